This is an optimization exercise on Yosys and OpenROAD, whose aim is small area, not a production implementation. In this exercise RTL edits were held to simulation tests only and were not proved equivalent to the original. Runs are listed by start time; runs that overlapped did not see each other's results, and the first one shown may already differ from the original design. The series may have gaps, and a smaller design here may also do less where the tests do not look. The clock cells of run 7 come from the design's own scripts or RTL, not from TritonCTS. No driver is modelled on the clock port, so clock power and skew are understated where the tree is cut down; a real chip needs a root buffer or a tree. Power and IR drop assume default switching activity.

===== config.mk =====
export PLATFORM = sky130hd
export DESIGN_NAME = mcasp_slaver
export DESIGN_NICKNAME = mcasp_slaver
export VERILOG_FILES = /design/flow/design.v
export SDC_FILE = /design/flow/constraint.sdc
export NUM_CORES = 4
export LEC_CHECK = 0
export CAP_MARGIN = 20
export CORE_MARGIN = 2
export CORE_UTILIZATION = 40
export PLACE_DENSITY = 0.6
export SLEW_MARGIN = 20

===== constraint.sdc =====
create_clock -name core_clock -period 5.0 [get_ports {clk}]
set_input_delay 1.0000 -clock core_clock [delete_from_list [all_inputs] [get_ports {clk}]]
set_output_delay 1.0000 -clock core_clock [all_outputs]
set_load 0.01 [all_outputs]

===== run.sh =====
#!/bin/bash
# synth_recipe.tcl (not shown) runs the flow's synth.tcl, then flattens the netlist and writes it again
# the make line also repeats each setting of config.mk as NAME=value (left out here)
make -C /OpenROAD-flow-scripts/flow DESIGN_CONFIG=/design/flow/config.mk WORK_HOME=/design/flow/orfs CLKGATE_MAP_FILE= SYNTH_SCRIPT=/design/flow/synth_recipe.tcl finish

===== design.v =====
module mcasp_slaver(
					input clk,                 
					input rst,
					input dr,                  
					input fsx,
					input clkx,
					input transform_en,		   
					output reg rx_ready,
					output reg [31:0] rx_data_out, 
					output reg [11:0] data_cnt,
					output reg read_fh_num_en,     
					output fsx_risingedge
);
reg[2:0] fsx_r; 
always@(posedge clk or posedge rst)
	begin
		if(rst)
			begin
				fsx_r <= 3'b000;			
			end
		else
			begin
				fsx_r <={fsx_r[1:0],fsx};  
			end
	end
assign  fsx_risingedge  =  (fsx_r==3'b110); 
reg[5:0] clkx_r; 
always@(posedge clk or posedge rst)
	begin
		if(rst)
			begin
				clkx_r <= 6'd0;			
			end
		else
			begin
				clkx_r <={clkx_r[4:0],clkx};  
			end
	end
(*keep*) wire clkx_risingedge  =  (clkx_r[5:4]==2'b01);  	   
wire clkx_fallingedge =  (clkx_r[5:4]==2'b10);      
parameter rx_idle = 3'b001;
parameter rx_data = 3'b010;
parameter rx_end  = 3'b100;
reg[2:0] rx_state;
reg[7:0] rx_cnt;       
always@(posedge clk or posedge rst)
	begin
		if(rst)
			begin
				rx_state <= rx_idle;
				rx_cnt <= 8'd31;
				rx_ready <= 1'b0;
				data_cnt <= 12'd0;
				read_fh_num_en <= 1'b0;
			end
		else
			begin
				case(rx_state)
		rx_idle:
				begin
					if(transform_en)
						begin
							read_fh_num_en <= 1'b0;
							if(fsx_risingedge)
								rx_state <= rx_data;
							else
								rx_state <= rx_idle;
						end
					else
						begin
							rx_state <= rx_idle;
							read_fh_num_en <= 1'b1;
						end
				end
		rx_data:
				begin
				if(transform_en)
					if(clkx_risingedge)   
						begin
							if(rx_cnt == 8'd0)
								begin
									if(data_cnt == 12'd720)
										begin
											read_fh_num_en <= 1'b1;  
											rx_state <= rx_end;		 
											data_cnt <= 12'd0;
										end
									else
										begin
											rx_state <= rx_data;									
											data_cnt <= data_cnt + 12'd1;
										end
									rx_ready <= 1'b1;
									rx_cnt <= 8'd31;
								end
							else
								begin
									rx_cnt <= rx_cnt - 8'd1;
									rx_state <= rx_data;
									rx_ready <= 1'b0;
								end
						end
				if(!transform_en)
					begin
						rx_state <= rx_idle;
					end
			end	
		rx_end:
				begin
					read_fh_num_en <= 1'b1;
					rx_state <= rx_idle;
					rx_ready <= 1'b0;
				end
		default:
				begin
				    read_fh_num_en <= 1'b0;
					rx_state <= rx_idle;
					rx_ready <= 1'b0;
				end
				endcase			
			end	
	end
reg[31:0] rx_data_reg; 
always @(posedge clk or posedge rst)
begin
    if(rst)
        begin 
        rx_data_reg <= 32'd0; 
        rx_data_out <= 32'd0;
        end
    else
        begin
        case(rx_state)
        rx_data:
            begin
			if(clkx_risingedge)
				begin
				rx_data_reg[rx_cnt] <= dr;
					if(rx_cnt == 8'd31)
						rx_data_out	<= rx_data_reg;
					else
						rx_data_out <= rx_data_out;
					end
				end
        default:
            begin
            rx_data_reg <= 32'd0;
			rx_data_out <= rx_data_out;
            end
        endcase
        end
end
endmodule 

==> parameters.txt, run 1 <==
Parameter                              Value

Outcome
  Outcome  no timing/DRC/antenna violations

Critical path
  Ordered list of cells on the worst path    inv_1 -> ha_1 -> nor4b_2 -> nand4_1 -> or2_1 -> nor3_1 -> xor2_1
  CP endpoint kind    flop
  Crit path max fanout    12
  Master of the slowest instance on the critical path    nor4b_2
  Minimum setup slack among reg-to-reg paths    2.14 ns
  CP peak stage delay    0.68 ns
  Data arrival time of the worst path    3.15 ns
  Nature of the critical path startpoint    flop
  Destination of the worst register-to-register timing path    data_cnt[10]
  Critical path data required time    5.29 ns
  Worst Reg2Reg Path Length in Cells    7
  Launch point of the worst reg-to-reg path    rx_cnt[0]
  Critical setup path kind    flop to flop

Drt
  Count of TritonRoute iterations in the first routing pass    4
  Total Routed Length    9560 um
  Per-cell via count in the routed design    around 5.4
  Remaining number of nets flagged by the antenna check after routing    0
  Routed length per placed instance    16.8 um
  Number of violations reported at the end of detailed-routing iteration 0    about 150
  Routed vias    3088
  Number of remaining DRC errors    0

Pwr
  Pwr per Cell Area    around 270 mW/mm^2
  Switching part of the total    23.0%
  Fraction of power consumed by sequential logic    55.4%
  P_sw    0.335 mW
  Cell Int Power    1.12 mW
  Leakage power total    2.30 nW
  Power after layout    1.45 mW
  Fraction of power consumed by the clock network    about two fifths
  Comb power frac    4.5%
  IR drop worst, VDD    about 150 uV

Clock network
  Buffers inserted by post-CTS timing repair    0
  Clock-pin slew of the registers on the worst-case setup and hold paths    ~0.09 ns
  H-tree levels    3
  Later-pin clock latency in the skew report    0.37 ns
  TritonCTS clock tree    done
  Hold-fix buffers, CTS    0
  Number of CTS-inserted buffers    9
  Root buffer selected by CTS    clkbuf_8
  Post-cts sizing count    0
  Maximum number of buffers from clock root to sink    2
  Sinks on the clock net    98

Logic synthesis
  Seq cells post-synth    98
  Cell taking the most area after synthesis    dfrtp_1
  Seq/Total Area, Yosys    a little under three fifths
  Instance count of the mapped netlist    around 380
  Average size of a mapped cell    11.8 sq um
  Dominant register cell in the synthesized netlist    dfrtp_1
  Share of synthesized flip-flops with an asynchronous set or reset    between 90% and 100%
  Largest cells by area after synthesis    dfrtp_1 (52%), mux2_2 (7.1%), a32o_1 (5.4%)
  Cell area after synthesis    0.00447 sq mm
  Unique cell type count in the Yosys netlist    between 50 and 60
  Number of enable-type register cells in the synthesized netlist    0
  Fraction of post-synthesis cell area in the top cell type by area    around half
  YS warnings    1

Timing
  Tightest slew margin relative to the limit    38.5%
  Hold Slack    0.354 ns
  Ratio of final minimum period to clock period    57.1%
  Max-slew violation count    0
  Achievable frequency    around 350 MHz
  PnR worst setup slack    2.14 ns
  Setup TNS after final layout    0 ns
  Final clock skew    0.0138 ns
  Final worst path period need    about 2.9 ns
  Measured slew at the worst slew-check pin    0.915 ns
  Number of failing hold endpoints at the final stage    0
  Setup repair after global routing missed its margin    no
  Final Setup Violations    0

GRT
  Number of global-route vias before repair    roughly 3000
  Antenna violations before repair    0
  GR Overflow Total    0
  Total GRT Usage    17.1%
  Pin count of the biggest net entering global routing    50
  Global-route wire length before repair    15600 um

Run
  Max-cap violations    0

Worst hold path
  Worst Min Path Start    clkx_r[3]
  Hold/Removal Path Class    flop to flop
  Worst Hold Path EP    clkx_r[4]
  Number of cells on the worst hold path    0

Floorplanning
  Floorplan core area    0.0109 sq mm
  Overall die height    110 um
  DIE AREA    0.0120 sq mm
  Num rows    38
  Die Wd    110 um
  Top-level port count    53
  Initial cell density of the core    41.0%

Placement
  Standard cell area after detailed placement    roughly 0.005 sq mm
  Routability Congestion    0.807
  Post-Place Worst Slack    1.95 ns
  Placed cell count    554
  I/O Buffers    52
  Placed wire-length estimate after detailed placement    ~6400 um

Cells and area
  Final Core Density    49.0%
  Final-layout fill cell count    roughly 1000
  ANT cells    0
  Combined area of the multi-input logic cells    around 0.0019 sq mm
  Fraction of final layout cells sized beyond drive strength 1    15.6%
  Nets    approximately 440
  Sequential cell area    0.00246 sq mm
  Area Overhead vs Synth    19.5%
  Final Non-Filler Cells    570
  Final Instance Area    0.00534 sq mm
## placed cells by master, fill, tap and decap left out, types with 3 or more instances in the layout
cell,count
a21oi_1,7
a32o_1,24
and3_1,7
buf_4,4
clkbuf_8,10
clkdlybuf4s50_1,52
dfrtp_1,92
dfstp_2,6
ha_1,4
inv_1,7
mux2_1,6
mux2_2,28
mux2i_1,8
nand2_1,46
nand2b_1,5
nand3_1,10
nand4_1,5
nor2_1,20
nor2b_1,3
nor3_1,12
nor4b_1,3
o21ai_0,10
or3_1,3
xnor2_1,5
xor2_1,8
## worst max-delay path by stage
| stage | start | end | slack, ns | cells after the start |
|---|---|---|---|---|
| after global routing | rx_cnt[0] | data_cnt[8] | 1.80 | 7 |
| final | rx_cnt[0] | data_cnt[10] | 2.14 | 7 |
| after floorplan | rst | clkx_r[0] | 1.45 | 1 |
| after detailed placement | transform_en | data_cnt[8] | 1.95 | 6 |
| after global placement | transform_en | data_cnt[10] | 2.04 | 6 |
| after CTS | rx_cnt[0] | data_cnt[8] | 2.14 | 7 |
## kinds of logic (layout without fill, tap and decap cells)
kind of cell,after synthesis,count (layout),synth area share (%)
XOR/XNOR,13,13,2.55
flip-flops,98,98,55.1
AO/OA/AOI/OAI,55,55,10.8
adder cells (fa/ha/maj),4,4,1.12
multiplexers,42,42,10.4
buffers and inverters,29,80,2.86
AND/OR/NAND/NOR,138,138,17.2
## synthesized netlist by cell type, drive strengths merged, types with 2 or more instances
cell	instances
nand2b	5
inv	8
dfstp	6
nor4	2
nand3b	2
or3	3
o31ai	2
nor2	20
nor4b	6
a2111oi	2
clkbuf	13
nand2	46
nor2b	3
nor3b	3
o21ai	11
and3	7
a21bo	2
a32o	24
xnor2	5
o21a	2
and4	2
nand4	5
buf	8
dfrtp	92
ha	4
or4	2
nor3	14
mux2i	8
xor2	8
or2	3
mux2	34
nand3	10
a31oi	2
and2	2
a21oi	7
## power groups by stage
stage | clock [mW] | combinational [mW] | sequential (mW)
floorplan | 0 | 0.0485 | 0.818
global placement | 0 | 0.0666 | 0.820
detailed placement | 0 | 0.0669 | 0.821
CTS | 0.593 | 0.0673 | 0.805
global route | 0.627 | 0.0740 | 0.806
finish | 0.583 | 0.0657 | 0.805
## layout make-up
cell class | instances | area share, %
flip-flops and latches | 98 | 46.1
repair buffers | 56 | 10.3
inverters | 8 | 0.586
clock inverters | 5 | 1.59
well taps | 140 | 3.28
multi-input cells | 252 | 35.5
clock buffers | 11 | 2.65
## critical path: cells and delay by family, from the launching register on
family | cells | cell delay (ns)
and+or+nand+nor | 4 | 1.88
buffers and inverters | 1 | 0.07
adders and majority gates | 1 | 0.26
DFF | 1 | 0.43
xor gates and xnor gates | 1 | 0.16
## per-layer routing
metal,vias to the layer above,GRT usage [%],wire [um]
met2,63,24.6,4310
met3,6,4.09,326
met1,1558,25.7,4850
li1,1461,-,-
met5,-,0,0
met4,0,4.70,77
==> inputs of run 2 (changes only) <==
==> design.v (replaced) <==
module mcasp_slaver(
					input clk,
					input rst,
					input dr,
					input fsx,
					input clkx,
					input transform_en,
					output reg rx_ready,
					output reg [31:0] rx_data_out,
					output [11:0] data_cnt,
					output reg read_fh_num_en,
					output fsx_risingedge
);
reg fsx_r0, fsx_r2;
reg fsx_r1;
always @(posedge clk or posedge rst)
	if (rst) begin
		fsx_r0 <= 1'b0;
		fsx_r2 <= 1'b0;
	end else begin
		fsx_r0 <= fsx;
		fsx_r2 <= fsx_r1;
	end
always @(posedge clk)
	fsx_r1 <= fsx_r0;
assign fsx_risingedge = fsx_r2 & fsx_r1 & ~fsx_r0;
reg [1:0] clkx_lo;
reg [5:2] clkx_hi;
always @(posedge clk or posedge rst)
	if (rst)
		clkx_lo <= 2'b00;
	else
		clkx_lo <= {clkx_lo[0], clkx};
always @(posedge clk)
	clkx_hi <= {clkx_hi[4:2], clkx_lo[1]};
wire clkx_risingedge = ~clkx_hi[5] & clkx_hi[4];
reg st_data, st_end;
reg [4:0] up_cnt;           
reg [9:0] cnt;              
assign data_cnt = {2'b00, cnt};
wire edge_d   = st_data & clkx_risingedge;
wire step     = edge_d & transform_en;
wire last_bit = &up_cnt;              
wire first_bit = ~|up_cnt;            
wire cnt_top  = cnt[9] & cnt[7] & cnt[6] & cnt[4];    
wire word_end = step & last_bit;
wire wrap     = word_end & cnt_top;
always @(posedge clk or posedge rst)
	if (rst) begin
		st_data <= 1'b0;
		st_end <= 1'b0;
		up_cnt <= 5'd0;
		cnt <= 10'd0;
		rx_ready <= 1'b0;
		read_fh_num_en <= 1'b0;
	end else begin
		st_end <= wrap;
		if (st_data)
			st_data <= transform_en & ~wrap;
		else
			st_data <= ~st_end & transform_en & fsx_risingedge;
		if (step)
			up_cnt <= up_cnt + 5'd1;
		if (word_end)
			cnt <= cnt_top ? 10'd0 : cnt + 10'd1;
		if (step)
			rx_ready <= last_bit;
		else if (st_end)
			rx_ready <= 1'b0;
		if (st_data)
			read_fh_num_en <= wrap;
		else if (!st_end)
			read_fh_num_en <= ~transform_en;
	end
reg [31:0] sreg;
always @(posedge clk)
	if (!st_data)
		sreg <= 32'd0;
	else if (clkx_risingedge)
		sreg <= {sreg[30:0], dr};
always @(posedge clk or posedge rst)
	if (rst)
		rx_data_out <= 32'd0;
	else if (edge_d & first_bit)
		rx_data_out <= sreg;
endmodule
==> run 2 against run 1 <==
Fmax increased by 7.5%. Synthesized cell count shrank 15%. Register-to-register slack improved by 0.20 ns. Non-clock buffer count down 3. Cell area fell by 19%. Critical endpoint is now rx_data_out[26]. Critical path type unchanged. Clock power decreased by 17%. Largest power group unchanged. Power shrank 9.8%. Worst hold slack lost 0.020 ns. Combinational power shrank 12%. Critical path depth shrank 5.
==> parameters.txt, run 2 <==
Parameter                              Value

Clock network
  Clock-pin slew of the registers on the worst-case setup and hold paths    0.08 ns (was 0.09 ns)
  Later-pin clock latency in the skew report    0.35 ns (was 0.37 ns)
  Maximum number of buffers from clock root to sink    2 (unchanged)
  Post-cts sizing count    0 (unchanged)
  Hold-fix buffers, CTS    0 (unchanged)
  H-tree levels    3 (unchanged)
  Buffers inserted by post-CTS timing repair    0 (unchanged)
  Number of CTS-inserted buffers    9 (unchanged)
  Root buffer selected by CTS    clkbuf_8 (unchanged)
  Sinks on the clock net    92 (was 98)
  TritonCTS clock tree    done (unchanged)

GRT
  Number of global-route vias before repair    2279 (was 3010)
  Global-route wire length before repair    11000 um (was 15600 um)
  Antenna violations before repair    0 (unchanged)
  Total GRT Usage    14.2% (was 17.1%)
  Pin count of the biggest net entering global routing    56 (was 50)
  GR Overflow Total    0 (unchanged)

Pwr
  Power after layout    1.31 mW (was 1.45 mW)
  Comb power frac    4.4% (was 4.5%)
  IR drop worst, VDD    182 uV (was 147 uV)
  P_sw    0.295 mW (was 0.335 mW)
  Cell Int Power    1.02 mW (was 1.12 mW)
  Fraction of power consumed by sequential logic    58.8% (was 55.4%)
  Pwr per Cell Area    304 mW/mm^2 (was 273 mW/mm^2)
  Switching part of the total    22.5% (was 23.0%)
  Fraction of power consumed by the clock network    36.8% (was 40.1%)
  Leakage power total    1.77 nW (was 2.30 nW)

Drt
  Per-cell via count in the routed design    4.95 (was 5.42)
  Total Routed Length    6310 um (was 9560 um)
  Top sig layer    met4 (unchanged)
  Routed vias    2380 (was 3088)
  Count of TritonRoute iterations in the first routing pass    4 (unchanged)
  Met1 Wirelength    3150 um (was 4850 um)
  Number of violations reported at the end of detailed-routing iteration 0    116 (was 146)
  Met3 wire length    249 um (was 326 um)
  Number of remaining DRC errors    0 (unchanged)
  Remaining number of nets flagged by the antenna check after routing    0 (unchanged)
  Routed length per placed instance    13.1 um (was 16.8 um)
  Length of routed met2 wiring    2790 um (was 4310 um)

Timing
  Setup TNS after final layout    0 ns (unchanged)
  Number of failing hold endpoints at the final stage    0 (unchanged)
  Max-slew violation count    0 (unchanged)
  Hold Slack    0.333 ns (was 0.354 ns)
  Measured slew at the worst slew-check pin    0.989 ns (was 0.915 ns)
  Ratio of final minimum period to clock period    53.1% (was 57.1%)
  Achievable frequency    376 MHz (was 350 MHz)
  Final worst path period need    2.66 ns (was 2.86 ns)
  Final Setup Violations    0 (unchanged)
  Setup repair after global routing missed its margin    no (unchanged)
  Final clock skew    0.0104 ns (was 0.0138 ns)
  Tightest slew margin relative to the limit    34.1% (was 38.5%)

Cells and area
  Final Core Density    49.9% (was 49.0%)
  Area Overhead vs Synth    21.7% (was 19.5%)
  Most frequent cells in the layout    nand2_1 (80), dfrtp_1 (55), clkdlybuf4s50_1 (50), dfxtp_1 (37) (was dfrtp_1 (92), clkdlybuf4s50_1 (52), nand2_1 (46), mux2_2 (28), a32o_1 (24))
  Nets    378 (was 435)
  ANT cells    0 (unchanged)
  Combined area of the multi-input logic cells    0.00133 sq mm (was 0.00189 sq mm)
  Final-layout fill cell count    799 (was 1002)
  Sequential cell area    0.00212 sq mm (was 0.00246 sq mm)
  Fraction of final layout cells sized beyond drive strength 1    14.7% (was 15.6%)
  Most frequent standard cell in the layout excluding fill and tap cells    nand2_1 (was dfrtp_1)

Logic synthesis
  Cell area after synthesis    0.00354 sq mm (was 0.00447 sq mm)
  Multiplexer share of the synthesized area    10.5% (was 10.4%)
  YS warnings    1 (unchanged)
  Average size of a mapped cell    11.0 sq um (was 11.8 sq um)
  Fraction of post-synthesis cell area in the top cell type by area    38.9% (was 51.6%)
  Ranking of synthesized cells by instance count    nand2_1 (80), dfrtp_1 (55), dfxtp_1 (37) (was dfrtp_1 (92), nand2_1 (46), mux2_2 (28))
  Number of enable-type register cells in the synthesized netlist    0 (unchanged)
  Leading cell type by number of instances after synthesis    nand2_1 (was dfrtp_1)
  Xor/xnor cell area share of the yosys netlist    0.742% (was 2.55%)
  Cell taking the most area after synthesis    dfrtp_1 (unchanged)
  Main combinational cell family by area after synthesis    simple AND/OR/NAND/NOR gates (unchanged)
  Dominant register cell in the synthesized netlist    dfrtp_1 (unchanged)
  Unique cell type count in the Yosys netlist    38 (was 52)
  Largest cells by area after synthesis    dfrtp_1 (39%), dfxtp_1 (21%), mux2_2 (10%) (was dfrtp_1 (52%), mux2_2 (7.1%), a32o_1 (5.4%))
  Seq cells post-synth    92 (was 98)
  Area fraction in and, or, nand and nor cells after synthesis    14.3% (was 17.2%)
  Seq/Total Area, Yosys    59.8% (was 55.1%)
  Post-synthesis compound-gate area fraction    10.1% (was 10.8%)
  Instance count of the mapped netlist    323 (was 379)
  Share of synthesized flip-flops with an asynchronous set or reset    59.8% (was 100%)
  Synthesized-area fraction occupied by adder cells    1.41% (was 1.12%)

Critical path
  Critical setup path kind    flop to flop (unchanged)
  Minimum setup slack among reg-to-reg paths    2.34 ns (was 2.14 ns)
  Data arrival time of the worst path    2.89 ns (was 3.15 ns)
  Critical path data required time    5.23 ns (was 5.29 ns)
  Launch point of the worst reg-to-reg path    st_data (was rx_cnt[0])
  Launching instance or port of the critical path    st_data (was rx_cnt[0])
  Crit path max fanout    37 (was 12)
  Nature of the critical path startpoint    flop (unchanged)
  CP endpoint kind    flop (unchanged)

Outcome
  Outcome  no timing/DRC/antenna violations (unchanged)

Floorplanning
  Floorplan core area    0.00864 sq mm (was 0.0109 sq mm)
  Die Wd    98.1 um (was 110 um)
  Top-level port count    53 (unchanged)
  Overall die height    98.1 um (was 110 um)
  DIE AREA    0.00962 sq mm (was 0.0120 sq mm)
  Initial cell density of the core    41.0% (about the same)
  Num rows    34 (was 38)

Worst hold path
  Worst Min Path Start    clkx_hi[2] (was clkx_r[3])
  Hold/Removal Path Class    flop to flop (unchanged)

Placement
  Placed wire-length estimate after detailed placement    3930 um (was 6400 um)
  Routability Congestion    0.826 (was 0.807)
  I/O Buffers    50 (was 52)

Run
  Max-cap violations    0 (unchanged)
[run 2: cell families (layout without fill, tap and decap cells)]
group	count (synthesis)	count (layout)
buffers and inverters	23	72
adders and majority gates	4	4
and+or+nand+nor	116	116
muxes	33	33
DFF	92	92
xor gates and xnor gates	3	3
other	1	2
AOI/OAI and AO/OA	51	51
[run 2: layer usage]
layer	GRT usage, %	vias up
li1	-	1170
met1	19.8	1151
met2	20.7	49
met3	3.87	10
met4	6.62	0
met5	0	-
[run 2: final cells by class]
type	count	share of cell area [%]
multi-input combinational	209	30.8
tap	108	3.13
timing repair buffer	53	12.1
clock buffer	13	4.18
clock inverter	3	0.406
sequential	92	49.1
inverter	3	0.261
[run 2: worst paths after layout]
kind                                   endpoint  cells past startpoint
min in group asynchronous       rx_data_out[31]                      3
worst max register to register  rx_data_out[26]                      2
max in group asynchronous              rx_ready                      3
worst min register to register       clkx_hi[3]                      0
worst min-delay path                 clkx_hi[3]                      0
worst max-delay path            rx_data_out[26]                      2
[run 2: power groups by stage]
stage               clock network (mW)  registers (mW)  logic, mW
floorplan                            0           0.781     0.0465
global placement                     0           0.788     0.0594
detailed placement                   0           0.787     0.0599
CTS                              0.501           0.772     0.0600
global route                     0.534           0.775     0.0681
finish                           0.482           0.772     0.0578
[run 2: worst max-delay path, cell delays in order (launching register included)]
cell     delay (ns)
dfrtp_1        1.00
nand3_2        0.95
mux2_2         0.57
[run 2: stage by stage]
step                      setup WS [ns]  instance area (sq um)  cells
after floorplan                    2.66                   3550    324
after global placement             2.15                   4110    465
after detailed placement           2.11                   4110    465
after CTS                          2.26                   4310    481
after global routing               2.04                   4310    481
final                              2.34                   4310    481
==> inputs of run 3 (changes only) <==
--- a/design.v
+++ b/design.v
@@ -1 +1,8 @@
+module mcbsp_ao22(input a, input x, input b, input y, output o);
+	assign o = (a & x) | (b & y);
+endmodule
+module mcbsp_ha(input a, input b, output s, output c);
+	assign s = a ^ b;
+	assign c = a & b;
+endmodule
 module mcasp_slaver(
@@ -40,9 +47,27 @@
 assign data_cnt = {2'b00, cnt};
-wire edge_d   = st_data & clkx_risingedge;
-wire step     = edge_d & transform_en;
-wire last_bit = &up_cnt;              
+wire edge_d = st_data & clkx_risingedge;    
+wire hold_d = st_data & ~clkx_risingedge;   
+wire step   = edge_d & transform_en;        
+wire [5:0] uc;
+wire [4:0] up_nxt;
+assign uc[0] = step;
+genvar gi;
+generate
+	for (gi = 0; gi < 5; gi = gi + 1) begin : g_up
+		mcbsp_ha u_ha (.a(up_cnt[gi]), .b(uc[gi]), .s(up_nxt[gi]), .c(uc[gi+1]));
+	end
+endgenerate
+wire word_end = uc[5];
 wire first_bit = ~|up_cnt;            
-wire cnt_top  = cnt[9] & cnt[7] & cnt[6] & cnt[4];    
-wire word_end = step & last_bit;
-wire wrap     = word_end & cnt_top;
+wire [10:0] cc;
+wire [9:0] cnt_inc;
+assign cc[0] = word_end;
+generate
+	for (gi = 0; gi < 10; gi = gi + 1) begin : g_cnt
+		mcbsp_ha u_ha (.a(cnt[gi]), .b(cc[gi]), .s(cnt_inc[gi]), .c(cc[gi+1]));
+	end
+endgenerate
+wire cnt_top = cnt[9] & cnt[7] & cnt[6] & cnt[4];    
+wire wrap    = word_end & cnt_top;
+wire [9:0] cnt_nxt = cnt_inc & ~({10{wrap}} & 10'b1011010001);
 always @(posedge clk or posedge rst)
@@ -57,25 +82,26 @@
 		st_end <= wrap;
-		if (st_data)
-			st_data <= transform_en & ~wrap;
-		else
-			st_data <= ~st_end & transform_en & fsx_risingedge;
-		if (step)
-			up_cnt <= up_cnt + 5'd1;
-		if (word_end)
-			cnt <= cnt_top ? 10'd0 : cnt + 10'd1;
-		if (step)
-			rx_ready <= last_bit;
-		else if (st_end)
-			rx_ready <= 1'b0;
-		if (st_data)
-			read_fh_num_en <= wrap;
-		else if (!st_end)
-			read_fh_num_en <= ~transform_en;
+		st_data <= transform_en & ~wrap & (st_data | (~st_end & fsx_risingedge));
+		up_cnt <= up_nxt;
+		cnt <= cnt_nxt;
+		rx_ready <= word_end | (rx_ready & ~(step | st_end));
+		read_fh_num_en <= wrap | ~(st_data | (transform_en & ~st_end));
 	end
 reg [31:0] sreg;
+wire [31:0] sreg_nxt;
+wire [31:0] sreg_in = {sreg[30:0], dr};
+generate
+	for (gi = 0; gi < 32; gi = gi + 1) begin : g_sreg
+		mcbsp_ao22 u_ao (.a(edge_d), .x(sreg_in[gi]), .b(hold_d), .y(sreg[gi]), .o(sreg_nxt[gi]));
+	end
+endgenerate
 always @(posedge clk)
-	if (!st_data)
-		sreg <= 32'd0;
-	else if (clkx_risingedge)
-		sreg <= {sreg[30:0], dr};
+	sreg <= sreg_nxt;
+wire ld  = edge_d & first_bit;
+wire nld = ~ld;
+wire [31:0] out_nxt;
+generate
+	for (gi = 0; gi < 32; gi = gi + 1) begin : g_out
+		mcbsp_ao22 u_ao (.a(ld), .x(sreg[gi]), .b(nld), .y(rx_data_out[gi]), .o(out_nxt[gi]));
+	end
+endgenerate
 always @(posedge clk or posedge rst)
@@ -83,4 +109,4 @@
 		rx_data_out <= 32'd0;
-	else if (edge_d & first_bit)
-		rx_data_out <= sreg;
+	else
+		rx_data_out <= out_nxt;
 endmodule
==> flow/run.sh (new file) <==
#!/bin/bash
export BUFFER_PORTS_ARGS="-buffer_cell sky130_fd_sc_hd__buf_1"
bash standard.sh > standard.log 2>&1
==> standard.sh (new file) <==
#!/bin/bash
# synth_recipe.tcl (not shown) runs the flow's synth.tcl, then flattens the netlist and writes it again
# the make line also repeats each setting of config.mk as NAME=value (left out here)
make -C /OpenROAD-flow-scripts/flow DESIGN_CONFIG=/design/flow/config.mk WORK_HOME=/design/flow/orfs CLKGATE_MAP_FILE= SYNTH_SCRIPT=/design/flow/synth_recipe.tcl "${@:-finish}"
--- a/config.mk
+++ b/config.mk
@@ -12 +12,2 @@
 export SLEW_MARGIN = 20
+export SYNTH_HIERARCHICAL = 1
removed: run.sh
==> run 3 against run 2 <==
Die area fell by 13%. Synthesized area down 14%. Critical path depth grew 16. Register-to-register slack got worse by 1.1 ns. Cell area is 17% lower.
==> parameters.txt, run 3 <==
Parameter                              Value

Critical path
  Destination of the worst register-to-register timing path    cnt[9] (was rx_data_out[26])
  Worst Reg2Reg Path Length in Cells    17 (was 2)
  Critical setup path kind    input pin to flop (was flop to flop)
  Data arrival time of the worst path    4.28 ns (was 2.89 ns)
  Nature of the critical path startpoint    input pin (was flop)
  Crit path max fanout    3 (was 37)
  Launch point of the worst reg-to-reg path    st_data (unchanged)
  Critical path data required time    5.23 ns (about the same)
  Minimum setup slack among reg-to-reg paths    1.28 ns (was 2.34 ns)
  CP endpoint kind    flop (unchanged)

Drt
  Total Routed Length    5570 um (was 6310 um)
  Per-cell via count in the routed design    5.11 (was 4.95)
  Routed vias    1875 (was 2380)
  Number of violations reported at the end of detailed-routing iteration 0    92 (was 116)
  Routed length per placed instance    15.2 um (was 13.1 um)
  Number of remaining DRC errors    0 (unchanged)
  Remaining number of nets flagged by the antenna check after routing    0 (unchanged)
  Count of TritonRoute iterations in the first routing pass    4 (unchanged)

Floorplanning
  Floorplan core area    0.00733 sq mm (was 0.00864 sq mm)
  Num rows    31 (was 34)
  Initial cell density of the core    41.7% (was 41.0%)
  Overall die height    91.5 um (was 98.1 um)
  DIE AREA    0.00837 sq mm (was 0.00962 sq mm)
  Top-level port count    53 (unchanged)
  Die Wd    91.5 um (was 98.1 um)

Outcome
  Outcome  no timing/DRC/antenna violations (unchanged)

Clock network
  Buffers inserted by post-CTS timing repair    0 (unchanged)
  Later-pin clock latency in the skew report    0.36 ns (was 0.35 ns)
  Post-cts sizing count    0 (unchanged)
  Sinks on the clock net    92 (unchanged)
  TritonCTS clock tree    done (unchanged)
  H-tree levels    3 (unchanged)
  Maximum number of buffers from clock root to sink    2 (unchanged)
  Number of CTS-inserted buffers    9 (unchanged)
  Hold-fix buffers, CTS    0 (unchanged)
  Clock-pin slew of the registers on the worst-case setup and hold paths    0.09 ns (was 0.08 ns)
  Root buffer selected by CTS    clkbuf_8 (unchanged)

Worst hold path
  Worst Min Path Start    clkx_hi[2] (unchanged)
  Number of cells on the worst hold path    0 (unchanged)
  Worst Hold Path EP    clkx_hi[3] (unchanged)
  Hold/Removal Path Class    flop to flop (unchanged)

Logic synthesis
  Largest cells by area after synthesis    dfrtp_1 (45%), dfxtp_1 (24%), a22o_1 (19%) (was dfrtp_1 (39%), dfxtp_1 (21%), mux2_2 (10%))
  Cell taking the most area after synthesis    dfrtp_1 (unchanged)
  YS warnings    7 (was 1)
  Xor/xnor cell area share of the yosys netlist    0% (was 0.742%)
  Leading cell type by number of instances after synthesis    a22o_1 (was nand2_1)
  Ranking of synthesized cells by instance count    a22o_1 (65), dfrtp_1 (55), dfxtp_1 (37) (was nand2_1 (80), dfrtp_1 (55), dfxtp_1 (37))
  Area fraction in and, or, nand and nor cells after synthesis    2.82% (was 14.3%)
  Fraction of post-synthesis cell area in the top cell type by area    45.0% (was 38.9%)
  Seq cells post-synth    92 (unchanged)
  Multiplexer share of the synthesized area    0% (was 10.5%)
  Post-synthesis compound-gate area fraction    20.5% (was 10.1%)
  Unique cell type count in the Yosys netlist    23 (was 38)
  Synthesized-area fraction occupied by adder cells    6.13% (was 1.41%)
  Cell area after synthesis    0.00306 sq mm (was 0.00354 sq mm)
  Seq/Total Area, Yosys    69.2% (was 59.8%)
  Average size of a mapped cell    15.2 sq um (was 11.0 sq um)
  Main combinational cell family by area after synthesis    compound AO/OA/AOI/OAI gates (was simple AND/OR/NAND/NOR gates)
  Number of enable-type register cells in the synthesized netlist    0 (unchanged)
  Share of synthesized flip-flops with an asynchronous set or reset    59.8% (unchanged)
  Instance count of the mapped netlist    201 (was 323)
  Dominant register cell in the synthesized netlist    dfrtp_1 (unchanged)

GRT
  GR Overflow Total    0 (unchanged)
  Antenna violations before repair    0 (unchanged)
  Global-route wire length before repair    9390 um (was 11000 um)
  Number of global-route vias before repair    1841 (was 2279)
  Total GRT Usage    14.3% (was 14.2%)
  Pin count of the biggest net entering global routing    56 (unchanged)

Placement
  Post-Place Worst Slack    0.553 ns (was 2.11 ns)
  Placed cell count    351 (was 465)
  Placed wire-length estimate after detailed placement    3330 um (was 3930 um)
  Routability Congestion    0.677 (was 0.826)
  I/O Buffers    50 (unchanged)

Pwr
  IR drop worst, VDD    158 uV (was 182 uV)
  Pwr per Cell Area    367 mW/mm^2 (was 304 mW/mm^2)
  Leakage power total    1.69 nW (was 1.77 nW)

Cells and area
  Final-layout fill cell count    645 (was 799)
  Final Core Density    49.1% (was 49.9%)
  Area Overhead vs Synth    17.6% (was 21.7%)
  Most frequent cells in the layout    a22o_1 (65), dfrtp_1 (55), buf_1 (50), dfxtp_1 (37), ha_1 (15) (was nand2_1 (80), dfrtp_1 (55), clkdlybuf4s50_1 (50), dfxtp_1 (37))
  Most frequent standard cell in the layout excluding fill and tap cells    a22o_1 (was nand2_1)
  ANT cells    0 (unchanged)
  Fraction of final layout cells sized beyond drive strength 1    8.96% (was 14.7%)
  Final Non-Filler Cells    367 (was 481)
  Nets    284 (was 378)

Timing
  Setup repair after global routing missed its margin    no (unchanged)
  Setup TNS after final layout    0 ns (unchanged)
  Measured slew at the worst slew-check pin    0.971 ns (was 0.989 ns)
  Achievable frequency    247 MHz (was 376 MHz)
  Max-slew violation count    0 (unchanged)
  Tightest slew margin relative to the limit    35.2% (was 34.1%)
  PnR worst setup slack    0.948 ns (was 2.34 ns)
  Final worst path period need    4.05 ns (was 2.66 ns)
  Number of failing hold endpoints at the final stage    0 (unchanged)
  Hold Slack    0.332 ns (was 0.333 ns)
  Ratio of final minimum period to clock period    81.0% (was 53.1%)
  Final Setup Violations    0 (unchanged)
  Final clock skew    0.0166 ns (was 0.0104 ns)

Run
  Max-cap violations    0 (unchanged)
[run 3: changes by cell type after synthesis, sizes merged, moves of 3 or more]
cell	before	now
a21boi	32	5
nand4	3	0
ha	4	15
xnor2	3	0
a22o	0	65
mux2	32	0
a31oi	3	0
nand3	8	0
nor2	8	1
nand2	80	1
buf	11	2
o21ai	9	0
clkbuf	9	1
[run 3: report_power, final]
part | switching [mW] | internal [mW] | total [mW]
Combinational | 0.0284 | 0.0142 | 0.0426
Clock | 0.276 | 0.243 | 0.518
Sequential | 0.00770 | 0.752 | 0.760
Total | 0.312 | 1.01 | 1.32
[run 3: worst max path at each step]
stage | slack, ns | startpoint | end
5_1_grt | 0.74 | transform_en | cnt[9]
3_5_place_dp | 0.55 | transform_en | cnt[9]
6_report | 0.95 | transform_en | cnt[9]
3_3_place_gp | 0.68 | transform_en | cnt[9]
2_1_floorplan | 0.89 | transform_en | cnt[9]
4_1_cts | 0.92 | transform_en | cnt[9]
[run 3: logic make-up after synthesis]
family / count (synthesis)
buffers and inverters: 8
and+or+nand+nor: 12
other: 1
DFF: 92
adders and majority gates: 15
AOI/OAI and AO/OA: 73
[run 3: layout make-up]
class	instances	area [sq um]	area share, %
Clock buffer	9	124	3.44
Clock inverter	7	85.1	2.36
Inverter	5	18.8	0.522
Multi-Input combinational cell	102	920	25.6
Sequential cell	92	2120	58.8
Tap cell	99	124	3.44
Timing Repair Buffer	53	210	5.84
[run 3: layer usage]
| metal | track usage (%) | part of all wire, % | up-vias |
|---|---|---|---|
| met3 | 4.23 | 3.5 | 7 |
| met2 | 21.5 | 44 | 34 |
| met1 | 19.6 | 51 | 929 |
| met4 | 5.30 | 1.4 | 0 |
| met5 | 0 | 0 | - |
| li1 | - | - | 905 |
[run 3: metrics by stage]
stage	total power [mW]	instance area [sq um]
2_1_floorplan	0.803	3060
3_3_place_gp	0.819	3390
3_5_place_dp	0.820	3390
4_1_cts	1.34	3600
5_1_grt	1.38	3600
6_report	1.32	3600
[run 3: modules after synthesis, one instance, submodules excluded]
module / flip-flops and latches / copies in the design / area, sq um / cells
mcasp_slaver: 92 / 1 / 2310 / 122
mcbsp_ha: 0 / 15 / 12.5 / 1
mcbsp_ao22: 0 / 64 / 8.76 / 1
[run 3: worst max-delay path, stage by stage]
cell      delay [ns]
buf_1           0.10
and4b_1         0.21
ha_1            0.18
ha_1            0.18
ha_1            0.18
ha_1            0.18
ha_1            0.22
ha_1            0.20
ha_1            0.18
ha_1            0.17
ha_1            0.18
ha_1            0.18
ha_1            0.18
ha_1            0.19
ha_1            0.19
ha_1            0.18
ha_1            0.26
a21boi_0        0.12
==> inputs of run 4 (changes only) <==
==> flow/run.sh (replaced) <==
#!/bin/bash
export BUFFER_PORTS_ARGS="-buffer_cell sky130_fd_sc_hd__buf_1"
export CTS_ARGS="-sink_clustering_enable -repair_clock_nets -dont_use_dummy_load"
bash standard.sh > standard.log 2>&1
==> run 4 against run 3 <==
Critical endpoint unchanged. Wire length down 1.2%. Cell count down 1.9%. Global-route usage down 0.35 points. Still clean. Largest cell class unchanged.
==> parameters.txt, run 4 <==
Parameter                              Value

GRT
  GR Overflow Total    0 (unchanged)
  Antenna violations before repair    0 (unchanged)
  Pin count of the biggest net entering global routing    56 (unchanged)
  Number of global-route vias before repair    1801 (was 1841)
  Total GRT Usage    14.0% (was 14.3%)
  Global-route wire length before repair    9200 um (was 9390 um)

Timing
  Final Setup Violations    0 (unchanged)
  Number of failing hold endpoints at the final stage    0 (unchanged)
  Ratio of final minimum period to clock period    81.6% (was 81.0%)
  Tightest slew margin relative to the limit    35.1% (was 35.2%)
  Max-slew violation count    0 (unchanged)
  Measured slew at the worst slew-check pin    0.972 ns (was 0.971 ns)
  Final clock skew    0.0370 ns (was 0.0166 ns)
  Setup repair after global routing missed its margin    no (unchanged)
  Setup TNS after final layout    0 ns (unchanged)
  Achievable frequency    245 MHz (was 247 MHz)
  Final worst path period need    4.08 ns (was 4.05 ns)

Clock network
  Hold-fix buffers, CTS    0 (unchanged)
  Root buffer selected by CTS    clkbuf_8 (unchanged)
  Later-pin clock latency in the skew report    0.35 ns (was 0.36 ns)
  Maximum number of buffers from clock root to sink    2 (unchanged)
  H-tree levels    3 (unchanged)
  Clock-pin slew of the registers on the worst-case setup and hold paths    0.07 ns (was 0.09 ns)
  TritonCTS clock tree    done (unchanged)
  Sinks on the clock net    92 (unchanged)
  Number of CTS-inserted buffers    9 (unchanged)
  Post-cts sizing count    0 (unchanged)
  Buffers inserted by post-CTS timing repair    0 (unchanged)

Drt
  Number of remaining DRC errors    0 (unchanged)
  Routed vias    1845 (was 1875)
  Number of violations reported at the end of detailed-routing iteration 0    73 (was 92)
  Remaining number of nets flagged by the antenna check after routing    0 (unchanged)
  Per-cell via count in the routed design    5.13 (was 5.11)
  Total Routed Length    5500 um (was 5570 um)
  Routed length per placed instance    15.3 um (was 15.2 um)
  Count of TritonRoute iterations in the first routing pass    4 (unchanged)

Logic synthesis
  Average size of a mapped cell    15.2 sq um (unchanged)
  Largest cells by area after synthesis    dfrtp_1 (45%), dfxtp_1 (24%), a22o_1 (19%) (unchanged)
  Seq/Total Area, Yosys    69.2% (unchanged)
  Share of synthesized flip-flops with an asynchronous set or reset    59.8% (unchanged)
  Ranking of synthesized cells by instance count    a22o_1 (65), dfrtp_1 (55), dfxtp_1 (37) (unchanged)
  Unique cell type count in the Yosys netlist    23 (unchanged)
  Fraction of post-synthesis cell area in the top cell type by area    45.0% (unchanged)
  Instance count of the mapped netlist    201 (unchanged)
  Seq cells post-synth    92 (unchanged)
  Dominant register cell in the synthesized netlist    dfrtp_1 (unchanged)
  YS warnings    7 (unchanged)
  Leading cell type by number of instances after synthesis    a22o_1 (unchanged)
  Cell taking the most area after synthesis    dfrtp_1 (unchanged)
  Cell area after synthesis    0.00306 sq mm (unchanged)
  Number of enable-type register cells in the synthesized netlist    0 (unchanged)

Cells and area
  Most frequent cells in the layout    a22o_1 (65), dfrtp_1 (55), buf_1 (50), dfxtp_1 (37), ha_1 (15) (unchanged)
  Area Overhead vs Synth    14.8% (was 17.6%)
  Combined area of the multi-input logic cells    920 sq um (unchanged)
  ANT cells    0 (unchanged)
  Final Instance Area    0.00351 sq mm (was 0.00360 sq mm)
  Final-layout fill cell count    656 (was 645)
  Most frequent standard cell in the layout excluding fill and tap cells    a22o_1 (unchanged)
  Fraction of final layout cells sized beyond drive strength 1    6.51% (was 8.96%)
  Nets    284 (unchanged)
  Sequential cell area    0.00212 sq mm (unchanged)

Placement
  Routability Congestion    0.677 (unchanged)
  Standard cell area after detailed placement    0.00339 sq mm (unchanged)
  Placed wire-length estimate after detailed placement    3330 um (unchanged)
  I/O Buffers    50 (unchanged)

Pwr
  Pwr per Cell Area    335 mW/mm^2 (was 367 mW/mm^2)
  IR drop worst, VDD    109 uV (was 158 uV)
  Leakage power total    1.65 nW (was 1.69 nW)

Critical path
  Nature of the critical path startpoint    input pin (unchanged)
  CP endpoint kind    flop (unchanged)
  Critical path data required time    5.20 ns (was 5.23 ns)
  Minimum setup slack among reg-to-reg paths    1.29 ns (was 1.28 ns)
  Critical setup path kind    input pin to flop (unchanged)
  Crit path max fanout    3 (unchanged)
  Data arrival time of the worst path    4.27 ns (was 4.28 ns)
  Worst Reg2Reg Path Length in Cells    17 (unchanged)

Worst hold path
  Hold/Removal Path Class    flop to flop (unchanged)
  Number of cells on the worst hold path    0 (unchanged)

Outcome
  Outcome  no timing/DRC/antenna violations (unchanged)

Floorplanning
  DIE AREA    0.00837 sq mm (unchanged)
  Die Wd    91.5 um (unchanged)
  Overall die height    91.5 um (unchanged)
  Floorplan core area    0.00733 sq mm (unchanged)
  Top-level port count    53 (unchanged)
  Num rows    31 (unchanged)
  Initial cell density of the core    41.7% (unchanged)

Run
  Max-cap violations    0 (unchanged)
==> run 4: Yosys stat by module (local to each module, per instance) <==
module	area, sq um	times used
mcasp_slaver	2310	1
mcbsp_ha	12.5	15
mcbsp_ao22	8.76	64
==> run 4: area by class of cell <==
cell class                 count  area share, %
timing repair buffer          53           5.98
sequential                    92           60.3
clock buffer                   9           3.53
inverter                       5          0.534
tap                           99           3.53
multi-input combinational    102           26.2
==> run 4: cell families after synthesis <==
family                     after synthesis  synth area share [%]
DFF                                     92                  69.2
and+or+nand+nor                         12                  2.82
other                                    1                 0.123
buffers and inverters                    8                  1.23
AOI/OAI and AO/OA                       73                  20.5
adders and majority gates               15                  6.13
==> run 4: metrics by stage <==
step                util [%]  worst slack, ns  hold WS [ns]  power, mW  instances
finish                  47.9            0.922         0.327       1.18        360
global route            47.9            0.709         0.347       1.23        360
CTS                     47.9            0.902         0.329       1.20        360
detailed placement      46.2            0.553         0.315      0.820        351
global placement        46.2            0.678         0.313      0.819        351
floorplan                  -            0.890         0.310      0.803        202
==> run 4: critical path, cell delays in order <==
cell      delay (ns)
buf_1           0.10
and4b_1         0.21
ha_1            0.18
ha_1            0.18
ha_1            0.18
ha_1            0.18
ha_1            0.22
ha_1            0.19
ha_1            0.18
ha_1            0.17
ha_1            0.18
ha_1            0.18
ha_1            0.18
ha_1            0.19
ha_1            0.19
ha_1            0.18
ha_1            0.26
a21boi_0        0.12
==> run 4: worst paths after layout <==
kind	startpoint	endpoint
worst max-delay path	transform_en	cnt[9]
worst min register to register	clkx_hi[2]	clkx_hi[3]
worst min-delay path	clkx_hi[2]	clkx_hi[3]
max in group asynchronous	rst	rx_data_out[8]
min in group asynchronous	rst	rx_data_out[24]
worst max register to register	st_data	cnt[9]
==> run 4: routing by layer <==
| metal | track usage, % | share of wire [%] | vias up |
|---|---|---|---|
| met4 | 4.92 | 1.3 | 0 |
| met5 | 0 | 0 | - |
| met1 | 19.1 | 50 | 904 |
| met3 | 3.73 | 3.4 | 6 |
| met2 | 21.4 | 45 | 36 |
| li1 | - | - | 899 |
==> run 4: power breakdown <==
part | leakage (nW) | internal (mW) | switching, mW | total, mW
combinational | 0.531 | 0.0142 | 0.0283 | 0.0425
sequential | 1.05 | 0.753 | 0.00762 | 0.760
clock | 0.0647 | 0.162 | 0.212 | 0.374
==> inputs of run 5 (changes only) <==
==> flow/run.sh (replaced) <==
#!/bin/bash
export BUFFER_PORTS_ARGS="-buffer_cell sky130_fd_sc_hd__buf_1"
export CTS_ARGS="-sink_clustering_enable -repair_clock_nets -dont_use_dummy_load -buf_list sky130_fd_sc_hd__clkbuf_8 -sink_clustering_size 24"
bash standard.sh > standard.log 2>&1
==> run 5 against run 4 <==
Cell count is the same. Via count is the same. Combinational power is essentially flat.
==> parameters.txt, run 5 <==
Parameter                              Value

Outcome
  Outcome  no timing/DRC/antenna violations (unchanged)

Logic synthesis
  Unique cell type count in the Yosys netlist    23 (unchanged)
  Multiplexer share of the synthesized area    0% (unchanged)
  YS warnings    7 (unchanged)
  Average size of a mapped cell    15.2 sq um (unchanged)
  Fraction of post-synthesis cell area in the top cell type by area    45.0% (unchanged)
  Dominant register cell in the synthesized netlist    dfrtp_1 (unchanged)
  Xor/xnor cell area share of the yosys netlist    0% (unchanged)
  Cell area after synthesis    0.00306 sq mm (unchanged)
  Area fraction in and, or, nand and nor cells after synthesis    2.82% (unchanged)
  Cell taking the most area after synthesis    dfrtp_1 (unchanged)
  Number of enable-type register cells in the synthesized netlist    0 (unchanged)
  Share of synthesized flip-flops with an asynchronous set or reset    59.8% (unchanged)
  Leading cell type by number of instances after synthesis    a22o_1 (unchanged)
  Post-synthesis compound-gate area fraction    20.5% (unchanged)
  Main combinational cell family by area after synthesis    compound AO/OA/AOI/OAI gates (unchanged)
  Ranking of synthesized cells by instance count    a22o_1 (65), dfrtp_1 (55), dfxtp_1 (37) (unchanged)
  Seq/Total Area, Yosys    69.2% (unchanged)
  Instance count of the mapped netlist    201 (unchanged)
  Seq cells post-synth    92 (unchanged)
  Synthesized-area fraction occupied by adder cells    6.13% (unchanged)
  Largest cells by area after synthesis    dfrtp_1 (45%), dfxtp_1 (24%), a22o_1 (19%) (unchanged)

Timing
  Max-slew violation count    0 (unchanged)
  Final worst path period need    4.08 ns (unchanged)
  PnR worst setup slack    0.922 ns (unchanged)
  Final clock skew    0.0370 ns (unchanged)
  Number of failing hold endpoints at the final stage    0 (unchanged)
  Setup TNS after final layout    0 ns (unchanged)
  Hold Slack    0.327 ns (unchanged)
  Tightest slew margin relative to the limit    35.1% (unchanged)
  Ratio of final minimum period to clock period    81.6% (unchanged)
  Final Setup Violations    0 (unchanged)
  Setup repair after global routing missed its margin    no (unchanged)
  Measured slew at the worst slew-check pin    0.972 ns (unchanged)
  Achievable frequency    245 MHz (unchanged)

Critical path
  Ordered list of cells on the worst path    buf_1 -> and4b_1 -> ha_1 -> ha_1 -> ha_1 -> ha_1 -> ha_1 -> ha_1 -> ha_1 -> ha_1 -> ha_1 -> ha_1 -> ha_1 -> ha_1 -> ha_1 -> ha_1 -> ha_1 -> a21boi_0 (unchanged)
  Master of the slowest instance on the critical path    ha_1 (unchanged)
  CP delay by family, top    adder cells (unchanged)
  Critical setup path kind    input pin to flop (unchanged)
  Crit path max fanout    3 (unchanged)
  Nature of the critical path startpoint    input pin (unchanged)
  Data arrival time of the worst path    4.27 ns (about the same)
  CP peak stage delay    0.26 ns (about the same)
  Critical path data required time    5.20 ns (about the same)
  Buffers and inverters on the worst path    1 (unchanged)
  Most frequent cell on the critical path    ha_1 (unchanged)
  CP endpoint kind    flop (unchanged)

Pwr
  IR drop worst, VDD    109 uV (unchanged)
  Pwr per Cell Area    335 mW/mm^2 (unchanged)
  Power after layout    1.18 mW (unchanged)
  Leakage power total    1.65 nW (unchanged)

GRT
  Total GRT Usage    14.0% (unchanged)
  Pin count of the biggest net entering global routing    56 (unchanged)
  GR Overflow Total    0 (unchanged)
  Global-route wire length before repair    9200 um (unchanged)
  Number of global-route vias before repair    1801 (unchanged)
  Antenna violations before repair    0 (unchanged)

Drt
  Per-cell via count in the routed design    5.13 (unchanged)
  Routed vias    1845 (unchanged)
  Routed length per placed instance    15.3 um (unchanged)
  Total Routed Length    5500 um (unchanged)
  Number of violations reported at the end of detailed-routing iteration 0    73 (unchanged)
  Remaining number of nets flagged by the antenna check after routing    0 (unchanged)
  Number of remaining DRC errors    0 (unchanged)
  Count of TritonRoute iterations in the first routing pass    4 (unchanged)

Placement
  Routability Congestion    0.677 (unchanged)
  I/O Buffers    50 (unchanged)
  Post-Place Worst Slack    0.553 ns (unchanged)
  Placed wire-length estimate after detailed placement    3330 um (unchanged)

Floorplanning
  Initial cell density of the core    41.7% (unchanged)
  Top-level port count    53 (unchanged)
  Overall die height    91.5 um (unchanged)
  Num rows    31 (unchanged)
  Floorplan core area    0.00733 sq mm (unchanged)
  DIE AREA    0.00837 sq mm (unchanged)
  Die Wd    91.5 um (unchanged)

Cells and area
  ANT cells    0 (unchanged)
  Nets    284 (unchanged)
  Most frequent standard cell in the layout excluding fill and tap cells    a22o_1 (unchanged)
  Most frequent cells in the layout    a22o_1 (65), dfrtp_1 (55), buf_1 (50), dfxtp_1 (37), ha_1 (15) (unchanged)
  Fraction of final layout cells sized beyond drive strength 1    6.51% (unchanged)
  Area Overhead vs Synth    14.8% (unchanged)

Clock network
  Hold-fix buffers, CTS    0 (unchanged)
  Buffers inserted by post-CTS timing repair    0 (unchanged)
  Root buffer selected by CTS    clkbuf_8 (unchanged)
  Post-cts sizing count    0 (unchanged)
  Number of CTS-inserted buffers    9 (unchanged)
  H-tree levels    3 (unchanged)
  Later-pin clock latency in the skew report    0.35 ns (about the same)
  Sinks on the clock net    92 (unchanged)
  TritonCTS clock tree    done (unchanged)
  Maximum number of buffers from clock root to sink    2 (unchanged)
  Clock-pin slew of the registers on the worst-case setup and hold paths    0.07 ns (about the same)

Worst hold path
  Hold/Removal Path Class    flop to flop (unchanged)

Run
  Max-cap violations    0 (unchanged)
## run 5: cell counts in the layout (fill, tap and decap cells not counted)
Identical to the previous run, type by type.
## run 5: worst paths after layout
check / startpoint / endpoint / slack (ns) / depth (start not counted)
setup / recovery: transform_en / cnt[9] / 0.92 / 18
hold / removal: clkx_hi[2] / clkx_hi[3] / 0.33 / 0
setup reg to reg: st_data / cnt[9] / 1.29 / 17
hold reg to reg: clkx_hi[2] / clkx_hi[3] / 0.33 / 0
max in group asynchronous: rst / rx_data_out[8] / 3.68 / 3
min in group asynchronous: rst / rx_data_out[24] / 0.80 / 3
## run 5: cell families (layout without fill, tap and decap cells)
family,after synthesis,in the layout
AOI/OAI and AO/OA,73,73
adders and majority gates,15,15
buffers and inverters,8,67
DFF,92,92
other,1,2
and+or+nand+nor,12,12
## run 5: stage by stage
stage / instance area [sq um] / util (%) / std cells
2_1_floorplan: 3060 / - / 202
3_3_place_gp: 3390 / 46.2 / 351
3_5_place_dp: 3390 / 46.2 / 351
4_1_cts: 3510 / 47.9 / 360
5_1_grt: 3510 / 47.9 / 360
6_report: 3510 / 47.9 / 360
## run 5: routing by layer
| layer | track usage [%] | up-vias | part of all wire (%) |
|---|---|---|---|
| met5 | 0 | - | 0 |
| met4 | 4.92 | 0 | 1.3 |
| met3 | 3.73 | 6 | 3.4 |
| met2 | 21.4 | 36 | 45 |
| met1 | 19.1 | 904 | 50 |
| li1 | - | 899 | - |
## run 5: per-module statistics from Yosys (local to each module, per instance)
module	times used	cell area, sq um	flops+latches
mcasp_slaver	1	2310	92
mcbsp_ao22	64	8.76	0
mcbsp_ha	15	12.5	0
## run 5: area by class of cell
| class | count | area (sq um) |
|---|---|---|
| multi-input cells | 102 | 920 |
| flip-flops and latches | 92 | 2120 |
| clock buffers | 9 | 124 |
| inverters | 5 | 18.8 |
| repair buffers | 53 | 210 |
| fillers | 656 | 3820 |
| well taps | 99 | 124 |
## run 5: worst reg2reg max path, stage by stage (launching register included)
cell and delay, ns:
dfrtp_1 0.39, and4b_1 0.23, ha_1 0.18, ha_1 0.18
ha_1 0.18, ha_1 0.18, ha_1 0.22, ha_1 0.19
ha_1 0.18, ha_1 0.17, ha_1 0.18, ha_1 0.18
ha_1 0.18, ha_1 0.19, ha_1 0.19, ha_1 0.18
ha_1 0.26, a21boi_0 0.12
## run 5: power by group
| group | internal (mW) | leakage, nW | switching (mW) |
|---|---|---|---|
| logic | 0.0142 | 0.531 | 0.0283 |
| clock network | 0.162 | 0.0647 | 0.212 |
| registers | 0.753 | 1.05 | 0.00762 |
==> inputs of run 6 (changes only) <==
==> flow/run.sh (replaced) <==
#!/bin/bash
export BUFFER_PORTS_ARGS="-buffer_cell sky130_fd_sc_hd__buf_1"
export CTS_ARGS="-sink_clustering_enable -repair_clock_nets -dont_use_dummy_load -buf_list sky130_fd_sc_hd__clkbuf_16"
bash standard.sh > standard.log 2>&1
==> run 6 against run 5 <==
First-iteration DRC count grew 9.6%. Setup slack lost 0.018 ns. Register-to-register slack is essentially flat. Global-route usage grew 0.11 points. Synthesized area is the same. Still clean on timing, DRC and antenna. Clock-buffer cell count is the same. Sequential power is essentially flat. Critical endpoint unchanged. Wire length is essentially flat. Combinational power is essentially flat. Core utilization grew 1.4 points. Via count grew 2.0%. Critical path depth is the same. Highest routed layer unchanged.
==> parameters.txt, run 6 <==
Parameter                              Value

Clock network
  Root buffer selected by CTS    clkbuf_16 (was clkbuf_8)
  Post-cts sizing count    0 (unchanged)
  Sinks on the clock net    92 (unchanged)
  Number of CTS-inserted buffers    9 (unchanged)
  TritonCTS clock tree    done (unchanged)
  Hold-fix buffers, CTS    0 (unchanged)
  Maximum number of buffers from clock root to sink    2 (unchanged)
  Later-pin clock latency in the skew report    0.34 ns (was 0.35 ns)
  Clock-pin slew of the registers on the worst-case setup and hold paths    0.05 ns (was 0.07 ns)
  H-tree levels    3 (unchanged)
  Buffers inserted by post-CTS timing repair    0 (unchanged)

Logic synthesis
  Leading cell type by number of instances after synthesis    a22o_1 (unchanged)
  Dominant register cell in the synthesized netlist    dfrtp_1 (unchanged)
  Synthesized-area fraction occupied by adder cells    6.13% (unchanged)
  Instance count of the mapped netlist    201 (unchanged)
  Cell area after synthesis    0.00306 sq mm (unchanged)
  Ranking of synthesized cells by instance count    a22o_1 (65), dfrtp_1 (55), dfxtp_1 (37) (unchanged)
  Xor/xnor cell area share of the yosys netlist    0% (unchanged)
  Seq cells post-synth    92 (unchanged)
  Unique cell type count in the Yosys netlist    23 (unchanged)
  Share of synthesized flip-flops with an asynchronous set or reset    59.8% (unchanged)
  Largest cells by area after synthesis    dfrtp_1 (45%), dfxtp_1 (24%), a22o_1 (19%) (unchanged)
  Post-synthesis compound-gate area fraction    20.5% (unchanged)
  Multiplexer share of the synthesized area    0% (unchanged)
  Seq/Total Area, Yosys    69.2% (unchanged)
  Number of enable-type register cells in the synthesized netlist    0 (unchanged)
  Area fraction in and, or, nand and nor cells after synthesis    2.82% (unchanged)
  Fraction of post-synthesis cell area in the top cell type by area    45.0% (unchanged)
  YS warnings    7 (unchanged)
  Cell taking the most area after synthesis    dfrtp_1 (unchanged)
  Average size of a mapped cell    15.2 sq um (unchanged)
  Main combinational cell family by area after synthesis    compound AO/OA/AOI/OAI gates (unchanged)

Critical path
  Crit path max fanout    3 (unchanged)
  Nature of the critical path startpoint    input pin (unchanged)
  Data arrival time of the worst path    4.28 ns (was 4.27 ns)
  Minimum setup slack among reg-to-reg paths    1.28 ns (was 1.29 ns)
  Critical path data required time    5.18 ns (was 5.20 ns)
  Critical setup path kind    input pin to flop (unchanged)
  CP endpoint kind    flop (unchanged)

Floorplanning
  Num rows    31 (unchanged)
  Top-level port count    53 (unchanged)
  Overall die height    91.5 um (unchanged)
  Initial cell density of the core    41.7% (unchanged)
  Die Wd    91.5 um (unchanged)
  Floorplan core area    0.00733 sq mm (unchanged)
  DIE AREA    0.00837 sq mm (unchanged)

Cells and area
  Most frequent cells in the layout    a22o_1 (65), dfrtp_1 (55), buf_1 (50), dfxtp_1 (37), ha_1 (15) (unchanged)
  Nets    284 (unchanged)
  Area Overhead vs Synth    18.1% (was 14.8%)
  ANT cells    0 (unchanged)
  Fraction of final layout cells sized beyond drive strength 1    6.51% (unchanged)
  Most frequent standard cell in the layout excluding fill and tap cells    a22o_1 (unchanged)

Timing
  Tightest slew margin relative to the limit    35.4% (was 35.1%)
  PnR worst setup slack    0.904 ns (was 0.922 ns)
  Measured slew at the worst slew-check pin    0.967 ns (was 0.972 ns)
  Final clock skew    0.0266 ns (was 0.0370 ns)
  Final Setup Violations    0 (unchanged)
  Achievable frequency    244 MHz (was 245 MHz)
  Ratio of final minimum period to clock period    81.9% (was 81.6%)
  Setup repair after global routing missed its margin    no (unchanged)
  Max-slew violation count    0 (unchanged)
  Setup TNS after final layout    0 ns (unchanged)
  Number of failing hold endpoints at the final stage    0 (unchanged)
  Final worst path period need    4.10 ns (was 4.08 ns)

Drt
  Number of remaining DRC errors    0 (unchanged)
  Count of TritonRoute iterations in the first routing pass    4 (unchanged)
  Routed length per placed instance    15.3 um (about the same)
  Total Routed Length    5500 um (about the same)
  Per-cell via count in the routed design    5.23 (was 5.13)
  Number of violations reported at the end of detailed-routing iteration 0    80 (was 73)
  Routed vias    1881 (was 1845)
  Remaining number of nets flagged by the antenna check after routing    0 (unchanged)

Placement
  Placed wire-length estimate after detailed placement    3330 um (unchanged)
  Post-Place Worst Slack    0.553 ns (unchanged)
  Routability Congestion    0.677 (unchanged)
  I/O Buffers    50 (unchanged)

GRT
  Total GRT Usage    14.1% (was 14.0%)
  GR Overflow Total    0 (unchanged)
  Pin count of the biggest net entering global routing    56 (unchanged)
  Antenna violations before repair    0 (unchanged)
  Number of global-route vias before repair    1856 (was 1801)
  Global-route wire length before repair    9290 um (was 9200 um)

Pwr
  IR drop worst, VDD    147 uV (was 109 uV)
  Leakage power total    1.69 nW (was 1.65 nW)
  Pwr per Cell Area    374 mW/mm^2 (was 335 mW/mm^2)

Worst hold path
  Hold/Removal Path Class    flop to flop (unchanged)

Run
  Max-cap violations    0 (unchanged)

Outcome
  Outcome  no timing/DRC/antenna violations (unchanged)
## run 6: cell types whose count changed in the layout (fill, tap and decap cells not counted)
cell       previous run  this run
clkbuf_16             0         9
clkbuf_8              9         0
## run 6: metal layers
layer | part of all wire, % | up-vias | GRT usage, % | wire length, um
li1 | - | 896 | - | -
met1 | 50 | 943 | 19.1 | 2730
met2 | 46 | 35 | 21.6 | 2500
met3 | 3.5 | 7 | 3.24 | 192
met4 | 1.3 | 0 | 6.06 | 73
met5 | 0 | - | 0 | 0
## run 6: worst paths after layout
path,from,end,cells after the start
worst max-delay path,transform_en,cnt[9],18
worst min-delay path,clkx_hi[2],clkx_hi[3],0
worst max register to register,st_data,cnt[9],17
worst min register to register,clkx_hi[2],clkx_hi[3],0
max in group asynchronous,rst,rx_data_out[8],3
min in group asynchronous,rst,rx_data_out[25],3
## run 6: cell families after synthesis
kind of cell / after synthesis
AO/OA/AOI/OAI: 73
adder cells (fa/ha/maj): 15
buffers and inverters: 8
flip-flops: 92
other: 1
AND/OR/NAND/NOR: 12
## run 6: worst max-delay path, stage by stage
cell and delay, ns:
buf_1 0.10, and4b_1 0.21, ha_1 0.18, ha_1 0.18, ha_1 0.18, ha_1 0.18
ha_1 0.22, ha_1 0.20, ha_1 0.18, ha_1 0.17, ha_1 0.18, ha_1 0.18
ha_1 0.18, ha_1 0.19, ha_1 0.19, ha_1 0.18, ha_1 0.26, a21boi_0 0.12
## run 6: metrics by stage
stage | utilization [%] | hold WS [ns] | total power, mW | cells | cell area (sq um)
finish | 49.3 | 0.324 | 1.35 | 360 | 3610
global route | 49.3 | 0.343 | 1.41 | 360 | 3610
CTS | 49.3 | 0.326 | 1.37 | 360 | 3610
detailed placement | 46.2 | 0.315 | 0.820 | 351 | 3390
global placement | 46.2 | 0.313 | 0.819 | 351 | 3390
floorplan | - | 0.310 | 0.803 | 202 | 3060
## run 6: area by class of cell
cell class	count	area, sq um
sequential	92	2120
multi-input combinational	102	920
fill	647	3720
inverter	5	18.8
timing repair buffer	53	210
clock buffer	9	225
tap	99	124
## run 6: modules after synthesis (local to each module, per instance)
module        copies in the design  cells  flip-flops and latches
mcbsp_ao22                      64      1                       0
mcbsp_ha                        15      1                       0
mcasp_slaver                     1    122                      92
## run 6: where the power goes
| group | internal (mW) | total [mW] | switching, mW |
|---|---|---|---|
| clock | 0.316 | 0.549 | 0.232 |
| combinational | 0.0142 | 0.0425 | 0.0283 |
| sequential | 0.754 | 0.761 | 0.00775 |
| total | 1.08 | 1.35 | 0.268 |
==> inputs of run 7 (changes only) <==
==> flow/run.sh (replaced) <==
#!/bin/bash
here=$(pwd)
export BUFFER_PORTS_ARGS="-buffer_cell sky130_fd_sc_hd__buf_1"
export PRE_CTS_TCL=$here/flow/clock_tree.tcl
export CLK_BUF=${CLK_BUF:-sky130_fd_sc_hd__clkbuf_8}
export CLK_GROUPS=${CLK_GROUPS:-4}
export CLK_BUF_LADDER=${CLK_BUF_LADDER:-"sky130_fd_sc_hd__clkbuf_8 sky130_fd_sc_hd__buf_8 sky130_fd_sc_hd__buf_12 sky130_fd_sc_hd__clkbuf_16"}
export POST_CTS_TCL=$here/flow/clock_size.tcl
export CLK_SLEW_LIMIT=${CLK_SLEW_LIMIT:-0.118}
bash standard.sh > standard.log 2>&1
==> flow/clock_size.tcl (new file) <==
# After cts.tcl's placement and repair: give each clock group buffer the
# smallest cell of CLK_BUF_LADDER whose estimated clock-pin slew is at most
# CLK_SLEW_LIMIT (ns), then legalize again.
set block [ord::get_db_block]
set db [ord::get_db]
set limit $::env(CLK_SLEW_LIMIT)
set_propagated_clock [all_clocks]
proc grp_slew {j} {
  set w 0
  foreach p [get_pins -of_objects [get_nets clk_grp_$j]] {
    set s [get_property $p slew_max]
    if {$s > $w} { set w $s }
  }
  return $w
}
for {set j 0} {$j < $::env(CLK_GROUPS)} {incr j} {
  set inst [$block findInst "clkbuf_grp_$j"]
  foreach m $::env(CLK_BUF_LADDER) {
    $inst swapMaster [$db findMaster $m]
    estimate_parasitics -placement
    set w [grp_slew $j]
    puts "clock_size.tcl: group $j $m estimated slew $w"
    if {$w <= $limit} { break }
  }
}
unset_propagated_clock [all_clocks]
detailed_placement
check_placement -verbose
estimate_parasitics -placement
==> flow/clock_tree.tcl (new file) <==
# Clock tree made here instead of by clock_tree_synthesis: the flip-flops
# are split into CLK_GROUPS clusters by position (k-means), and each
# cluster is driven by one CLK_BUF buffer placed at its centre, fed
# straight from the clock port. The buffers are legalized by the detailed
# placement that cts.tcl runs next.
set clk_buf $::env(CLK_BUF)
set k $::env(CLK_GROUPS)
set block [ord::get_db_block]
set db [ord::get_db]
set master [$db findMaster $clk_buf]
set clk_net [$block findNet clk]

set sinks {}
foreach it [$clk_net getITerms] {
  lappend sinks $it
}
set n [llength $sinks]
puts "clock_tree.tcl: $n sinks, $k groups of $clk_buf"

# sink positions
set xs {}
set ys {}
foreach it $sinks {
  set inst [$it getInst]
  set bb [$inst getBBox]
  lappend xs [expr {([$bb xMin] + [$bb xMax]) / 2.0}]
  lappend ys [expr {([$bb yMin] + [$bb yMax]) / 2.0}]
}

# initial centres: spread along the longer side of the sinks' bounding box
set xmin [tcl::mathfunc::min {*}$xs]
set xmax [tcl::mathfunc::max {*}$xs]
set ymin [tcl::mathfunc::min {*}$ys]
set ymax [tcl::mathfunc::max {*}$ys]
set cx {}
set cy {}
if {$k == 4} {
  foreach fx {0.25 0.75} {
    foreach fy {0.25 0.75} {
      lappend cx [expr {$xmin + $fx * ($xmax - $xmin)}]
      lappend cy [expr {$ymin + $fy * ($ymax - $ymin)}]
    }
  }
} else {
  for {set j 0} {$j < $k} {incr j} {
    set f [expr {($j + 0.5) / $k}]
    if {($xmax - $xmin) >= ($ymax - $ymin)} {
      lappend cx [expr {$xmin + $f * ($xmax - $xmin)}]
      lappend cy [expr {($ymin + $ymax) / 2.0}]
    } else {
      lappend cx [expr {($xmin + $xmax) / 2.0}]
      lappend cy [expr {$ymin + $f * ($ymax - $ymin)}]
    }
  }
}

# balanced k-means: each group holds at most ceil(n / k) sinks
set cap [expr {($n + $k - 1) / $k}]
for {set iter 0} {$iter < 50} {incr iter} {
  # all (distance, sink, group) pairs, nearest first
  set pairs {}
  for {set i 0} {$i < $n} {incr i} {
    for {set j 0} {$j < $k} {incr j} {
      set d [expr {abs([lindex $xs $i] - [lindex $cx $j]) + abs([lindex $ys $i] - [lindex $cy $j])}]
      lappend pairs [list $d $i $j]
    }
  }
  set pairs [lsort -real -index 0 $pairs]
  set assign [lrepeat $n -1]
  set count [lrepeat $k 0]
  foreach p $pairs {
    lassign $p d i j
    if {[lindex $assign $i] >= 0} { continue }
    if {[lindex $count $j] >= $cap} { continue }
    lset assign $i $j
    lset count $j [expr {[lindex $count $j] + 1}]
  }
  set ncx {}
  set ncy {}
  for {set j 0} {$j < $k} {incr j} {
    set sx 0.0
    set sy 0.0
    set m 0
    for {set i 0} {$i < $n} {incr i} {
      if {[lindex $assign $i] == $j} {
        set sx [expr {$sx + [lindex $xs $i]}]
        set sy [expr {$sy + [lindex $ys $i]}]
        incr m
      }
    }
    if {$m > 0} {
      lappend ncx [expr {$sx / $m}]
      lappend ncy [expr {$sy / $m}]
    } else {
      lappend ncx [lindex $cx $j]
      lappend ncy [lindex $cy $j]
    }
  }
  set cx $ncx
  set cy $ncy
}

for {set j 0} {$j < $k} {incr j} {
  set inst [odb::dbInst_create $block $master "clkbuf_grp_$j"]
  set net [odb::dbNet_create $block "clk_grp_$j"]
  $net setSigType CLOCK
  set w [$master getWidth]
  set h [$master getHeight]
  $inst setLocation [expr {int([lindex $cx $j] - $w / 2)}] [expr {int([lindex $cy $j] - $h / 2)}]
  $inst setPlacementStatus PLACED
  [$inst findITerm A] connect $clk_net
  [$inst findITerm X] connect $net
  set m 0
  for {set i 0} {$i < $n} {incr i} {
    if {[lindex $assign $i] == $j} {
      set it [lindex $sinks $i]
      $it disconnect
      $it connect $net
      incr m
    }
  }
  puts "clock_tree.tcl: group $j at ([lindex $cx $j], [lindex $cy $j]) drives $m sinks"
}
global_connect

# clock_tree_synthesis is replaced by the tree above
proc clock_tree_synthesis {args} {
  puts "clock_tree.tcl: clock_tree_synthesis skipped"
}
--- a/config.mk
+++ b/config.mk
@@ -9,4 +9,4 @@
 export CORE_MARGIN = 2
-export CORE_UTILIZATION = 40
-export PLACE_DENSITY = 0.6
+export CORE_UTILIZATION = 65
+export PLACE_DENSITY = 0.75
 export SLEW_MARGIN = 20
==> run 7 against run 6 <==
Largest power group unchanged. Highest routed layer unchanged. Flip-flop and latch count did not move. Via count is 1.3% higher. Still clean. Critical endpoint unchanged. Worst hold slack improved by 0.030 ns. Critical path type unchanged. Global-route usage up 6.7 points. Synthesized area is the same.
==> parameters.txt, run 7 <==
Parameter                              Value

Outcome
  Outcome  no timing/DRC/antenna violations (unchanged)

Logic synthesis
  Average size of a mapped cell    15.2 sq um (unchanged)
  Number of enable-type register cells in the synthesized netlist    0 (unchanged)
  Seq/Total Area, Yosys    69.2% (unchanged)
  Leading cell type by number of instances after synthesis    a22o_1 (unchanged)
  Seq cells post-synth    92 (unchanged)
  Ranking of synthesized cells by instance count    a22o_1 (65), dfrtp_1 (55), dfxtp_1 (37) (unchanged)
  Largest cells by area after synthesis    dfrtp_1 (45%), dfxtp_1 (24%), a22o_1 (19%) (unchanged)
  Fraction of post-synthesis cell area in the top cell type by area    45.0% (unchanged)
  Share of synthesized flip-flops with an asynchronous set or reset    59.8% (unchanged)
  YS warnings    7 (unchanged)
  Instance count of the mapped netlist    201 (unchanged)
  Dominant register cell in the synthesized netlist    dfrtp_1 (unchanged)
  Cell area after synthesis    0.00306 sq mm (unchanged)
  Cell taking the most area after synthesis    dfrtp_1 (unchanged)
  Unique cell type count in the Yosys netlist    23 (unchanged)

Timing
  Final clock skew    0.0116 ns (was 0.0266 ns)
  Setup repair after global routing missed its margin    no (unchanged)
  Achievable frequency    234 MHz (was 244 MHz)
  Number of failing hold endpoints at the final stage    0 (unchanged)
  Final worst path period need    4.27 ns (was 4.10 ns)
  Max-slew violation count    0 (unchanged)
  Measured slew at the worst slew-check pin    0.951 ns (was 0.967 ns)
  Ratio of final minimum period to clock period    85.5% (was 81.9%)
  Setup TNS after final layout    0 ns (unchanged)
  Final Setup Violations    0 (unchanged)
  Tightest slew margin relative to the limit    36.6% (was 35.4%)

GRT
  Total GRT Usage    20.8% (was 14.1%)
  Antenna violations before repair    0 (unchanged)
  Global-route wire length before repair    8960 um (was 9290 um)
  Pin count of the biggest net entering global routing    56 (unchanged)
  Number of global-route vias before repair    1852 (was 1856)
  GR Overflow Total    0 (unchanged)

Floorplanning
  Die Wd    72.6 um (was 91.5 um)
  DIE AREA    0.00527 sq mm (was 0.00837 sq mm)
  Floorplan core area    0.00444 sq mm (was 0.00733 sq mm)
  Top-level port count    53 (unchanged)
  Num rows    24 (was 31)
  Overall die height    72.6 um (was 91.5 um)
  Initial cell density of the core    68.9% (was 41.7%)

Critical path
  CP delay by family, top    adder cells (unchanged)
  Most frequent cell on the critical path    ha_1 (unchanged)
  Launch point of the worst reg-to-reg path    st_data (unchanged)
  Critical path data required time    5.00 ns (was 5.18 ns)
  Ordered list of cells on the worst path    buf_1 -> and4b_1 -> ha_1 -> ha_1 -> ha_1 -> ha_1 -> ha_1 -> ha_1 -> ha_1 -> ha_1 -> ha_1 -> ha_1 -> ha_1 -> ha_1 -> ha_1 -> ha_1 -> ha_1 -> a21boi_0 (unchanged)
  Nature of the critical path startpoint    input pin (unchanged)
  Master of the slowest instance on the critical path    ha_1 (unchanged)
  Critical setup path kind    input pin to flop (unchanged)
  Crit path max fanout    3 (unchanged)
  CP peak stage delay    0.27 ns (was 0.26 ns)
  Launching instance or port of the critical path    transform_en (unchanged)
  Data arrival time of the worst path    4.28 ns (about the same)
  Buffers and inverters on the worst path    1 (unchanged)
  CP endpoint kind    flop (unchanged)

Pwr
  Leakage power total    1.61 nW (was 1.69 nW)
  Pwr per Cell Area    318 mW/mm^2 (was 374 mW/mm^2)
  IR drop worst, VDD    306 uV (was 147 uV)
  Power after layout    1.08 mW (was 1.35 mW)

Cells and area
  Most frequent standard cell in the layout excluding fill and tap cells    a22o_1 (unchanged)
  ANT cells    0 (unchanged)
  Nets    278 (was 284)
  Most frequent cells in the layout    a22o_1 (65), dfrtp_1 (55), buf_1 (50), dfxtp_1 (37), ha_1 (15) (unchanged)
  Area Overhead vs Synth    10.8% (was 18.1%)
  Fraction of final layout cells sized beyond drive strength 1    4.31% (was 6.51%)

Placement
  Routability Congestion    0.748 (was 0.677)
  Placed wire-length estimate after detailed placement    3400 um (was 3330 um)
  I/O Buffers    50 (unchanged)

Drt
  Routed vias    1905 (was 1881)
  Number of violations reported at the end of detailed-routing iteration 0    114 (was 80)
  Number of remaining DRC errors    0 (unchanged)
  Count of TritonRoute iterations in the first routing pass    4 (unchanged)
  Routed length per placed instance    17.5 um (was 15.3 um)
  Remaining number of nets flagged by the antenna check after routing    0 (unchanged)
  Per-cell via count in the routed design    6.21 (was 5.23)
  Total Routed Length    5360 um (was 5500 um)

Worst hold path
  Hold/Removal Path Class    flop to flop (unchanged)
  Worst Min Path Start    clkx_hi[3] (was clkx_hi[2])

Clock network
  Clock-pin slew of the registers on the worst-case setup and hold paths    0.11 ns (was 0.05 ns)
  Later-pin clock latency in the skew report    0.14 ns (was 0.34 ns)

Run
  Max-cap violations    0 (unchanged)
## run 7: cell counts after synthesis
Identical to the previous run, type by type.
## run 7: worst paths after layout
kind                              end  slack, ns  cells past startpoint
setup reg to reg               cnt[9]       1.24                     17
max in group asynchronous   up_cnt[3]       3.45                      2
min in group asynchronous     st_data       1.01                      2
setup / recovery               cnt[9]       0.73                     18
hold / removal             clkx_hi[4]       0.35                      0
hold reg to reg            clkx_hi[4]       0.35                      0
## run 7: kinds of logic after synthesis
family          Yosys count  synth area share [%]
other cells               1                 0.123
buf+inv                   8                  1.23
simple gates             12                  2.82
fa+ha+maj                15                  6.13
flops                    92                  69.2
compound gates           73                  20.5
## run 7: worst register-to-register path, stage by stage, from the launching register on
cell	delay [ns]
dfrtp_1	0.41
and4b_1	0.23
ha_1	0.18
ha_1	0.18
ha_1	0.18
ha_1	0.19
ha_1	0.22
ha_1	0.19
ha_1	0.18
ha_1	0.19
ha_1	0.18
ha_1	0.18
ha_1	0.18
ha_1	0.18
ha_1	0.18
ha_1	0.18
ha_1	0.28
a21boi_0	0.12
## run 7: layout make-up
cell class | instances | area, sq um
inverters | 5 | 20.0
multi-input cells | 102 | 920
repair buffers | 52 | 203
flip-flops and latches | 92 | 2120
fillers | 307 | 1050
well taps | 52 | 65.1
plain buffers | 4 | 65.1
## run 7: per-module statistics from Yosys, one instance, submodules excluded
module	flops+latches	cells inside	cell area (sq um)	copies in the design
mcasp_slaver	92	122	2310	1
mcbsp_ao22	0	1	8.76	64
mcbsp_ha	0	1	12.5	15
## run 7: layer usage
layer  up-vias  wire [um]  share of wire (%)  track usage [%]
met5         -          0                  0                0
met4         0         40               0.75             1.65
met3         4        246                4.6             2.07
met2        56       2540                 47             34.3
met1       969       2530                 47             31.8
li1        876          -                  -                -
## run 7: metrics by stage
step	instance area [sq um]	hold WS, ns	instances	util (%)	worst slack, ns
detailed placement	3320	0.332	303	74.7	0.569
finish	3390	0.354	307	76.3	0.727
global placement	3320	0.312	303	74.7	0.687
global route	3390	0.357	307	76.3	0.540
floorplan	3060	0.310	202	-	0.890
## run 7: power breakdown
group          switching (mW)  internal (mW)  leakage, nW
Sequential            0.00833          0.752         1.05
Combinational          0.0286         0.0139        0.526
Clock                   0.173          0.102       0.0317

-- what the ideal ports hide --
How much do the figures lean on ideal ports? The routed layouts below were timed once more, with nothing changed but the port constraints. Step 1 sets driving cells, clkbuf_16 on the clock port and buf_2 on the other inputs (assumed; they add their load-dependent delay and slew). Step 2 moves the port delays by t, midway between the first and last clock arrival at a register: inputs arrive t later, outputs are due t later. That takes back most of the time a late clock gives input paths. Slacks: ideal / step 1 / step 2; pairs: ideal / step 1.
run	t, ns	slack for setup (ns)	hold WS [ns]	slew at the worst register clock pin (ns)	pins driven straight from the clock port
run 1	0.398	2.144 / 2.144 / 1.906	0.354 / 0.354 / 0.354	0.10 / 0.10	1
run 2	0.381	2.344 / 2.344 / 2.113	0.333 / 0.333 / 0.333	0.09 / 0.09	1
run 3	0.379	0.948 / 0.957 / 0.578	0.332 / 0.332 / 0.332	0.10 / 0.10	1
run 4	0.362	0.922 / 0.931 / 0.570	0.327 / 0.327 / 0.327	0.10 / 0.10	1
run 5	0.362	0.922 / 0.931 / 0.570	0.327 / 0.327 / 0.327	0.10 / 0.10	1
run 6	0.355	0.904 / 0.917 / 0.562	0.324 / 0.324 / 0.324	0.07 / 0.07	1
run 7	0.203	0.727 / 0.771 / 0.568	0.354 / 0.354 / 0.354	0.11 / 0.11	4
After both steps every run listed still meets setup and hold. The setup slack of run 3, which loses most, moves by +0.009 ns with the drivers and by -0.370 ns with both steps.
